Background: an optimization exercise with open tools, aiming at a short achievable clock period and few clock cycles. Do not read the settings as production practice.
At most, simulation tests tie the RTL to the original design; equivalence was not proved.
Order is by start time. A run may have started before the one above it ended, and the first run may already hold edits.
Not every run is shown, and edits may drop behaviour that the tests do not exercise.
No functional check of the RTL was part of run 2.
No activity file was given, so power comes from the tool's default toggle rates.

===== flow/design.v =====
module alu(
    input signed      [31:0] SrcAE,SrcBE,              
    input             [3:0]  ALUControlE,              
    input             [2:0]  funct3E,
    input                    BranchE,
    output signed [31:0]     ALUResult,                
    output reg               branch_condition          
);
   parameter beq = 3'b000;
   parameter bne = 3'b001;
   parameter blt = 3'b100;
   parameter bge = 3'b101;
   parameter bltu = 3'b110;
   parameter bgeu = 3'b111;
   reg [31:0]		  ResultReg;
   wire [31:0]		temp,Sum;
   wire			      V,slt, sltu;
   assign temp = ALUControlE[0] ? ~SrcBE:SrcBE;
   assign Sum = SrcAE + temp + ALUControlE[0]; 
   assign slt = (SrcAE[31] == SrcBE[31]) ? (SrcAE < SrcBE) : SrcAE[31];  
   assign sltu = $unsigned(SrcAE) < $unsigned(SrcBE); 
   always@(*)
     case(ALUControlE)
       4'b0000: ResultReg <= Sum;  
       4'b0001: ResultReg <= Sum;  
       4'b0010: ResultReg <= SrcAE&SrcBE;  
       4'b0011: ResultReg <= SrcAE|SrcBE;  
       4'b0100: ResultReg <= SrcAE^SrcBE;  
       4'b0101: ResultReg <= {31'b0,slt};  
       4'b0110: ResultReg <= {31'b0,sltu};  
       4'b1000: ResultReg <= SrcAE + (SrcBE <<12);  
       4'b1001: ResultReg <= SrcBE <<12;  
       4'b1010: ResultReg <= SrcAE << SrcBE[4:0];  
       4'b1011: ResultReg <= SrcAE >>> SrcBE[4:0];  
       4'b1100: ResultReg <= SrcAE >> SrcBE[4:0];  
       default:  ResultReg <= 32'b0;
     endcase
   always @(*) begin
    if (BranchE == 1'b1) begin
      case (funct3E)
        beq: branch_condition = (SrcAE == SrcBE); 
        bne: branch_condition = (SrcAE != SrcBE);
        blt: branch_condition = (SrcAE < SrcBE);
        bge: branch_condition = (SrcAE >= SrcBE);         
        bltu: branch_condition = sltu;
        bgeu: branch_condition = !sltu;
        default: branch_condition = 0;
      endcase
    end
    else branch_condition = 0;
   end
  assign ALUResult = ResultReg;
endmodule
module Controller (
    input      [6:0] OP,
    input      [2:0] funct3,
    input            funct7b5,
    output           MemWriteD,
    output           ALUSrcD,
    output           RegWriteD,
    output           BranchD,
    output           JumpD,
    output     [1:0] ResultSrcD,
    output reg [3:0] ALUControlD,
    output     [2:0] ImmSrcD
);
    parameter op_LW_SW   = 2'b00 ;
    parameter op_Btype   = 2'b01 ;
    parameter op_R_Itype = 2'b10 ;
    parameter op_Utype   = 2'b11 ;
    reg [11:0] control_signals;
    wire [1:0]   ALUOP;
    always @(*) begin
        case (OP)
            7'b0000011: control_signals = 12'b1_000_1_0_01_0_00_0; 
            7'b0100011: control_signals = 12'b0_001_1_1_00_0_00_0; 
            7'b0110011: control_signals = 12'b1_000_0_0_00_0_10_0; 
            7'b1100011: control_signals = 12'b0_010_0_0_00_1_01_0; 
            7'b0010011: control_signals = 12'b1_000_1_0_00_0_10_0; 
            7'b1101111: control_signals = 12'b1_011_0_0_10_0_00_1; 
            7'b1100111: control_signals = 12'b1_000_1_0_10_0_00_1; 
            7'b0110111: control_signals = 12'b1_100_1_0_00_0_11_0; 
            7'b0010111: control_signals = 12'b1_100_1_0_00_0_11_0; 
            7'b0000000: control_signals = 12'b0_000_0_0_00_0_00_0; 
            default: control_signals = 12'b0_000_0_0_00_0_00_0;
        endcase
    end
    assign {RegWriteD,ImmSrcD,ALUSrcD,MemWriteD,
	   ResultSrcD,BranchD,ALUOP,JumpD} = control_signals;
    wire RtypeSub = funct7b5 & OP[5];  
    always @(*) begin
	    case(ALUOP)
          op_LW_SW:  ALUControlD = 4'b0000;  
          op_Btype:  ALUControlD = 4'b0001;  
          op_R_Itype:  
            case(funct3) 
                3'b000:    
                    if (RtypeSub) ALUControlD = 4'b0001;  
                    else ALUControlD = 4'b0000;  
                3'b001: ALUControlD = 4'b1010;  
                3'b010: ALUControlD = 4'b0101;  
                3'b011: ALUControlD = 4'b0110;  
                3'b100: ALUControlD = 4'b0100;  
                3'b101: 
                    if (funct7b5) ALUControlD = 4'b1011;  
                    else ALUControlD = 4'b1100;  
                3'b110: ALUControlD = 4'b0011;  
                3'b111: ALUControlD = 4'b0010;  
                default: ALUControlD = 4'b0000;
                endcase
            op_Utype:  
                case(OP[5])
                1'b0: ALUControlD = 4'b1000;  
                1'b1: ALUControlD = 4'b1001;  
                default: ALUControlD = 4'b0000;
                endcase
            default: ALUControlD = 4'b0000;
	    endcase
     end
endmodule
module Register_File (
    input             clk,
    input             rst_n,
    input      [4:0]  A1,
    input      [4:0]  A2,
    input      [4:0]  RdW,
    input      [31:0] ResultW,
    input             RegWriteW,
    output  [31:0] RD1,
    output  [31:0] RD2
);
    reg [31:0] Registers[31:0];
    assign RD1 = (A1 == 0) ? 32'd0: (RegWriteW && RdW == A1)? ResultW:Registers[A1];
    assign RD2 = (A2 == 0) ? 32'd0: (RegWriteW && RdW == A2)? ResultW:Registers[A2];
    always @(posedge clk) begin
        if (RegWriteW && (|RdW)) begin     
            Registers[RdW] <= ResultW;
        end
    end
endmodule
module hazard_unit (
    input      [4:0] Rs1E,
    input      [4:0] Rs2E,
    input      [4:0] RdM,
    input      [4:0] RdW,
    input      [4:0] Rs1D,
    input      [4:0] Rs2D,
    input      [4:0] RdE,
    input      [1:0] ResultSrcE,
    input            RegWriteM,
    input            RegWriteW,
    input            PCSrcE,
    output reg       StallF,
    output reg       StallD,
    output reg       FlushE,
    output reg       FlushD,
    output reg [1:0] ForwardAE,
    output reg [1:0] ForwardBE
);
    reg lwStall;
    always @(*) begin
        if (((Rs1E == RdM) && RegWriteM) && (Rs1E != 0) ) begin
            ForwardAE = 2'b10;
        end
        else if ( ((Rs1E == RdW) && RegWriteW) && (Rs1E != 0) ) begin
            ForwardAE = 2'b01;
        end
        else begin
            ForwardAE = 2'b00;
        end
    end
    always @(*) begin
        if (((Rs2E == RdM) && RegWriteM) && (Rs2E != 0) ) begin
            ForwardBE = 2'b10;
        end
        else if ( ((Rs2E == RdW) && RegWriteW) && (Rs2E != 0) ) begin
            ForwardBE = 2'b01;
        end
        else begin
            ForwardBE = 2'b00;
        end
    end
    always @ (*) begin
        lwStall = (ResultSrcE[0] & ((Rs1D == RdE) | (Rs2D == RdE)));
        StallD  = lwStall;
        FlushE  = lwStall | PCSrcE;
        StallF  = lwStall; 
        FlushD  = PCSrcE;
    end
endmodule
module first_register (
    input             clk,
    input             rst_n,
    input             StallD,
    input             FlushD,
    input      [31:0] instr,
    input      [31:0] PCF,
    input      [31:0] PCPlus4F,
    output reg [31:0] instrD, 
    output reg [31:0] PCD,
    output reg [31:0] PCPlus4D
);
    always @(posedge clk) begin
        if (!rst_n) begin
            instrD    <= 32'd0;
            PCD      <= 32'd0;
            PCPlus4D <= 32'd0;
        end
        else if (StallD) begin
            instrD   <= instrD;
            PCD      <= PCD;
            PCPlus4D <= PCPlus4D;
        end
        else if (FlushD) begin
            instrD   <= 32'd0;
            PCD      <= 32'd0;
            PCPlus4D <= 32'd0;
        end
        else begin
            instrD   <= instr;
            PCD      <= PCF;
            PCPlus4D <= PCPlus4F;
        end
    end
endmodule
module Second_register (
    input [31:0]      PCD, 
    input [31:0]      ImmExtD,
    input [31:0]      PCPlus4D,
    input [31:0]      RD1,
    input [31:0]      RD2,
    input [4:0]       RdD,
    input [4:0]       Rs1D,
    input [4:0]       Rs2D,
    input [2:0]       funct3,
    input             rst_n,
    input             clk,
    input             RegWriteD,
    input             MemWriteD,
    input             JumpD,
    input             BranchD,
    input             ALUSrcD,
    input             branch_condition,
    input             FlushE,
    input [1:0]       ResultSrcD,
    input [3:0]       ALUControlD,
    input [2:0]       ImmSrcD,
    output reg        RegWriteE,
    output reg        MemWriteE,
    output reg        JumpE,
    output reg        BranchE,
    output reg        ALUSrcE,
    output            PCSrcE,
    output reg [1:0]  ResultSrcE,
    output reg [3:0]  ALUControlE,
    output reg [31:0] PCE,
    output reg [31:0] ImmExtE,
    output reg [31:0] PCPlus4E,
    output reg [31:0] RD1E,
    output reg [31:0] RD2E,
    output reg [2:0]  funct3E,
    output reg [4:0]  RdE,
    output reg [4:0]  Rs1E,
    output reg [4:0]  Rs2E,
    output reg [2:0]  ImmSrcE
);
    always @(posedge clk) begin
        if (!rst_n) begin
            RegWriteE   <= 0;
            MemWriteE   <= 0;
            JumpE       <= 0;
            BranchE     <= 0;
            ALUSrcE     <= 0;
            ResultSrcE  <= 2'b00;
            ALUControlE <= 4'b0000;
            PCE         <= 32'd0;
            ImmExtE     <= 32'd0;
            PCPlus4E    <= 32'd0;
            RD1E        <= 32'd0;
            RD2E        <= 32'd0;
            funct3E     <= 3'd0;
            RdE         <= 5'd0;
            Rs1E        <= 5'd0;
            Rs2E        <= 5'd0;
            ImmSrcE     <= 3'b0;
        end
        else if (FlushE) begin
            RegWriteE   <= 0;
            MemWriteE   <= 0;
            JumpE       <= 0;
            BranchE     <= 0;
            ALUSrcE     <= 0;
            ResultSrcE  <= 2'b00;
            ALUControlE <= 4'b0000;
            PCE         <= 32'd0;
            ImmExtE     <= 32'd0;
            PCPlus4E    <= 32'd0;
            RD1E        <= 32'd0;
            RD2E        <= 32'd0;
            funct3E     <= 3'd0;
            RdE         <= 5'd0;
            Rs1E        <= 5'd0;
            Rs2E        <= 5'd0;
            ImmSrcE     <= 3'b0;
        end
        else begin
            RegWriteE   <= RegWriteD;
            MemWriteE   <= MemWriteD;
            JumpE       <= JumpD;
            BranchE     <= BranchD;
            ALUSrcE     <= ALUSrcD;
            ResultSrcE  <= ResultSrcD;
            ALUControlE <= ALUControlD;
            PCE         <= PCD;
            ImmExtE     <= ImmExtD;
            PCPlus4E    <= PCPlus4D;
            RD1E        <= RD1;
            RD2E        <= RD2;
            funct3E     <= funct3;
            RdE         <= RdD;
            Rs1E        <= Rs1D;
            Rs2E        <= Rs2D;
            ImmSrcE     <= ImmSrcD;
        end
    end
    assign PCSrcE = (branch_condition && BranchE) || JumpE;
endmodule
module third_register (
    input      [31:0] WriteDataE,
    input      [31:0] ALUResult,
    input      [31:0] PCPlus4E,
    input      [4:0]  RdE,
    input             clk,
    input             rst_n,
    input             RegWriteE,
    input             MemWriteE,
    input      [1:0]  ResultSrcE,
    input      [2:0]  funct3E,
    output reg [31:0] ALUResultM,
    output reg [31:0] WriteDataM,
    output reg [31:0] PCPlus4M,
    output reg [4:0]  RdM,
    output reg        RegWriteM,
    output reg        MemWriteM,
    output reg [1:0]  ResultSrcM,
    output reg [2:0]  funct3M
);
    always @(posedge clk) begin
        if (!rst_n) begin
           RegWriteM  <= 0;
           MemWriteM  <= 0;
           ResultSrcM <= 2'b00;
           ALUResultM <= 32'd0;
           WriteDataM <= 32'd0;
           RdM        <= 5'd0;
           PCPlus4M   <= 32'd0;
           funct3M    <= 3'b0;
        end
        else begin
           RegWriteM  <= RegWriteE;
           MemWriteM  <= MemWriteE;
           ResultSrcM <= ResultSrcE;
           ALUResultM <= ALUResult;
           WriteDataM <= WriteDataE;
           RdM        <= RdE;
           PCPlus4M   <= PCPlus4E;
           funct3M    <= funct3E;
        end
    end
endmodule
module fourth_register (
    input      [31:0] ALUResultM,
    input      [31:0] ReadData,
    input      [31:0] PCPlus4M,
    input      [4:0]  RdM,
    input             rst_n,
    input             clk,
    input             RegWriteM,
    input      [1:0]  ResultSrcM,
    output reg [31:0] ALUResultW,
    output reg [31:0] ReadDataW,
    output reg [31:0] PCPlus4W,
    output reg [4:0]  RdW,
    output reg [1:0]  ResultSrcW,
    output reg        RegWriteW
);
    always @(posedge clk) begin
        if(!rst_n) begin
            ALUResultW <= 32'd0;
            ReadDataW  <= 32'd0;
            PCPlus4W   <= 32'd0;
            RdW        <= 5'd0;
            ResultSrcW <= 2'd0;
            RegWriteW  <= 1'd0; 
        end
        else begin
            ALUResultW <= ALUResultM;
            ReadDataW  <= ReadData;
            PCPlus4W   <= PCPlus4M;
            RdW        <= RdM;
            ResultSrcW <= ResultSrcM;
            RegWriteW  <= RegWriteM; 
        end
    end
endmodule
module datapath (
    input             clk,rst_n,
    input      [31:0] instr,
    input             MemWriteD,
    input             ALUSrcD,
    input             RegWriteD,
    input             BranchD,
    input             JumpD,
    input      [1:0]  ResultSrcD,
    input      [3:0]  ALUControlD,
    input      [2:0]  ImmSrcD,
    input      [31:0] ReadData,
    input             StallF,
    input             StallD,
    input             FlushE,
    input             FlushD,
    input      [1:0]  ForwardAE,
    input      [1:0]  ForwardBE,
    output            MemWriteM,
    output reg [31:0] PCF,
    output     [4:0]  Rs1E,
    output     [4:0]  Rs2E,
    output     [4:0]  RdM,
    output     [4:0]  RdW,
    output     [4:0]  Rs1D,
    output     [4:0]  Rs2D,
    output     [4:0]  RdE,
    output     [1:0]  ResultSrcE,
    output            RegWriteM,
    output            RegWriteW,
    output            PCSrcE,
    output     [31:0] ALUResultM, WriteDataM,
    output     [31:0] instrD,
    output     [2:0]  funct3M
);
    wire [31:0] PCPlus4F,PCPlus4D, PCPlus4E, PCPlus4M, PCPlus4W;
    wire [31:0] PCD, ResultW, RD1, RD2;
    wire        branch_condition;
    wire        RegWriteE,MemWriteE,JumpE,BranchE,ALUSrcE;
    wire [31:0] PCE,ImmExtE, RD1E,RD2E;
    wire [2:0]  funct3E, ImmSrcE;
    wire [31:0] SrcAE,SrcBE,WriteDataE,ALUResult,ALUResultW;
    wire [3:0]  ALUControlE;
    wire [31:0] PCTargetE;
    wire [31:0] ImmExtD;
    wire [1:0]  ResultSrcM;
    wire [31:0] ReadDataW;
    wire [1:0]  ResultSrcW;
    reg  [31:0] ImmExtD_reg;
    assign      PCPlus4F = PCF + 32'd4;
    wire [31:0] FwdAE, FwdM;
    assign      FwdM = ResultSrcM[1] ? PCPlus4M : ALUResultM;
    assign      FwdAE = ForwardAE[1] ? FwdM : (ForwardAE[0] ? ResultW : RD1E);
    assign      PCTargetE = ALUSrcE ? ((FwdAE + ImmExtE) & 32'hFFFF_FFFE) : (PCE + ImmExtE);
    assign      ImmExtD = ImmExtD_reg;
    assign      Rs1D = instrD[19:15];
    assign      Rs2D = instrD[24:20];
    assign      SrcAE = (ImmSrcE == 3'b100) ? PCE : FwdAE;
    assign      WriteDataE = ForwardBE[1] ? FwdM : (ForwardBE[0] ? ResultW : RD2E);
    assign      SrcBE = ALUSrcE ?  ImmExtE:WriteDataE;
    always @(posedge clk) begin 
        if (!rst_n) begin
            PCF <= 32'd0;
        end
        else if(StallF) begin
             PCF <= PCF;   
        end
        else begin
            PCF <= PCSrcE ? PCTargetE : PCPlus4F;
        end
    end 
    first_register first_register_i (.clk(clk),
                                     .rst_n(rst_n),
                                     .StallD(StallD),
                                     .FlushD(FlushD),
                                     .instr(instr),
                                     .PCF(PCF),
                                     .PCPlus4F(PCPlus4F),
                                     .instrD(instrD),
                                     .PCD(PCD),
                                     .PCPlus4D(PCPlus4D)
                                     );
    always @(*) begin
      case(ImmSrcD)
        3'b000: ImmExtD_reg = {{20{instrD[31]}},instrD[31:20]}; 
        3'b001: ImmExtD_reg = {{20{instrD[31]}},instrD[31:25],instrD[11:7]}; 
        3'b010: ImmExtD_reg = {{20{instrD[31]}},instrD[7],instrD[30:25],instrD[11:8],1'b0}; 
        3'b011: ImmExtD_reg = {{12{instrD[31]}},instrD[19:12],instrD[20],instrD[30:21],1'b0}; 
        3'b100: ImmExtD_reg = {{12{instrD[31]}},instrD[31:12]}; 
        default: ImmExtD_reg = 32'b0;
      endcase
	end
    Register_File RF (.clk(clk),
                      .rst_n(rst_n),
                      .A1(instrD[19:15]),
                      .A2(instrD[24:20]),
                      .RdW(RdW),
                      .ResultW(ResultW),
                      .RegWriteW(RegWriteW),
                      .RD1(RD1),
                      .RD2(RD2)
                      );
    Second_register Second_register_i (.PCD(PCD),
                                       .ImmExtD(ImmExtD),
                                       .PCPlus4D(PCPlus4D),
                                       .RD1(RD1),
                                       .RD2(RD2),
                                       .RdD(instrD[11:7]),
                                       .Rs1D(Rs1D),
                                       .Rs2D(Rs2D),
                                       .funct3(instrD[14:12]),
                                       .rst_n(rst_n),
                                       .clk(clk),
                                       .RegWriteD(RegWriteD),
                                       .MemWriteD(MemWriteD),
                                       .JumpD(JumpD),
                                       .BranchD(BranchD),
                                       .ALUSrcD(ALUSrcD),
                                       .branch_condition(branch_condition),
                                       .FlushE(FlushE),
                                       .ResultSrcD(ResultSrcD),
                                       .ALUControlD(ALUControlD),
                                       .ImmSrcD(ImmSrcD),
                                       .RegWriteE(RegWriteE),
                                       .MemWriteE(MemWriteE),
                                       .JumpE(JumpE),
                                       .BranchE(BranchE),
                                       .ALUSrcE(ALUSrcE),
                                       .PCSrcE(PCSrcE),
                                       .ResultSrcE(ResultSrcE),
                                       .ALUControlE(ALUControlE),
                                       .PCE(PCE),
                                       .ImmExtE(ImmExtE),
                                       .PCPlus4E(PCPlus4E),
                                       .RD1E(RD1E),
                                       .RD2E(RD2E),
                                       .funct3E(funct3E),
                                       .RdE(RdE),
                                       .Rs1E(Rs1E),
                                       .Rs2E(Rs2E),
                                       .ImmSrcE(ImmSrcE)
                                       );
    alu alu_i (.SrcAE(SrcAE),
               .SrcBE(SrcBE),
               .ALUControlE(ALUControlE),
               .funct3E(funct3E),
               .BranchE(BranchE),
               .ALUResult(ALUResult),
               .branch_condition(branch_condition)
               );
    third_register third_register_i (.WriteDataE(WriteDataE),
                                     .ALUResult(ALUResult),
                                     .PCPlus4E(PCPlus4E),
                                     .RdE(RdE),
                                     .clk(clk),
                                     .rst_n(rst_n),
                                     .RegWriteE(RegWriteE),
                                     .MemWriteE(MemWriteE),
                                     .ResultSrcE(ResultSrcE),
                                     .funct3E(funct3E),
                                     .ALUResultM(ALUResultM),
                                     .WriteDataM(WriteDataM),
                                     .PCPlus4M(PCPlus4M),
                                     .RdM(RdM),
                                     .RegWriteM(RegWriteM),
                                     .MemWriteM(MemWriteM),
                                     .ResultSrcM(ResultSrcM),
                                     .funct3M(funct3M)
                                     );
    fourth_register fourth_register_i (.ALUResultM(ALUResultM),
                                       .ReadData(ReadData),
                                       .PCPlus4M(PCPlus4M),
                                       .RdM(RdM),
                                       .rst_n(rst_n),
                                       .clk(clk),
                                       .RegWriteM(RegWriteM),
                                       .ResultSrcM(ResultSrcM),
                                       .ALUResultW(ALUResultW),
                                       .ReadDataW(ReadDataW),
                                       .PCPlus4W(PCPlus4W),
                                       .RdW(RdW),
                                       .ResultSrcW(ResultSrcW),
                                       .RegWriteW(RegWriteW)
                                       );
     assign ResultW = ResultSrcW[1] ? PCPlus4W : (ResultSrcW[0] ? ReadDataW : ALUResultW);
endmodule
module riscv_core (
    input         clk,rst_n,
    input  [31:0] instr,  
    input  [31:0] ReadData,  
    output [31:0] PCF,  
    output        MemWriteM,     
    output [31:0] ALUResultM,  
    output [31:0] WriteDataM,  
    output [2:0]  funct3M
);
    wire       MemWriteD, ALUSrcD, RegWriteD,BranchD,JumpD;
    wire [1:0] ResultSrcD;
    wire [2:0] ImmSrcD;
    wire [3:0] ALUControlD;
    wire       StallF,StallD,FlushE,FlushD;
    wire [1:0] ForwardAE,ForwardBE;
    wire [4:0] Rs1E,Rs2E, RdM,RdW,Rs1D,Rs2D,RdE;
    wire [1:0] ResultSrcE;
    wire       RegWriteM, RegWriteW, PCSrcE;
    wire [31:0]instrD;
    Controller Controller_i (.OP(instrD[6:0]),
                             .funct3(instrD[14:12]),
                             .funct7b5(instrD[30]),
                             .MemWriteD(MemWriteD),
                             .ALUSrcD(ALUSrcD),
                             .RegWriteD(RegWriteD),
                             .BranchD(BranchD),
                             .JumpD(JumpD),
                             .ResultSrcD(ResultSrcD),
                             .ALUControlD(ALUControlD),
                             .ImmSrcD(ImmSrcD));
    datapath datapath_i (.clk(clk),
                         .rst_n(rst_n),
                         .instr(instr),
                         .MemWriteD(MemWriteD),
                         .ALUSrcD(ALUSrcD),
                         .RegWriteD(RegWriteD),
                         .BranchD(BranchD),
                         .JumpD(JumpD),
                         .ResultSrcD(ResultSrcD),
                         .ALUControlD(ALUControlD),
                         .ImmSrcD(ImmSrcD),
                         .ReadData(ReadData),
                         .StallF(StallF),
                         .StallD(StallD),
                         .FlushE(FlushE),
                         .FlushD(FlushD),
                         .ForwardAE(ForwardAE),
                         .ForwardBE(ForwardBE), 
                         .MemWriteM(MemWriteM),
                         .PCF(PCF),
                         .Rs1E(Rs1E),
                         .Rs2E(Rs2E),
                         .RdM(RdM),
                         .RdW(RdW),
                         .Rs1D(Rs1D),
                         .Rs2D(Rs2D),
                         .RdE(RdE),
                         .ResultSrcE(ResultSrcE),
                         .RegWriteM(RegWriteM),
                         .RegWriteW(RegWriteW),
                         .PCSrcE(PCSrcE),
                         .ALUResultM(ALUResultM),
                         .WriteDataM(WriteDataM),
                         .instrD(instrD),
                         .funct3M(funct3M));
    hazard_unit hazard_unit_i ( .Rs1E(Rs1E),
                                .Rs2E(Rs2E),
                                .RdM(RdM),
                                .RdW(RdW),
                                .Rs1D(Rs1D),
                                .Rs2D(Rs2D),
                                .RdE(RdE),
                                .ResultSrcE(ResultSrcE),
                                .RegWriteM(RegWriteM),
                                .RegWriteW(RegWriteW),
                                .PCSrcE(PCSrcE),
                                .StallF(StallF),
                                .StallD(StallD),
                                .FlushE(FlushE),
                                .FlushD(FlushD),
                                .ForwardAE(ForwardAE),
                                .ForwardBE(ForwardBE));
endmodule

===== flow/run.sh =====
#!/bin/bash
# synth_recipe.tcl (not shown) runs the flow's synth.tcl, then flattens the netlist and writes it again
# the make line also repeats each setting of config.mk as NAME=value (left out here)
make -C /OpenROAD-flow-scripts/flow DESIGN_CONFIG=/design/flow/config.mk WORK_HOME=/design/flow/orfs CLKGATE_MAP_FILE= SYNTH_SCRIPT=/design/flow/synth_recipe.tcl finish

===== flow/config.mk =====
export PLATFORM = sky130hd
export DESIGN_NAME = riscv_core
export DESIGN_NICKNAME = riscv_core
export VERILOG_FILES = /design/flow/design.v
export SDC_FILE = /design/flow/constraint.sdc
export NUM_CORES = 4
export LEC_CHECK = 0
export CAP_MARGIN = 20
export CORE_MARGIN = 2
export CORE_UTILIZATION = 40
export SLEW_MARGIN = 20

===== flow/constraint.sdc =====
create_clock -name core_clock -period 10.0 [get_ports {clk}]
set_input_delay 2.0000 -clock core_clock [delete_from_list [all_inputs] [get_ports {clk}]]
set_output_delay 2.0000 -clock core_clock [all_outputs]
set_load 0.01 [all_outputs]

==> run notes, run 1 <==
status complete, no violations; Synth Cell Area 79000 um^2; fin. max-slew vios 0; largest net degree at the start of global routing 120; crit-path max FO 56; Worst setup SP type flip-flop; Critical Path AT 8.56 ns; post-DR wirelength/cell 32.9 um; initial antenna violation count 14; critical path, cell by cell xnor2_1, nand4_1, nor2_4, mux2i_1, a211oi_1, ha_1, nor2b_1, o21ai_0, nand2b_1, a211oi_1, o21ai_0, nor3_1, nand2_1, fa_1, nor4_1, nor3_1, a41o_2, nor3_4, buf_4, a22o_1; DIE WIDTH 448 um; Initial Util 40.1%; hpwl dp 192000 um; critical path start-end classification flip-flop to flip-flop; Pwr per Cell Area 171 nW/um^2; die height 448 um; Max VDD drop 0.189 mV; Worst EP required 10.76 ns; share of cells above drive strength 1 20.1%; final-stage net count 6337; CTS tree done; fin crit share 78.0%; Clock Root Buffer clkbuf_16; FP Rows 163; Clock Tree Buf Depth 3; slew margin rel. 15.6%; Initial DRT Pass Iterations 9; H-tree Lvls 4; unique cell type count in the Yosys netlist 88; Total GRT Usage 28.7%; # hold bufs at CTS 0; CP max-delay cell nor2_4; fmax 128 MHz; Die Area 201000 um^2; Min-Delay Path Class flip-flop to flip-flop; vias after detailed routing 54800; cts bufs inserted 168; final setup violation count 0; Setup Buffers After CTS 0; clk latency of the worst-skew pair 0.85 ns; clk slew on worst S/H paths 0.06 ns; Final WS setup 2.20 ns; worst slew pin tran 1.23 ns; final wirelength 291000 um; Yosys top cell by area edfxtp_1; crit path capture type flip-flop; drt drc 0; Synth Warn # 9; first-pass GRT wire length 408000 um; vias per cell 6.20; syn avg cell area 13.3 um^2; Layout Utilization 45.6%; maxcap violations 0; number of port buffers 165; Final Hold Vio Count 0; CTS Sinks 1540; routability cong. 1.04; vias in the first global route 53900; Post-Syn Instances 5938; RSZ-0062 raised after global routing false; # fillers 17400; Seq cells post-synth 1540; Max stage delay on crit path 0.83 ns; Area Overhead vs Synth 13.7%; minimum clock period 7.80 ns; post-synth top area share 38.9%; DRT antenna net count 0; EDFF count, synth 1024; ys async rst share 0%; Fin Clk Skew 0.0721 ns; Remaining Overflow, GRT 0; setup tns final 0 ns; Synth Flop Type edfxtp_1; 1st-iter DRT viols 6850; DP Worst Slack 2.34 ns; Seq/Total Area, Yosys 52.0%; # IOs 166; static leakage power 31.0 nW; Core Area 197000 um^2; synth top area cells edfxtp_1 39%, mux4_2 18%, dfxtp_1 13%; post-CTS sizing 0
-- sequential cells by signal, summed over array words and instances (netlist names), 21 cells and up --
signal / cells
datapath_i.RF.Registers: 1024
datapath_i.first_register_i.instrD: 32
datapath_i.first_register_i.PCPlus4D: 32
datapath_i.third_register_i.PCPlus4M: 32
datapath_i.PCF: 32
datapath_i.Second_register_i.PCE: 30
datapath_i.fourth_register_i.ALUResultW: 32
datapath_i.Second_register_i.PCPlus4E: 32
datapath_i.fourth_register_i.PCPlus4W: 32
datapath_i.Second_register_i.RD2E: 32
datapath_i.Second_register_i.RD1E: 32
datapath_i.third_register_i.WriteDataM: 32
datapath_i.fourth_register_i.ReadDataW: 32
datapath_i.third_register_i.ALUResultM: 32
datapath_i.first_register_i.PCD: 30
datapath_i.Second_register_i.ImmExtE: 21
-- cell usage after synthesis (10+ instances only) --
library cell and n:
o21a_1 28, nor3_1 105, nand3b_1 12, a211oi_1 59, a211o_1 19, inv_1 97
buf_2 46, xnor2_1 136, a31oi_1 50, mux4_2 640, clkbuf_1 294, mux2_2 53
nand3_1 88, ha_1 203, a21o_1 55, nor2_1 460, buf_1 76, nand2b_1 26
o211ai_1 24, dfxtp_1 516, a221oi_1 22, xor2_1 53, and3_1 29, o22ai_1 39
o21ai_0 194, nand4_1 15, and2_1 248, a22oi_1 14, nor2b_1 18, or3_1 17
o21bai_1 10, nor3b_1 15, o21ai_1 36, edfxtp_1 1024, mux2i_1 302, o221ai_1 26
a22o_1 63, nand2_1 308, a21oi_1 378
-- cells by family after synthesis --
kind of cell,Yosys count,share of synthesized area [%]
fa+ha+maj,211,3.38
xor+xnor,189,2.10
buf+inv,523,2.57
mux,995,22.8
other cells,1,0.00475
flops,1540,52.0
compound gates,1098,8.77
simple gates,1381,8.33
-- through the flow --
| stage | power [mW] | std cells | hold slack [ns] | cell area, um^2 |
|---|---|---|---|---|
| after global placement | 9.32 | 8532 | 0.430 | 84300 |
| after floorplan | 8.46 | 5969 | 0.412 | 79100 |
| after CTS | 15.4 | 8834 | 0.436 | 89700 |
| final | 15.4 | 8842 | 0.428 | 89800 |
| after global routing | 15.8 | 8836 | 0.448 | 89800 |
| after detailed placement | 9.32 | 8532 | 0.425 | 84300 |
-- layer usage --
layer	global-route usage, %	up-vias	routed length [um]
li1	-	23200	-
met1	35.8	28000	108000
met2	45.4	2824	136000
met3	5.52	753	23900
met4	19.0	12	22100
met5	0	-	90
-- final cells by class --
cell class	count	area, um^2	share of cell area, %
repair buffers	342	3040	3.38
well taps	2640	3300	3.68
multi-input cells	3906	36500	40.6
clock inverters	79	832	0.927
clock buffers	223	4570	5.09
diodes	7	17.5	0.0195
inverters	105	394	0.439
flip-flops and latches	1540	41100	45.8
-- power by group --
part           total [mW]  switching (mW)  internal, mW
Combinational        2.14            1.31         0.825
Sequential           7.11           0.181          6.93
Clock                6.14            2.67          3.47
-- critical path: cells and delay by family (launching register included) --
kind                       cells  cell delay, ns
AOI/OAI and AO/OA              6            1.98
xor gates and xnor gates       1            0.22
adders and majority gates      2            0.95
buffers and inverters          1            0.58
DFF                            1            0.62
muxes                          1            0.25
and+or+nand+nor                9            3.07
-- placed cells by master (no fill, tap or decap), types with 164 or more instances in the layout --
| master | n |
|---|---|
| a21oi_1 | 378 |
| and2_1 | 247 |
| buf_4 | 172 |
| clkbuf_16 | 169 |
| clkdlybuf4s50_1 | 164 |
| dfxtp_1 | 501 |
| edfxtp_1 | 1024 |
| ha_1 | 203 |
| mux2i_1 | 300 |
| mux4_2 | 640 |
| nand2_1 | 307 |
| nor2_1 | 426 |
| o21ai_0 | 192 |
-- worst paths after layout --
path / startpoint / to / slack, ns / depth (start not counted)
hold / removal: datapath_i.first_register_i.PCPlus4D[21]$_SDFFE_PN0N_ / datapath_i.Second_register_i.PCPlus4E[21]$_SDFF_PP0_ / 0.43 / 1
setup / recovery: datapath_i.fourth_register_i.RdW[2]$_SDFF_PN0_ / datapath_i.first_register_i.PCD[21]$_SDFFE_PN0N_ / 2.20 / 20
hold reg to reg: datapath_i.first_register_i.PCPlus4D[21]$_SDFFE_PN0N_ / datapath_i.Second_register_i.PCPlus4E[21]$_SDFF_PP0_ / 0.43 / 1
setup reg to reg: datapath_i.fourth_register_i.RdW[2]$_SDFF_PN0_ / datapath_i.first_register_i.PCD[21]$_SDFFE_PN0N_ / 2.20 / 20
Testbench counts, summed over its fixed seeds: cycles 123,150.
==> run 2, diff against run 1 <==
==> flow/design.v (replaced) <==
module riscv_core (
    input         clk,rst_n,
    input  [31:0] instr,  
    input  [31:0] ReadData,  
    output [31:0] PCF,  
    output        MemWriteM,     
    output [31:0] ALUResultM,  
    output [31:0] WriteDataM,  
    output [2:0]  funct3M
);
    reg  [31:0] pc_q;
    reg  [31:0] rf [1:31];
    reg         vE;
    reg         brE, jalrE, ldE, stE, wrE, cstE, predE, retE;
    reg  [4:0]  rdE;
    reg  [2:0]  f3E;
    reg  [31:0] rf1E, rf2E, immE, cnstE, altE;
    reg         aM1, aW1, aX1, aR1;            
    reg         bM1, bW1, bX1, bR1, bI1;       
    reg         sM2, sW2, sX2, sR2;            
    reg         opAdd, opSub, opSll, opSlt, opSltu, opXor, opSrl, opSra, opOr, opAnd;
    reg         memWM, ldM, wrM;
    reg  [4:0]  rdM;
    reg  [2:0]  f3M;
    reg  [31:0] resM, wdM;
    reg         wrW, wrX;
    reg  [4:0]  rdW, rdX;
    reg  [31:0] resW, resX;
    reg  [31:0] ras0, ras1, ras2, ras3;
    assign PCF        = pc_q;
    assign MemWriteM  = memWM;
    assign ALUResultM = resM;
    assign WriteDataM = wdM;
    assign funct3M    = f3M;
    wire [4:0]  op   = instr[6:2];
    wire [4:0]  rs1  = instr[19:15];
    wire [4:0]  rs2  = instr[24:20];
    wire [4:0]  rd   = instr[11:7];
    wire [2:0]  f3   = instr[14:12];
    wire        isLUI  = (op == 5'b01101);
    wire        isAUI  = (op == 5'b00101);
    wire        isJAL  = (op == 5'b11011);
    wire        isJALR = (op == 5'b11001);
    wire        isBR   = (op == 5'b11000);
    wire        isLD   = (op == 5'b00000);
    wire        isST   = (op == 5'b01000);
    wire        isOPI  = (op == 5'b00100);
    wire        isOP   = (op == 5'b01100);
    wire        use1 = isJALR | isBR | isLD | isST | isOPI | isOP;
    wire        use2 = isBR | isST | isOP;
    wire        wrD  = (isLUI | isAUI | isJAL | isJALR | isLD | isOPI | isOP) & (rd != 5'd0);
    wire [31:0] immI = {{20{instr[31]}}, instr[31:20]};
    wire [31:0] immS = {{20{instr[31]}}, instr[31:25], instr[11:7]};
    wire [31:0] immB = {{20{instr[31]}}, instr[7], instr[30:25], instr[11:8], 1'b0};
    wire [31:0] immJ = {{12{instr[31]}}, instr[19:12], instr[20], instr[30:21], 1'b0};
    wire [31:0] immU = {instr[31:12], 12'b0};
    wire [31:0] pc4  = pc_q + 32'd4;
    wire [31:0] tJ   = pc_q + immJ;
    wire [31:0] tB   = pc_q + immB;
    wire [31:0] tU   = pc_q + immU;
    wire        rs1link = (rs1 == 5'd1) | (rs1 == 5'd5);
    wire        rdlink  = (rd  == 5'd1) | (rd  == 5'd5);
    wire        push    = (isJAL | isJALR) & rdlink;
    wire        pop     = isJALR & rs1link & ~rdlink;
    wire        ret     = pop & (instr[31:20] == 12'd0);
    wire        bback   = isBR & instr[31];
    wire [31:0] rd1 = (rs1 == 5'd0) ? 32'd0 : rf[rs1];
    wire [31:0] rd2 = (rs2 == 5'd0) ? 32'd0 : rf[rs2];
    wire        fE1 = vE & wrE & (rdE == rs1);
    wire        fM1 = wrM & (rdM == rs1);
    wire        fW1 = wrW & (rdW == rs1);
    wire        fE2 = vE & wrE & (rdE == rs2);
    wire        fM2 = wrM & (rdM == rs2);
    wire        fW2 = wrW & (rdW == rs2);
    wire        stall = vE & ldE & ((use1 & fE1) | (use2 & fE2));
    wire [31:0] A = ({32{aM1}} & resM) | ({32{aW1}} & resW) | ({32{aX1}} & resX) | ({32{aR1}} & rf1E);
    wire [31:0] B = ({32{bM1}} & resM) | ({32{bW1}} & resW) | ({32{bX1}} & resX) | ({32{bR1}} & rf2E)
                  | ({32{bI1}} & immE);
    wire [31:0] S = ({32{sM2}} & resM) | ({32{sW2}} & resW) | ({32{sX2}} & resX) | ({32{sR2}} & rf2E);
    wire [31:0] sum  = A + (opSub ? ~B : B) + {31'd0, opSub};
    wire        lt   = $signed(A) < $signed(B);
    wire        ltu  = A < B;
    wire        eq   = (A == B);
    wire [31:0] shl  = A << B[4:0];
    wire [31:0] shr  = $signed({opSra & A[31], A}) >>> B[4:0];
    wire [31:0] res = ({32{opAdd | opSub}} & sum)
                    | ({32{opSll}} & shl)
                    | ({32{opSrl | opSra}} & shr)
                    | ({32{opSlt}} & {31'd0, lt})
                    | ({32{opSltu}} & {31'd0, ltu})
                    | ({32{opXor}} & (A ^ B))
                    | ({32{opOr}} & (A | B))
                    | ({32{opAnd}} & (A & B))
                    | ({32{cstE}} & cnstE);
    wire        cmp    = f3E[2] ? (f3E[1] ? ltu : lt) : eq;
    wire        taken  = cmp ^ f3E[0];
    wire        mispBr = brE & (taken ^ predE);
    wire        mispJr = jalrE & ~(retE & (A[31:1] == altE[31:1]));
    wire        redir  = vE & (mispBr | mispJr);
    wire [31:0] redirPC = jalrE ? {sum[31:1], 1'b0} : altE;
    wire        acc   = ~redir & ~stall;       
    wire        predT = isJAL | bback | ret;
    wire [31:0] predPC = isJAL ? tJ : (isBR ? tB : ras0);
    always @(posedge clk) begin
        if (!rst_n)
            pc_q <= 32'd0;
        else if (redir)
            pc_q <= redirPC;
        else if (!stall)
            pc_q <= predT ? predPC : pc4;
    end
    always @(posedge clk) begin
        if (!rst_n) begin
            ras0 <= 32'd0; ras1 <= 32'd0; ras2 <= 32'd0; ras3 <= 32'd0;
        end else if (acc & push) begin
            ras0 <= pc4; ras1 <= ras0; ras2 <= ras1; ras3 <= ras2;
        end else if (acc & pop) begin
            ras0 <= ras1; ras1 <= ras2; ras2 <= ras3;
        end
    end
    always @(posedge clk) begin
        if (!rst_n)
            vE <= 1'b0;
        else
            vE <= acc;
        brE   <= isBR;
        jalrE <= isJALR;
        ldE   <= isLD;
        stE   <= isST;
        wrE   <= wrD;
        cstE  <= isLUI | isAUI | isJAL | isJALR;
        predE <= bback;
        retE  <= ret;
        rdE   <= rd;
        f3E   <= f3;
        rf1E  <= rd1;
        rf2E  <= rd2;
        immE  <= isST ? immS : immI;
        cnstE <= isLUI ? immU : (isAUI ? tU : pc4);
        altE  <= ret ? ras0 : (instr[31] ? pc4 : tB);
        aM1 <= fE1;
        aW1 <= ~fE1 & fM1;
        aX1 <= ~fE1 & ~fM1 & fW1;
        aR1 <= ~fE1 & ~fM1 & ~fW1;
        bI1 <= ~(isOP | isBR);
        bM1 <= (isOP | isBR) & fE2;
        bW1 <= (isOP | isBR) & ~fE2 & fM2;
        bX1 <= (isOP | isBR) & ~fE2 & ~fM2 & fW2;
        bR1 <= (isOP | isBR) & ~fE2 & ~fM2 & ~fW2;
        sM2 <= fE2;
        sW2 <= ~fE2 & fM2;
        sX2 <= ~fE2 & ~fM2 & fW2;
        sR2 <= ~fE2 & ~fM2 & ~fW2;
        opAdd  <= isLD | isST | ((isOP | isOPI) & (f3 == 3'b000) & ~(isOP & instr[30]));
        opSub  <= isOP & (f3 == 3'b000) & instr[30];
        opSll  <= (isOP | isOPI) & (f3 == 3'b001);
        opSlt  <= (isOP | isOPI) & (f3 == 3'b010);
        opSltu <= (isOP | isOPI) & (f3 == 3'b011);
        opXor  <= (isOP | isOPI) & (f3 == 3'b100);
        opSrl  <= (isOP | isOPI) & (f3 == 3'b101) & ~instr[30];
        opSra  <= (isOP | isOPI) & (f3 == 3'b101) & instr[30];
        opOr   <= (isOP | isOPI) & (f3 == 3'b110);
        opAnd  <= (isOP | isOPI) & (f3 == 3'b111);
    end
    always @(posedge clk) begin
        if (!rst_n) begin
            memWM <= 1'b0;
            wrM   <= 1'b0;
        end else begin
            memWM <= vE & stE;
            wrM   <= vE & wrE;
        end
        ldM  <= ldE;
        rdM  <= rdE;
        f3M  <= f3E;
        resM <= res;
        wdM  <= S;
    end
    always @(posedge clk) begin
        if (!rst_n) begin
            wrW <= 1'b0;
            wrX <= 1'b0;
        end else begin
            wrW <= wrM;
            wrX <= wrW;
        end
        rdW  <= rdM;
        resW <= ldM ? ReadData : resM;
        rdX  <= rdW;
        resX <= resW;
    end
    always @(posedge clk) begin
        if (wrW)
            rf[rdW] <= resW;
    end
endmodule
--- a/flow/config.mk
+++ b/flow/config.mk
@@ -7,2 +7,3 @@
 export LEC_CHECK = 0
+export ABC_CLOCK_PERIOD_IN_PS = 3000
 export CAP_MARGIN = 20
@@ -10,2 +11,4 @@
 export CORE_UTILIZATION = 40
+export SETUP_SLACK_MARGIN = 5
 export SLEW_MARGIN = 20
+export TNS_END_PERCENT = 100
==> run 2 against run 1 <==
Effect of this change: fmax up 52%; combinational power up 9.3%; synthesized area down 4.3%; via count down 0.42%; utilization up 0.80 points; hold slack worse by 0.071 ns; final area down 2.9%; first-iteration DRC count up 0.25%; cell count down 3.0%; worst setup slack better by 2.7 ns; sequential power down 3.5%; largest power group unchanged.
==> run notes, run 2 <==
FP Rows 159 (-2.5%); EDFF count, synth 992 (-3.1%); final wirelength 284000 um (-2.2%); Hold Path Depth 0 (-1); post-DR wirelength/cell 33.2 um (+0.83%); minimum clock period 5.14 ns (-2.65 ns); Post-Syn Instances 5831 (-1.8%); Area Overhead vs Synth 15.3%; Hold Crit Start ldE$_DFF_P_; fin. max-slew vios 0 (unchanged); Yosys top cell by area edfxtp_1; top cells by count, synth 992 x edfxtp_1, 576 x mux4_2, 485 x dfxtp_1; Synth Flop Type edfxtp_1; Core Area 188000 um^2 (-4.6%); R2R cell count 20 (unchanged); most common cell after layout, fill and taps aside edfxtp_1; reg2reg end ras2[13]$_SDFFE_PN0P_; fmax 194 MHz (+52%); DRT antenna net count 0 (unchanged); post-synth top area share 39.4% (+0.47 points); largest delay contributor family on the critical path compound AO/OA/AOI/OAI gates; vias after detailed routing 54600 (-0.42%); 1st-iter DRT viols 6867 (+0.25%); Pwr per Cell Area 174 nW/um^2 (+1.6%); Reg with most FFs rf; Reg2Reg Setup Slack 4.99 ns (+2.79 ns); clk latency of the worst-skew pair 0.85 ns (about the same); r2r startpoint aW1$_DFF_P_; hpwl dp 187000 um (-2.4%); DIE WIDTH 439 um (-2.1%); max reg flops 992 (-3.1%); RSZ-0062 raised after global routing true; die height 439 um (-2.1%); crit path capture type flip-flop; critical path start-end classification input port to flip-flop; routability cong. 1.03 (-1.6%); vias in the first global route 53100 (-1.6%); CTS Sinks 1477 (-4.1%); Synth Warn # 1 (-8); Worst setup SP type input port; worst slew pin tran 1.12 ns (-0.109 ns); Non-Filler Instances 8573 (-3.0%); Max stage delay on crit path 0.70 ns (-0.13 ns); status complete, no violations; final setup violation count 0 (unchanged); Synth Cell Area 75600 um^2 (-4.3%); ys async rst share 0% (unchanged); largest net degree at the start of global routing 133 (+11%); Die Area 192000 um^2 (-4.3%); WHS Endpoint ldM$_DFF_P_; clk slew on worst S/H paths 0.07 ns (about the same); maxcap violations 0 (unchanged); cts bufs inserted 159 (-5.4%); # IOs 166 (unchanged); critical path, cell by cell clkdlybuf4s50_1, ha_1, a21o_1, a21oi_1, nand2_1, a41oi_2, o41ai_4, buf_4, o41ai_4, buf_6, buf_4, mux2i_1, o221a_2, o21ai_0, a22oi_1, o22ai_1; Critical Path AT 5.80 ns (-2.76 ns); most frequent cells in the layout 992 x edfxtp_1, 576 x mux4_2, 466 x dfxtp_1, 451 x nand2_1, 365 x a21oi_1; share of cells above drive strength 1 21.5% (+1.4 points); Min-Delay Path Class flip-flop to flip-flop; unique cell type count in the Yosys netlist 82 (-6.8%); Clock Root Buffer clkbuf_16; fin crit share 51.4% (-27 points); first-pass GRT wire length 398000 um (-2.3%); slew margin rel. 25.2% (+9.6 points); syn avg cell area 13.0 um^2 (-2.5%); Initial DRT Pass Iterations 26 (+17); Initial Util 40.2% (+0.12 points); CP max-delay cell clkdlybuf4s50_1; initial antenna violation count 11 (-3); CP Buf/Inv Count 4 (+3); H-tree Lvls 4 (unchanged); crit-path max FO 6 (-89%); DP Worst Slack 2.47 ns (+0.136 ns); number of port buffers 163 (-1.2%); Remaining Overflow, GRT 0 (unchanged); Worst EP required 10.66 ns (-0.10 ns); Final Hold Vio Count 0 (unchanged); CTS tree done; drt drc 0 (unchanged); Clock Tree Buf Depth 3 (unchanged); Max VDD drop 0.182 mV (-3.7%); Seq/Total Area, Yosys 52.3% (+0.24 points); Fin Clk Skew 0.0575 ns (-0.0146 ns); vias per cell 6.37 (+2.7%); setup tns final 0 ns (unchanged); final-stage net count 6197 (-2.2%); placed insts 8221 (-3.6%); Total GRT Usage 28.9% (+0.26 points); Seq cells post-synth 1477 (-4.1%); synth top area cells edfxtp_1 39%, mux4_2 17%, dfxtp_1 13%; # hold bufs at CTS 0 (unchanged); static leakage power 30.5 nW (-1.4%); most frequent cell after synthesis edfxtp_1; Final WS setup 4.86 ns (+2.65 ns)
==> run 2: cell types whose count changed in the layout (fill, tap and decap cells not counted), sizes merged, moves of 48 or more <==
cell	change
and2	-232
a22oi	+248
nor3	-51
mux4	-64
inv	+51
a22o	-48
xnor2	-51
mux2i	-88
nand2	+161
nor2	-61
==> run 2: layer usage <==
layer / global-route usage, % / up-vias / part of all wire (%)
met4: 18.7 / 4 / 7.6
li1: - / 23100 / -
met5: 0 / - / 0.0091
met2: 46.1 / 2973 / 47
met1: 36.5 / 27900 / 38
met3: 4.90 / 684 / 8.0
==> run 2: worst max-delay path by stage <==
stage                                 from                     to  slack [ns]  depth (start not counted)
after floorplan                  instr[22]  pc_q[29]$_SDFFE_PN0P_        5.02                         16
after global placement    resW[31]$_DFF_P_  ras0[12]$_SDFFE_PN0P_        2.49                         15
after detailed placement  resW[31]$_DFF_P_   ras2[9]$_SDFFE_PN0P_        2.47                         17
after CTS                        instr[20]    rf2E[16]$_SDFF_PN0_        4.78                          8
after global routing              instr[7]  pc_q[28]$_SDFFE_PN0P_        4.81                         16
final                             instr[7]  pc_q[28]$_SDFFE_PN0P_        4.86                         16
==> run 2: layout make-up <==
cell class                 instances  area [um^2]
tap                             2495         3120
sequential                      1477        39500
inverter                         163          636
timing repair buffer             371         3620
antenna                            4         10.0
clock buffer                     203         4270
clock inverter                    87         1020
fill                           16700       101000
multi-input combinational       3773        35000
==> run 2: where the power goes <==
group          total, mW  internal (mW)  leakage [nW]  switching (mW)
clock               5.98           3.37          2.56            2.60
sequential          6.86           6.67          13.1           0.187
combinational       2.34          0.852          14.8            1.49
==> run 2: metrics by stage <==
step / area, um^2 / total power, mW / util, % / hold slack, ns
2_1_floorplan: 75700 / 8.20 / - / 0.331
3_3_place_gp: 80200 / 9.15 / 42.7 / 0.333
3_5_place_dp: 80200 / 9.16 / 42.7 / 0.346
4_1_cts: 86300 / 15.1 / 46.0 / 0.355
5_1_grt: 87200 / 15.6 / 46.4 / 0.361
6_report: 87200 / 15.2 / 46.4 / 0.357
==> run 2: kinds of logic (layout without fill, tap and decap cells) <==
| logic type | after synthesis | after routing | share of synthesized area (%) |
|---|---|---|---|
| adder cells (fa/ha/maj) | 186 | 186 | 3.12 |
| AO/OA/AOI/OAI | 1352 | 1352 | 11.8 |
| buffers and inverters | 583 | 824 | 2.95 |
| flip-flops | 1477 | 1477 | 52.3 |
| AND/OR/NAND/NOR | 1218 | 1220 | 7.10 |
| multiplexers | 841 | 841 | 20.8 |
| other | 0 | 4 | 0 |
| XOR/XNOR | 174 | 174 | 2.02 |
==> run 2: worst register-to-register path: stages (launching register included) <==
cell	delay, ns
dfxtp_4	0.41
buf_4	0.23
a22oi_2	0.41
nand2_2	0.26
ha_1	0.40
nor4_2	0.23
nand4_1	0.22
a21oi_2	0.22
nor4_4	0.06
buf_4	0.19
o32a_1	0.25
and2_2	0.28
a211oi_4	0.28
buf_12	0.18
buf_4	0.21
and2_2	0.33
buf_12	0.22
nor2_4	0.10
buf_8	0.18
nand2_1	0.09
a21oi_1	0.06
==> run 2: repair_timing <==
| item | in CTS | in global routing |
|---|---|---|
| gates resized for setup | 186 | 108 |
| gates cloned | 3 | 7 |
| endpoints found under the setup margin | 223 | 171 |
| endpoints found under the hold margin | 0 | 0 |
| pin swaps | 14 | 17 |
| buffers inserted | 15 | 33 |
==> run 3, diff against run 2 <==
==> flow/design.v (replaced) <==
module riscv_core (
    input         clk,rst_n,
    input  [31:0] instr,  
    input  [31:0] ReadData,  
    output [31:0] PCF,  
    output        MemWriteM,     
    output [31:0] ALUResultM,  
    output [31:0] WriteDataM,  
    output [2:0]  funct3M
);
    reg  [31:0] pc_q;
    reg  [31:0] rf [1:31];
    reg         vE;
    reg         brE, jalrE, ldE, stE, wrE, cstE, predE, retE, fuseE;
    reg  [4:0]  rdE;
    reg  [2:0]  f3E;
    reg  [3:0]  bixE;
    reg  [31:0] A, B, S, cnstE, altE;          
    reg         auiE;                          
    reg  [19:0] uimmE;
    reg         opAdd, opSub, opSll, opSlt, opSltu, opXor, opSrl, opSra, opOr, opAnd;
    reg         jrPend;
    reg  [31:0] jrTgt;
    reg         memWM, ldM, wrM;
    reg  [4:0]  rdM;
    reg  [2:0]  f3M;
    reg  [31:0] resM, wdM;
    reg  [31:0] ras0, ras1, ras2, ras3;
    reg         pushP, popP;
    reg  [31:0] pushV;
    reg  [15:0] bhtV, bhtT;
    reg         bhtWe, bhtD;
    reg  [3:0]  bhtI;
    assign PCF        = pc_q;
    assign MemWriteM  = memWM;
    assign ALUResultM = resM;
    assign WriteDataM = wdM;
    assign funct3M    = f3M;
    wire [4:0]  op   = instr[6:2];
    wire [4:0]  rs1  = instr[19:15];
    wire [4:0]  rs2  = instr[24:20];
    wire [4:0]  rd   = instr[11:7];
    wire [2:0]  f3   = instr[14:12];
    wire        isLUI  = (op == 5'b01101);
    wire        isAUI  = (op == 5'b00101);
    wire        isJAL  = (op == 5'b11011);
    wire        isJALR = (op == 5'b11001);
    wire        isBR   = (op == 5'b11000);
    wire        isLD   = (op == 5'b00000);
    wire        isST   = (op == 5'b01000);
    wire        isOPI  = (op == 5'b00100);
    wire        isOP   = (op == 5'b01100);
    wire        use1 = isJALR | isBR | isLD | isST | isOPI | isOP;
    wire        use2 = isBR | isST | isOP;
    wire        wrD  = (isLUI | isAUI | isJAL | isJALR | isLD | isOPI | isOP) & (rd != 5'd0);
    wire [31:0] immI = {{20{instr[31]}}, instr[31:20]};
    wire [31:0] immS = {{20{instr[31]}}, instr[31:25], instr[11:7]};
    wire [31:0] immB = {{20{instr[31]}}, instr[7], instr[30:25], instr[11:8], 1'b0};
    wire [31:0] immJ = {{12{instr[31]}}, instr[19:12], instr[20], instr[30:21], 1'b0};
    wire [31:0] immU = {instr[31:12], 12'b0};
    wire [31:0] pc4  = pc_q + 32'd4;
    wire [19:0] c0H  = cnstE[31:12];
    wire [19:0] auH  = c0H + uimmE;
    wire [19:0] auHp = c0H + uimmE + 20'd1;
    wire [19:0] auHm = c0H + uimmE + 20'hFFFFF;
    wire [31:0] cval = {auiE ? auH : c0H, cnstE[11:0]};
    wire        sgn  = instr[31];
    wire [19:0] pcH  = pc_q[31:12];
    wire [19:0] pcHp = pcH + 20'd1;
    wire [19:0] pcHm = pcH - 20'd1;
    wire [11:0] pcJ  = pc_q[31:20];
    wire [11:0] pcJp = pcJ + 12'd1;
    wire [11:0] pcJm = pcJ - 12'd1;
    wire [19:0] cH   = cval[31:12];
    wire [19:0] cHp  = auiE ? auHp : c0H + 20'd1;
    wire [19:0] cHm  = auiE ? auHm : c0H - 20'd1;
    wire [12:0] loB  = {1'b0, pc_q[11:0]} + {1'b0, immB[11:0]};
    wire [20:0] loJ  = {1'b0, pc_q[19:0]} + {1'b0, immJ[19:0]};
    wire [12:0] loR  = {1'b0, cnstE[11:0]} + {1'b0, immI[11:0]};
    wire [31:0] tB   = {sgn ? (loB[12] ? pcH : pcHm) : (loB[12] ? pcHp : pcH), loB[11:0]};
    wire [31:0] tJ   = {sgn ? (loJ[20] ? pcJ : pcJm) : (loJ[20] ? pcJp : pcJ), loJ[19:0]};
    wire [31:0] tR   = {sgn ? (loR[12] ? cH : cHm) : (loR[12] ? cHp : cH), loR[11:0]};
    wire        rs1link = (rs1 == 5'd1) | (rs1 == 5'd5);
    wire        rdlink  = (rd  == 5'd1) | (rd  == 5'd5);
    wire        push    = (isJAL | isJALR) & rdlink;
    wire        pop     = isJALR & rs1link & ~rdlink;
    wire        ret     = pop;
    wire [31:0] rtop    = pushP ? pushV : (popP ? ras1 : ras0);
    wire [3:0]  bix     = pc_q[5:2];
    wire        bhit    = bhtV[bix];
    wire        bpred   = bhit ? bhtT[bix] : instr[31];
    reg  [31:0] rd1, rd2;
    integer k;
    always @(*) begin
        rd1 = 32'd0;
        rd2 = 32'd0;
        for (k = 1; k < 32; k = k + 1) begin
            rd1 = rd1 | ({32{rs1 == k}} & rf[k]);
            rd2 = rd2 | ({32{rs2 == k}} & rf[k]);
        end
    end
    wire        exE = vE & ~jrPend;            
    wire        fE1 = exE & wrE & (rdE == rs1);
    wire        fM1 = wrM & (rdM == rs1);
    wire        fE2 = exE & wrE & (rdE == rs2);
    wire        fM2 = wrM & (rdM == rs2);
    wire        fuse = isJALR & exE & cstE & fE1;
    wire [31:0] resMW = ldM ? ReadData : resM;
    wire        stall = exE & ldE & ((use1 & fE1) | (use2 & fE2));
    wire [31:0] sum  = A + (opSub ? ~B : B) + {31'd0, opSub};
    wire        ltu  = A < B;
    wire        lt   = (A[31] ^ B[31]) ? A[31] : ltu;
    wire        eq   = (A == B);
    wire [31:0] shl  = A << B[4:0];
    wire signed [32:0] shx = {opSra & A[31], A};
    wire [32:0] shr  = shx >>> B[4:0];
    wire [31:0] res = ({32{opAdd | opSub}} & sum)
                    | ({32{opSll}} & shl)
                    | ({32{opSrl | opSra}} & shr[31:0])
                    | ({32{opSlt}} & {31'd0, lt})
                    | ({32{opSltu}} & {31'd0, ltu})
                    | ({32{opXor}} & (A ^ B))
                    | ({32{opOr}} & (A | B))
                    | ({32{opAnd}} & (A & B))
                    | ({32{cstE}} & cval);
    wire        cmp    = f3E[2] ? (f3E[1] ? ltu : lt) : eq;
    wire        taken  = cmp ^ f3E[0];
    wire        mispBr = exE & brE & (taken ^ predE);
    wire        jrBad  = exE & jalrE & ~(fuseE | (retE & (sum[31:1] == altE[31:1])));
    wire        kill   = mispBr | jrPend;      
    wire        selJ = ~stall & isJAL;
    wire        selB = ~stall & isBR & bpred;
    wire        selR = ~stall & fuse;
    wire        selT = ~stall & ret & ~fuse;
    wire        sel4 = ~stall & ~(isJAL | (isBR & bpred) | fuse | ret);
    wire [31:0] npcFD = ({32{selJ}} & tJ)
                      | ({32{selB}} & tB)
                      | ({32{selR}} & {tR[31:1], 1'b0})
                      | ({32{selT}} & rtop)
                      | ({32{sel4}} & pc4)
                      | ({32{stall}} & pc_q);
    always @(posedge clk) begin
        if (!rst_n)
            pc_q <= 32'd0;
        else if (jrPend)
            pc_q <= jrTgt;
        else if (mispBr)
            pc_q <= altE;
        else
            pc_q <= npcFD;
    end
    always @(posedge clk) begin
        if (!rst_n)
            jrPend <= 1'b0;
        else
            jrPend <= jrBad;
        jrTgt <= {sum[31:1], 1'b0};
    end
    always @(posedge clk) begin
        if (!rst_n) begin
            pushP <= 1'b0;
            popP  <= 1'b0;
        end else begin
            pushP <= push & ~stall & ~kill;
            popP  <= pop & ~stall & ~kill;
        end
        pushV <= pc4;
        if (!rst_n) begin
            ras0 <= 32'd0; ras1 <= 32'd0; ras2 <= 32'd0; ras3 <= 32'd0;
        end else if (pushP) begin
            ras0 <= pushV; ras1 <= ras0; ras2 <= ras1; ras3 <= ras2;
        end else if (popP) begin
            ras0 <= ras1; ras1 <= ras2; ras2 <= ras3;
        end
    end
    always @(posedge clk) begin
        if (!rst_n)
            bhtWe <= 1'b0;
        else
            bhtWe <= exE & brE;
        bhtI <= bixE;
        bhtD <= taken;
        if (!rst_n) begin
            bhtV <= 16'd0;
            bhtT <= 16'd0;
        end else if (bhtWe) begin
            bhtV[bhtI] <= 1'b1;
            bhtT[bhtI] <= bhtD;
        end
    end
    always @(posedge clk) begin
        if (!rst_n)
            vE <= 1'b0;
        else
            vE <= ~kill & ~stall;
        brE   <= isBR;
        jalrE <= isJALR;
        ldE   <= isLD;
        stE   <= isST;
        wrE   <= wrD;
        cstE  <= isLUI | isAUI | isJAL | isJALR;
        predE <= bpred;
        retE  <= ret;
        fuseE <= fuse;
        rdE   <= rd;
        f3E   <= f3;
        bixE  <= bix;
        A     <= fE1 ? res : (fM1 ? resMW : rd1);
        S     <= fE2 ? res : (fM2 ? resMW : rd2);
        B     <= (isOP | isBR) ? (fE2 ? res : (fM2 ? resMW : rd2)) : (isST ? immS : immI);
        cnstE <= isLUI ? immU : (isAUI ? pc_q : pc4);
        auiE  <= isAUI;
        uimmE <= instr[31:12];
        altE  <= isBR ? (bpred ? pc4 : tB) : rtop;
        opAdd  <= isLD | isST | ((isOP | isOPI) & (f3 == 3'b000) & ~(isOP & instr[30]));
        opSub  <= isOP & (f3 == 3'b000) & instr[30];
        opSll  <= (isOP | isOPI) & (f3 == 3'b001);
        opSlt  <= (isOP | isOPI) & (f3 == 3'b010);
        opSltu <= (isOP | isOPI) & (f3 == 3'b011);
        opXor  <= (isOP | isOPI) & (f3 == 3'b100);
        opSrl  <= (isOP | isOPI) & (f3 == 3'b101) & ~instr[30];
        opSra  <= (isOP | isOPI) & (f3 == 3'b101) & instr[30];
        opOr   <= (isOP | isOPI) & (f3 == 3'b110);
        opAnd  <= (isOP | isOPI) & (f3 == 3'b111);
    end
    always @(posedge clk) begin
        if (!rst_n) begin
            memWM <= 1'b0;
            wrM   <= 1'b0;
        end else begin
            memWM <= exE & stE;
            wrM   <= exE & wrE;
        end
        ldM  <= ldE;
        rdM  <= rdE;
        f3M  <= f3E;
        resM <= res;
        wdM  <= S;
    end
    always @(posedge clk) begin
        if (wrM)
            rf[rdM] <= resMW;
    end
endmodule
==> flow/flow/run.sh (new file) <==
#!/bin/bash
# Layout flow: the standard flow (standard.sh: ORFS synthesis and layout
# steps, the standard flow's SDC unchanged) with two changes to how the layout is made:
#  - the resizer repairs setup towards a tighter target than the 10 ns clock
#    (SETUP_SLACK_MARGIN 7), so the achieved period is as short as it can get;
#  - the slow OR3/OR4 cells are kept out of technology mapping (added to the
#    platform's own don't-use list), so abc builds carry chains from faster gates.
# The full output of the flow goes to standard_flow.log in this folder.
set -euo pipefail
here=$(pwd)
DU=" sky130_fd_sc_hd__probe_p_8 sky130_fd_sc_hd__probec_p_8 sky130_fd_sc_hd__lpflow_bleeder_1 sky130_fd_sc_hd__lpflow_clkbufkapwr_1 sky130_fd_sc_hd__lpflow_clkbufkapwr_16 sky130_fd_sc_hd__lpflow_clkbufkapwr_2 sky130_fd_sc_hd__lpflow_clkbufkapwr_4 sky130_fd_sc_hd__lpflow_clkbufkapwr_8 sky130_fd_sc_hd__lpflow_clkinvkapwr_1 sky130_fd_sc_hd__lpflow_clkinvkapwr_16 sky130_fd_sc_hd__lpflow_clkinvkapwr_2 sky130_fd_sc_hd__lpflow_clkinvkapwr_4 sky130_fd_sc_hd__lpflow_clkinvkapwr_8 sky130_fd_sc_hd__lpflow_decapkapwr_12 sky130_fd_sc_hd__lpflow_decapkapwr_3 sky130_fd_sc_hd__lpflow_decapkapwr_4 sky130_fd_sc_hd__lpflow_decapkapwr_6 sky130_fd_sc_hd__lpflow_decapkapwr_8 sky130_fd_sc_hd__lpflow_inputiso0n_1 sky130_fd_sc_hd__lpflow_inputiso0p_1 sky130_fd_sc_hd__lpflow_inputiso1n_1 sky130_fd_sc_hd__lpflow_inputiso1p_1 sky130_fd_sc_hd__lpflow_inputisolatch_1 sky130_fd_sc_hd__lpflow_isobufsrc_1 sky130_fd_sc_hd__lpflow_isobufsrc_16 sky130_fd_sc_hd__lpflow_isobufsrc_2 sky130_fd_sc_hd__lpflow_isobufsrc_4 sky130_fd_sc_hd__lpflow_isobufsrc_8 sky130_fd_sc_hd__lpflow_isobufsrckapwr_16 sky130_fd_sc_hd__lpflow_lsbuf_lh_hl_isowell_tap_1 sky130_fd_sc_hd__lpflow_lsbuf_lh_hl_isowell_tap_2 sky130_fd_sc_hd__lpflow_lsbuf_lh_hl_isowell_tap_4 sky130_fd_sc_hd__lpflow_lsbuf_lh_isowell_4 sky130_fd_sc_hd__lpflow_lsbuf_lh_isowell_tap_1 sky130_fd_sc_hd__lpflow_lsbuf_lh_isowell_tap_2 sky130_fd_sc_hd__lpflow_lsbuf_lh_isowell_tap_4  sky130_fd_sc_hd__or3_1 sky130_fd_sc_hd__or3_2 sky130_fd_sc_hd__or3_4 sky130_fd_sc_hd__or3b_1 sky130_fd_sc_hd__or3b_2 sky130_fd_sc_hd__or3b_4 sky130_fd_sc_hd__or4_1 sky130_fd_sc_hd__or4_2 sky130_fd_sc_hd__or4_4 sky130_fd_sc_hd__or4b_1 sky130_fd_sc_hd__or4b_2 sky130_fd_sc_hd__or4b_4 sky130_fd_sc_hd__or4bb_1 sky130_fd_sc_hd__or4bb_2 sky130_fd_sc_hd__or4bb_4"
bash standard.sh SETUP_SLACK_MARGIN=7 "DONT_USE_CELLS=$DU" finish > "$here/standard_flow.log" 2>&1
==> flow/standard.sh (new file) <==
#!/bin/bash
# synth_recipe.tcl (not shown) runs the flow's synth.tcl, then flattens the netlist and writes it again
# the make line also repeats each setting of config.mk as NAME=value (left out here)
make -C /OpenROAD-flow-scripts/flow DESIGN_CONFIG=/design/flow/config.mk WORK_HOME=/design/flow/orfs CLKGATE_MAP_FILE= SYNTH_SCRIPT=/design/flow/synth_recipe.tcl "${@:-finish}"
--- a/flow/config.mk
+++ b/flow/config.mk
@@ -7,3 +7,3 @@
 export LEC_CHECK = 0
-export ABC_CLOCK_PERIOD_IN_PS = 3000
+export ABC_CLOCK_PERIOD_IN_PS = 2500
 export CAP_MARGIN = 20
@@ -11,2 +11,3 @@
 export CORE_UTILIZATION = 40
+export PLACE_DENSITY = 0.5
 export SETUP_SLACK_MARGIN = 5
removed: flow/run.sh
==> run 3 against run 2 <==
Effect of this change: still clean on timing, DRC and antenna; sequential share of layout area down 7.2 points; flip-flop and latch count increased by 64; cell count up 24%; clock power increased by 13%; via count grew 39%; combinational power grew 64%; utilization is 10 points higher; fmax grew 17%; largest cell class unchanged.
==> run notes, run 3 <==
routability cong. 0.964 (-6.0%); maxcap violations 0 (unchanged); Reg with most FFs rf; Critical Path AT 5.13 ns (-0.67 ns); RSZ-0062 raised after global routing true; P_sw 5.40 mW (+26%); Fin Clk Skew 0.0576 ns (+0.0000821 ns); worst slew pin tran 1.25 ns (+0.128 ns); critical path, cell by cell buf_16, buf_12, and2_4, fa_2, a211oi_2, o21bai_1, o41a_1, o211ai_1, nand2_2, buf_12, buf_16, buf_6, nand2_4, xnor2_2, o211ai_1, nand3_1, o22ai_2, o21ai_1; GRT busiest layer met2; clk latency of the worst-skew pair 0.89 ns (+0.04 ns); static leakage power 39.2 nW (+28%); status complete, no violations; number of port buffers 163 (unchanged); Int Power 12.4 mW (+14%); Max VDD drop 0.142 mV (-22%); FF/Latch Area 41100 um^2 (+3.9%); vias after detailed routing 75800 (+39%); Worst EP required 10.73 ns (+0.07 ns); Area Overhead vs Synth 40.1%; Total GRT Usage 43.8% (+15 points); FP Rows 160 (+0.63%); Core Area 191000 um^2 (+1.5%); final-stage net count 8244 (+33%); final wirelength 454000 um (+60%); crit path capture type flip-flop; fin. max-slew vios 0 (unchanged); H-tree Lvls 4 (unchanged); met3 usage 16.5% (+12 points); CTS Sinks 1541 (+4.3%); # IOs 166 (unchanged); post-synth top area share 38.7% (-0.67 points); Min-Delay Path Class flip-flop to flip-flop; area of the multi-input gates 40500 um^2 (+16%); Final Hold Vio Count 0 (unchanged); cts bufs inserted 170 (+6.9%); Worst setup SP type input port; crit-path max FO 4 (-2); CP max-delay cell o41a_1; CTS tree done; unique cell type count in the Yosys netlist 105 (+28%); vias in the first global route 69700 (+31%); post-DR wirelength/cell 42.6 um (+28%); sequential power share 40.6% (-4.6 points); syn avg cell area 11.0 um^2 (-15%); 1st-iter DRT viols 13900 (+100%); Die Area 196000 um^2 (+1.7%); top cells by count, synth 992 x edfxtp_1, 549 x dfxtp_1, 480 x nor2_1; Remaining Overflow, GRT 0 (unchanged); Initial Util 40.3% (+0.10 points); first-pass GRT wire length 594000 um (+49%); final setup violation count 0 (unchanged); Clock Tree Buf Depth 3 (unchanged); # fillers 15700 (-5.9%); Sw Ratio 30.3% (+2.1 points); critical path start-end classification input port to flip-flop; GR Util met2 65.2% (+19 points); die height 442 um (+0.85%); max reg flops 992 (unchanged); minimum clock period 4.40 ns (-0.744 ns); Post-Syn Instances 6960 (+19%); combinational share of power 21.5% (+6.1 points); Synth Cell Area 76900 um^2 (+1.7%); initial antenna violation count 24 (+13); setup tns final 0 ns (unchanged); most frequent cells in the layout 992 x edfxtp_1, 636 x buf_4, 419 x a22oi_1, 413 x dfxtp_1, 401 x nand2_1; Seq cells post-synth 1541 (+4.3%); most frequent cell after synthesis edfxtp_1; Clock Root Buffer clkbuf_16; Initial DRT Pass Iterations 10 (-62%); ys async rst share 0% (unchanged); most common cell after layout, fill and taps aside edfxtp_1; Pwr per Cell Area 165 nW/um^2 (-5.0%); fin crit share 44.0% (-7.4 points); slew margin rel. 16.7% (-8.6 points); grt met1 use 48.6% (+12 points); synth top area cells edfxtp_1 39%, dfxtp_1 14%, a22oi_1 4.5%; Synth Flop Type edfxtp_1; Seq/Total Area, Yosys 53.0% (+0.78 points); Max stage delay on crit path 0.37 ns (-0.33 ns); clk slew on worst S/H paths 0.06 ns (about the same); hpwl dp 242000 um (+30%); Power Total 17.8 mW (+17%); vias per cell 7.12 (+12%); fmax 227 MHz (+17%); EDFF count, synth 992 (unchanged); clock group share of total power 37.9% (-1.5 points); share of cells above drive strength 1 34.9% (+13 points); Synth Warn # 1 (unchanged); DRT antenna net count 0 (unchanged); DIE WIDTH 442 um (+0.85%); Yosys top cell by area edfxtp_1; drt drc 0 (unchanged); largest net degree at the start of global routing 140 (+5.3%)
==> run 3: final timing paths <==
kind,startpoint,to,slack [ns],cells past startpoint
worst max-delay path,instr[20],pc_q[14]$_SDFF_PN0_,5.60,18
worst min-delay path,bixE[2]$_DFF_P_,bhtI[2]$_DFF_P_,0.32,0
worst min register to register,bixE[2]$_DFF_P_,bhtI[2]$_DFF_P_,0.32,0
worst max register to register,opSub$_DFF_P_,jrPend$_SDFF_PN0_,5.67,15
==> run 3: kinds of logic after synthesis <==
group | count (synthesis) | synth area share (%)
AO/OA/AOI/OAI | 2114 | 20.1
XOR/XNOR | 265 | 3.07
adder cells (fa/ha/maj) | 198 | 3.27
buffers and inverters | 678 | 3.49
flip-flops | 1541 | 53.0
multiplexers | 338 | 5.52
AND/OR/NAND/NOR | 1826 | 11.5
==> run 3: what timing repair did <==
action / 4_1_cts / 5_1_grt
pin swaps: 381 / 337
buffers inserted: 668 / 235
cloned: 59 / 12
hold buffers: 0 / 0
endpoints found under the setup margin: 402 / 419
gates resized for setup: 2043 / 444
==> run 3: layer usage <==
metal | vias up | part of all wire, % | routed length (um)
met1 | 36600 | 32 | 146000
met2 | 7431 | 42 | 192000
met4 | 14 | 12 | 53900
li1 | 29200 | - | -
met3 | 2541 | 14 | 62800
met5 | - | 0.020 | 92
==> run 3: cell type report <==
class	instances	area share [%]
Antenna cell	15	0.0348
Clock buffer	213	4.25
Clock inverter	103	1.24
Inverter	164	0.619
Multi-Input combinational cell	4745	37.6
Sequential cell	1541	38.1
Tap cell	2511	2.92
Timing Repair Buffer	1358	15.2
==> run 3: worst max-delay path: cells and delay by family <==
kind | cells | cell delay [ns]
XOR/XNOR | 1 | 0.05
adder cells (fa/ha/maj) | 1 | 0.36
buffers and inverters | 5 | 0.64
AND/OR/NAND/NOR | 4 | 0.54
AO/OA/AOI/OAI | 7 | 1.51
==> run 3: power by group through the flow <==
stage	combinational [mW]	sequential (mW)	clock [mW]
2_1_floorplan	1.56	7.26	0
3_3_place_gp	2.52	7.37	0
3_5_place_dp	2.52	7.37	0
4_1_cts	3.38	7.23	6.75
5_1_grt	3.93	7.25	7.00
6_report	3.83	7.24	6.75
==> run 3: stage by stage <==
step           hold slack (ns)  cells  setup slack, ns  util (%)  cell area, um^2
6_report                 0.315  10700             5.60      56.5           108000
5_1_grt                  0.322  10600             5.55      56.5           108000
4_1_cts                  0.314  10400             5.55      54.1           103000
3_5_place_dp             0.312   9345             3.24      43.7            83200
3_3_place_gp             0.311   9342             3.21      43.6            83200
2_1_floorplan            0.310   6960             5.05         -            79300
Testbench counts for the RTL of run 3, summed over its fixed seeds: cycles 90,405.
==> run 4, diff against run 3 <==
==> flow/run.sh (new file) <==
#!/bin/bash
# synth_recipe.tcl (not shown) runs the flow's synth.tcl, then flattens the netlist and writes it again
# the make line also repeats each setting of config.mk as NAME=value (left out here)
make -C /OpenROAD-flow-scripts/flow DESIGN_CONFIG=/design/flow/config.mk WORK_HOME=/design/flow/orfs CLKGATE_MAP_FILE= SYNTH_SCRIPT=/design/flow/synth_recipe.tcl finish
removed: flow/flow/run.sh
removed: flow/standard.sh
==> run 4 against run 3 <==
Effect of this change: critical path type unchanged; non-clock buffer count decreased by 872; routed wire length decreased by 13%; sequential share of layout area increased by 7.5 points; critical endpoint is now A[27]$_DFF_P_; still clean on timing, DRC and antenna; first-iteration DRC count decreased by 14%; final area decreased by 17%; largest power group unchanged.
==> run notes, run 4 <==
clk latency of the worst-skew pair 0.86 ns (-0.03 ns); Pwr per Cell Area 184 nW/um^2 (+11%); syn avg cell area 11.0 um^2 (-0.59%); Max VDD drop 0.144 mV (+1.6%); start point of the critical path instr[17]; Synth Warn # 1 (unchanged); Seq/Total Area, Yosys 53.0% (about the same); DP Worst Slack 3.07 ns (-0.161 ns); Final Hold Vio Count 0 (unchanged); Min-Delay Path Class flip-flop to flip-flop; H-tree Lvls 4 (unchanged); setup tns final 0 ns (unchanged); post-DR wirelength/cell 40.1 um (-5.8%); status complete, no violations; max reg flops 992 (unchanged); Non-Filler Instances 9829 (-7.7%); r2r startpoint opSub$_DFF_P_; static leakage power 31.5 nW (-20%); cts bufs inserted 171 (+0.59%); CTS tree done; Worst setup SP type input port; die height 443 um (about the same); Die Area 196000 um^2 (about the same); CTS Sinks 1541 (unchanged); FP Rows 161 (+0.63%); final-stage net count 7419 (-10%); Core Area 192000 um^2 (+0.62%); RSZ-0062 raised after global routing true; Final WS setup 4.92 ns (-0.683 ns); R2R cell count 14 (-1); DIE WIDTH 443 um (about the same); Synth Flop Type edfxtp_1; final setup violation count 0 (unchanged); ys async rst share 0% (unchanged); WHS Endpoint wdM[0]$_DFF_P_; Total GRT Usage 38.9% (-4.9 points); minimum clock period 5.08 ns (+0.683 ns); 1st-iter DRT viols 12000 (-14%); largest net degree at the start of global routing 148 (+5.7%); synth top area cells edfxtp_1 39%, dfxtp_1 14%, a22oi_1 6.3%; vias per cell 6.92 (-2.8%); fin. max-slew vios 0 (unchanged); unique cell type count in the Yosys netlist 109 (+3.8%); slew margin rel. 14.9% (-1.7 points); clk slew on worst S/H paths 0.06 ns (about the same); most frequent cell after synthesis edfxtp_1; fmax 197 MHz (-13%); share of cells above drive strength 1 13.2% (-22 points); worst slew pin tran 1.26 ns (+0.0144 ns); DRT antenna net count 0 (unchanged); Initial Util 40.1% (-0.21 points); first-pass GRT wire length 532000 um (-10%); Reg with most FFs rf; Area Overhead vs Synth 16.3%; Yosys top cell by area edfxtp_1; crit-path max FO 16 (+12); crit path capture type flip-flop; Synth Cell Area 77000 um^2 (about the same); placed insts 9430 (+0.91%); Hold Crit Start S[0]$_DFF_P_; Clock Root Buffer clkbuf_16; critical path start-end classification input port to flip-flop; Fin Hold WS 0.321 ns (+0.00590 ns); fin crit share 50.8% (+6.8 points); post-synth top area share 38.7% (about the same); most common cell after layout, fill and taps aside edfxtp_1; vias after detailed routing 68000 (-10%); top cells by count, synth 992 x edfxtp_1, 644 x a22oi_1, 549 x dfxtp_1; EDFF count, synth 992 (unchanged); routability cong. 0.974 (+1.0%); vias in the first global route 64400 (-7.7%); most frequent cells in the layout 992 x edfxtp_1, 644 x a22oi_1, 538 x dfxtp_1, 479 x nand2_1, 374 x nor2_1; Worst EP required 10.77 ns (+0.04 ns); Initial DRT Pass Iterations 8 (-2); Post-Syn Instances 7008 (+0.69%); # hold bufs at CTS 0 (unchanged); final wirelength 395000 um (-13%); Critical Path AT 5.85 ns (+0.72 ns); Hold Path Depth 0 (unchanged); Seq cells post-synth 1541 (unchanged); Clock Tree Buf Depth 3 (unchanged); Fin Clk Skew 0.0447 ns (-0.0129 ns); Reg2Reg Setup Slack 5.04 ns (-0.63 ns); maxcap violations 0 (unchanged); number of port buffers 163 (unchanged); Remaining Overflow, GRT 0 (unchanged); initial antenna violation count 13 (-46%); # IOs 166 (unchanged); hpwl dp 244000 um (+0.95%); drt drc 0 (unchanged); reg2reg end B[29]$_DFF_P_
run 4: cell count changes after synthesis, moves of 11 or more:
cell,delta
a21oi_1,+27
a221oi_1,-93
a22o_1,-91
a22oi_1,+180
and4_1,+18
buf_1,+14
nand2_1,+21
nand2b_1,-11
nand4_1,-39
nor2b_1,+16
nor3_1,-24
nor4_1,+13
o21ai_1,-13
or3_1,+34
run 4: kinds of logic after synthesis:
family	after synthesis	synth area share, %
AO/OA/AOI/OAI	2124	19.7
XOR/XNOR	267	3.11
adder cells (fa/ha/maj)	199	3.28
buffers and inverters	683	3.41
flip-flops	1541	53.0
multiplexers	341	5.66
AND/OR/NAND/NOR	1853	11.8
run 4: worst max path at each step:
stage	cells past startpoint	to	slack, ns
after CTS	15	pc_q[26]$_SDFF_PN0_	4.81
after global routing	15	pc_q[26]$_SDFF_PN0_	4.86
after floorplan	16	pc_q[29]$_SDFF_PN0_	5.01
after detailed placement	13	pc_q[26]$_SDFF_PN0_	3.07
after global placement	13	pc_q[26]$_SDFF_PN0_	3.06
final	12	A[27]$_DFF_P_	4.92
run 4: power by group:
group | internal [mW] | switching (mW)
Sequential | 7.01 | 0.232
Combinational | 0.897 | 1.72
Clock | 3.84 | 2.80
Total | 11.7 | 4.75
run 4: timing repair:
item,CTS,global route
buffers inserted,45,31
pin swaps,18,15
endpoints found under the setup margin,148,84
resized for setup,78,77
cloned,1,0
run 4: critical path: stages:
cell	delay, ns
clkdlybuf4s50_1	0.41
buf_4	0.26
or3b_2	0.63
nor2_4	0.64
buf_4	0.62
buf_4	0.36
a22oi_1	0.13
nand4_1	0.15
nor3_1	0.08
nand2_1	0.28
o211ai_1	0.15
o21ai_0	0.10
run 4: through the flow:
| step | utilization (%) | power, mW | area, um^2 |
|---|---|---|---|
| after global placement | 43.0 | 9.82 | 82500 |
| after global routing | 46.7 | 16.9 | 89500 |
| final | 46.7 | 16.5 | 89500 |
| after CTS | 46.4 | 16.4 | 88900 |
| after floorplan | - | 8.72 | 77000 |
| after detailed placement | 43.0 | 9.82 | 82500 |
run 4: cell type report:
| class | count | area, um^2 |
|---|---|---|
| Clock buffer | 212 | 4590 |
| Tap cell | 2526 | 3160 |
| Sequential cell | 1541 | 40800 |
| Fill cell | 17700 | 102000 |
| Antenna cell | 7 | 17.5 |
| Timing Repair Buffer | 486 | 4290 |
| Clock inverter | 102 | 1210 |
| Inverter | 170 | 641 |
| Multi-Input combinational cell | 4785 | 34800 |
run 4: metal layers:
metal | vias to the layer above | global-route usage [%] | routed length [um]
li1 | 27400 | - | -
met1 | 33200 | 45.6 | 136000
met2 | 5663 | 60.4 | 174000
met3 | 1628 | 11.8 | 48500
met4 | 8 | 28.1 | 35700
met5 | - | 0 | 46
==> run 5, diff against run 4 <==
--- a/flow/design.v
+++ b/flow/design.v
@@ -130,7 +130,9 @@
     wire        kill   = mispBr | jrPend;      
-    wire        selJ = ~stall & isJAL;
-    wire        selB = ~stall & isBR & bpred;
-    wire        selR = ~stall & fuse;
-    wire        selT = ~stall & ret & ~fuse;
-    wire        sel4 = ~stall & ~(isJAL | (isBR & bpred) | fuse | ret);
+    wire        hold = ~jrPend & stall;
+    wire        go   = ~jrPend & ~stall;
+    wire        selJ = go & isJAL;
+    wire        selB = go & isBR & bpred;
+    wire        selR = go & fuse;
+    wire        selT = go & ret & ~fuse;
+    wire        sel4 = go & ~(isJAL | (isBR & bpred) | fuse | ret);
     wire [31:0] npcFD = ({32{selJ}} & tJ)
@@ -140,3 +142,4 @@
                       | ({32{sel4}} & pc4)
-                      | ({32{stall}} & pc_q);
+                      | ({32{hold}} & pc_q)
+                      | ({32{jrPend}} & jrTgt);
     always @(posedge clk) begin
@@ -144,5 +147,3 @@
             pc_q <= 32'd0;
-        else if (jrPend)
-            pc_q <= jrTgt;
-        else if (mispBr)
+        else if (mispBr)                       
             pc_q <= altE;
==> flow/flow/run.sh (new file) <==
#!/bin/bash
# Layout flow: the standard flow (standard.sh: ORFS synthesis and layout
# steps, the standard flow's SDC unchanged) with two changes to how the layout is made:
#  - the resizer repairs setup towards a tighter target than the 10 ns clock
#    (SETUP_SLACK_MARGIN 7), so the achieved period is as short as it can get;
#  - the slow OR3/OR4 cells are kept out of technology mapping (added to the
#    platform's own don't-use list), so abc builds carry chains from faster gates.
# The full output of the flow goes to standard_flow.log in this folder.
set -euo pipefail
here=$(pwd)
DU=" sky130_fd_sc_hd__probe_p_8 sky130_fd_sc_hd__probec_p_8 sky130_fd_sc_hd__lpflow_bleeder_1 sky130_fd_sc_hd__lpflow_clkbufkapwr_1 sky130_fd_sc_hd__lpflow_clkbufkapwr_16 sky130_fd_sc_hd__lpflow_clkbufkapwr_2 sky130_fd_sc_hd__lpflow_clkbufkapwr_4 sky130_fd_sc_hd__lpflow_clkbufkapwr_8 sky130_fd_sc_hd__lpflow_clkinvkapwr_1 sky130_fd_sc_hd__lpflow_clkinvkapwr_16 sky130_fd_sc_hd__lpflow_clkinvkapwr_2 sky130_fd_sc_hd__lpflow_clkinvkapwr_4 sky130_fd_sc_hd__lpflow_clkinvkapwr_8 sky130_fd_sc_hd__lpflow_decapkapwr_12 sky130_fd_sc_hd__lpflow_decapkapwr_3 sky130_fd_sc_hd__lpflow_decapkapwr_4 sky130_fd_sc_hd__lpflow_decapkapwr_6 sky130_fd_sc_hd__lpflow_decapkapwr_8 sky130_fd_sc_hd__lpflow_inputiso0n_1 sky130_fd_sc_hd__lpflow_inputiso0p_1 sky130_fd_sc_hd__lpflow_inputiso1n_1 sky130_fd_sc_hd__lpflow_inputiso1p_1 sky130_fd_sc_hd__lpflow_inputisolatch_1 sky130_fd_sc_hd__lpflow_isobufsrc_1 sky130_fd_sc_hd__lpflow_isobufsrc_16 sky130_fd_sc_hd__lpflow_isobufsrc_2 sky130_fd_sc_hd__lpflow_isobufsrc_4 sky130_fd_sc_hd__lpflow_isobufsrc_8 sky130_fd_sc_hd__lpflow_isobufsrckapwr_16 sky130_fd_sc_hd__lpflow_lsbuf_lh_hl_isowell_tap_1 sky130_fd_sc_hd__lpflow_lsbuf_lh_hl_isowell_tap_2 sky130_fd_sc_hd__lpflow_lsbuf_lh_hl_isowell_tap_4 sky130_fd_sc_hd__lpflow_lsbuf_lh_isowell_4 sky130_fd_sc_hd__lpflow_lsbuf_lh_isowell_tap_1 sky130_fd_sc_hd__lpflow_lsbuf_lh_isowell_tap_2 sky130_fd_sc_hd__lpflow_lsbuf_lh_isowell_tap_4  sky130_fd_sc_hd__or3_1 sky130_fd_sc_hd__or3_2 sky130_fd_sc_hd__or3_4 sky130_fd_sc_hd__or3b_1 sky130_fd_sc_hd__or3b_2 sky130_fd_sc_hd__or3b_4 sky130_fd_sc_hd__or4_1 sky130_fd_sc_hd__or4_2 sky130_fd_sc_hd__or4_4 sky130_fd_sc_hd__or4b_1 sky130_fd_sc_hd__or4b_2 sky130_fd_sc_hd__or4b_4 sky130_fd_sc_hd__or4bb_1 sky130_fd_sc_hd__or4bb_2 sky130_fd_sc_hd__or4bb_4"
bash standard.sh SETUP_SLACK_MARGIN=7 "DONT_USE_CELLS=$DU" finish > "$here/standard_flow.log" 2>&1
==> flow/standard.sh (new file) <==
#!/bin/bash
# synth_recipe.tcl (not shown) runs the flow's synth.tcl, then flattens the netlist and writes it again
# the make line also repeats each setting of config.mk as NAME=value (left out here)
make -C /OpenROAD-flow-scripts/flow DESIGN_CONFIG=/design/flow/config.mk WORK_HOME=/design/flow/orfs CLKGATE_MAP_FILE= SYNTH_SCRIPT=/design/flow/synth_recipe.tcl "${@:-finish}"
removed: flow/run.sh
==> run 5 against run 4 <==
Effect of this change: non-clock buffer count up 846; hold slack gained 0.0030 ns; utilization up 9.7 points; first-iteration DRC count grew 13%; synthesized cell count down 1.4%; sequential share of layout area is 7.3 points lower; critical endpoint is now pc_q[19]$_SDFF_PN0_; final area rose by 20%; fmax rose by 18%.
==> run notes, run 5 <==
# hold bufs at CTS 0 (unchanged); slew margin rel. 17.8% (+2.9 points); Initial Util 40.3% (+0.20 points); Min-Delay Path Class flip-flop to flip-flop; fin crit share 43.0% (-7.8 points); WHS Endpoint wdM[28]$_DFF_P_; Clock Tree Buf Depth 3 (unchanged); vias after detailed routing 74700 (+10%); CTS Sinks 1541 (unchanged); Synth Warn # 1 (unchanged); top cells by count, synth 992 x edfxtp_1, 549 x dfxtp_1, 502 x a22oi_1; critical path start-end classification input port to flip-flop; main combinational cell family by area after synthesis compound AO/OA/AOI/OAI gates; FP Rows 160 (-0.62%); status complete, no violations; most common cell after layout, fill and taps aside edfxtp_1; synth top area cells edfxtp_1 39%, dfxtp_1 14%, a22oi_1 4.9%; critical path, cell by cell buf_6, buf_12, and2_4, fa_2, a211oi_4, o21a_1, o31a_1, buf_4, o21ai_4, buf_8, and3_4, buf_4, buf_6, nand2_4, xnor2_2, o211ai_1, a31oi_1; initial antenna violation count 32 (+19); RSZ-0062 raised after global routing true; Max stage delay on crit path 0.47 ns (-0.17 ns); clk latency of the worst-skew pair 0.90 ns (+0.04 ns); most frequent cell after synthesis edfxtp_1; most frequent cells in the layout 992 x edfxtp_1, 667 x buf_4, 462 x a22oi_1, 396 x dfxtp_1, 349 x nand2_1; Worst setup SP type input port; DRT antenna net count 0 (unchanged); 1st-iter DRT viols 13500 (+13%); post-DR wirelength/cell 42.1 um (+4.8%); R2R cell count 12 (-2); cts bufs inserted 171 (unchanged); CTS tree done; Die Area 196000 um^2 (-0.12%); Seq/Total Area, Yosys 53.0% (+0.066 points); final-stage net count 8176 (+10%); Hold Path Depth 0 (unchanged); Critical Path AT 5.02 ns (-0.83 ns); EDFF count, synth 992 (unchanged); Synth Cell Area 76900 um^2 (-0.13%); Fin Clk Skew 0.0782 ns (+0.0335 ns); routability cong. 0.993 (+2.0%); vias per cell 7.06 (+2.1%); Clock Root Buffer clkbuf_16; first-pass GRT wire length 581000 um (+9.2%); CP Buf/Inv Count 6 (+2); Reg with most FFs rf; Synth Area in Compound Gates 20.5% (+0.82 points); grt met1 use 49.0% (+3.3 points); unique cell type count in the Yosys netlist 119 (+9.2%); Core Area 191000 um^2 (-0.62%); number of port buffers 163 (unchanged); Hold Crit Start S[28]$_DFF_P_; die height 442 um (about the same); largest net degree at the start of global routing 82 (-45%); vias in the first global route 69400 (+7.9%); crit-path max FO 5 (-11); H-tree Lvls 4 (unchanged); Final Hold Vio Count 0 (unchanged); maxcap violations 0 (unchanged); adder-cell area share of the yosys netlist 3.30% (+0.017 points); Seq cells post-synth 1541 (unchanged); Yosys top cell by area edfxtp_1; r2r startpoint uimmE[0]$_DFF_P_; Post-Synth XOR/XNOR Area 3.19% (+0.074 points); static leakage power 38.8 nW (+23%); final wirelength 446000 um (+13%); start point of the critical path instr[20]; setup tns final 0 ns (unchanged); Total GRT Usage 42.9% (+4.0 points); final setup violation count 0 (unchanged); syn avg cell area 11.1 um^2 (+1.3%); share of cells above drive strength 1 35.3% (+22 points); Initial DRT Pass Iterations 7 (-1); Post-Syn Instances 6907 (-1.4%); GR Util met2 62.6% (+2.2 points); Synth Flop Type edfxtp_1; met3 usage 15.5% (+3.7 points); Area Overhead vs Synth 39.6%; max reg flops 992 (unchanged); CP max-delay cell o211ai_1; # IOs 166 (unchanged); ys async rst share 0% (unchanged); worst slew pin tran 1.23 ns (-0.0314 ns); clk slew on worst S/H paths 0.06 ns (about the same); post-synth top area share 38.7% (+0.049 points); final instance area 107000 um^2 (+20%); hpwl dp 246000 um (+0.82%); DIE WIDTH 442 um (about the same); drt drc 0 (unchanged); crit path capture type flip-flop; fin. max-slew vios 0 (unchanged); reg2reg end pc_q[27]$_SDFF_PN0_; Pwr per Cell Area 167 nW/um^2 (-9.4%); GRT busiest layer met2; Remaining Overflow, GRT 0 (unchanged); minimum clock period 4.30 ns (-0.778 ns); Synth Area in Simple Gates 11.0% (-0.81 points); DP Area 83500 um^2 (+1.2%); largest delay contributor family on the critical path compound AO/OA/AOI/OAI gates; fmax 232 MHz (+18%); Worst EP required 10.72 ns (-0.05 ns); Max VDD drop 0.163 mV (+14%); Reg2Reg Setup Slack 5.84 ns (+0.80 ns); post-synthesis mux area share 5.39% (-0.27 points)
## run 5: cell types whose count changed after synthesis, sizes merged, moves of 37 or more
| cell | change |
|---|---|
| nor2 | -37 |
| a22o | +86 |
| nand4 | +39 |
| a22oi | -141 |
| a221oi | +83 |
| nand2 | -84 |
## run 5: worst max path at each step
stage / endpoint / slack (ns) / depth (start not counted)
floorplan: pc_q[26]$_SDFF_PN0_ / 5.46 / 14
finish: pc_q[19]$_SDFF_PN0_ / 5.70 / 17
global route: pc_q[26]$_SDFF_PN0_ / 5.69 / 15
global placement: pc_q[30]$_SDFF_PN0_ / 2.76 / 13
detailed placement: pc_q[30]$_SDFF_PN0_ / 2.78 / 13
CTS: pc_q[26]$_SDFF_PN0_ / 5.82 / 15
## run 5: power by group
group	switching, mW	internal, mW	total, mW
Clock	2.85	3.95	6.80
Sequential	0.240	7.01	7.25
Combinational	2.30	1.58	3.88
## run 5: layout make-up
cell class / instances / area [um^2]
clock inverters: 102 / 1340
clock buffers: 216 / 4660
flip-flops and latches: 1541 / 41100
repair buffers: 1332 / 15500
well taps: 2511 / 3140
diodes: 19 / 47.5
multi-input cells: 4696 / 40800
inverters: 169 / 674
fillers: 15700 / 83200
repair inverters: 1 / 7.51
## run 5: through the flow
stage               hold WS (ns)  setup WS (ns)  cells  util (%)  power (mW)
global route               0.324           5.69  10600      56.3        18.3
CTS                        0.323           5.82  10300      53.5        17.4
detailed placement         0.312           2.78   9308      43.8        9.93
floorplan                  0.310           5.46   6907         -        8.79
finish                     0.324           5.70  10600      56.3        17.9
global placement           0.312           2.76   9308      43.8        9.93
## run 5: layer usage
metal  vias up  wire (um)
met5         -        192
met4        32      52100
met3      2344      61500
met2      7044     184000
met1     36300     148000
li1      29000          -
## run 5: repair_timing
| action | in CTS | in global routing |
|---|---|---|
| buffers inserted | 588 | 287 |
| setup endpoints to repair | 565 | 956 |
| pin swaps | 396 | 353 |
| cloned | 46 | 21 |
| resized for setup | 1918 | 568 |
## run 5: kinds of logic after synthesis
| logic type | count (synthesis) |
|---|---|
| AOI/OAI and AO/OA | 2163 |
| and+or+nand+nor | 1708 |
| DFF | 1541 |
| buffers and inverters | 679 |
| muxes | 347 |
| xor gates and xnor gates | 269 |
| adders and majority gates | 200 |
Testbench counts for the RTL of run 5, summed over its fixed seeds: cycles 90,405.
==> run 6, diff against run 5 <==
--- a/flow/config.mk
+++ b/flow/config.mk
@@ -10,4 +10,4 @@
 export CORE_MARGIN = 2
-export CORE_UTILIZATION = 40
-export PLACE_DENSITY = 0.5
+export CORE_UTILIZATION = 45
+export PLACE_DENSITY = 0.55
 export SETUP_SLACK_MARGIN = 5
==> run 6 against run 5 <==
Effect of this change: register-to-register slack improved by 0.02 ns; sequential power barely moved; global-route usage up 5.3 points; cell count shrank 3.5%; via count rose by 0.68%.
==> run notes, run 6 <==
crit-path max FO 5 (unchanged); Remaining Overflow, GRT 0 (unchanged); met2 wire length 179000 um (-2.9%); vias per cell 7.37 (+4.3%); # IOs 166 (unchanged); hpwl dp 238000 um (-3.5%); final-stage net count 8099 (-0.94%); fin crit share 42.3% (-0.78 points); minimum clock period 4.23 ns (-0.0783 ns); CTS tree done; DP Worst Slack 2.94 ns (+0.161 ns); setup tns final 0 ns (unchanged); Max VDD drop 0.203 mV (+24%); Critical Path AT 5.01 ns (about the same); Post-Syn Instances 6907 (unchanged); Total GRT Usage 48.1% (+5.3 points); met3 wire len 65300 um (+6.2%); combinational share of power 21.3% (-0.3 points); worst slew pin tran 1.35 ns (+0.118 ns); Int Power 12.3 mW (-2.2%); number of port buffers 163 (unchanged); syn avg cell area 11.1 um^2 (unchanged); synth top area cells edfxtp_1 39%, dfxtp_1 14%, a22oi_1 4.9%; # hold bufs at CTS 0 (unchanged); reg2reg end B[24]$_DFF_P_; ys async rst share 0% (unchanged); clk latency of the worst-skew pair 0.87 ns (-0.03 ns); critical path start-end classification input port to flip-flop; static leakage power 38.3 nW (-1.3%); Initial Util 45.4% (+5.0 points); final wirelength 438000 um (-1.7%); status complete, no violations; Pwr per Cell Area 166 nW/um^2 (-0.51%); 1st-iter DRT viols 15500 (+15%); Synth Warn # 1 (unchanged); initial antenna violation count 32 (unchanged); EDFF count, synth 992 (unchanged); Die Area 174000 um^2 (-11%); uppermost layer routed met5; maxcap violations 0 (unchanged); # fillers 13200 (-16%); largest delay contributor family on the critical path compound AO/OA/AOI/OAI gates; sequential power share 41.1% (+0.7 points); Hold Crit Start bixE[2]$_DFF_P_; Clock Root Buffer clkbuf_16; Fin Clk Skew 0.0728 ns (-0.00540 ns); clk slew on worst S/H paths 0.06 ns (about the same); H-tree Lvls 4 (unchanged); vias after detailed routing 75300 (+0.68%); CTS Sinks 1541 (unchanged); post-synth top area share 38.7% (unchanged); Area Overhead vs Synth 37.5%; CP max-delay cell fa_2; vias in the first global route 69400 (-0.0014%); crit path capture type flip-flop; Seq cells post-synth 1541 (unchanged); Power Total 17.6 mW (-2.0%); unique cell type count in the Yosys netlist 119 (unchanged); WHS Endpoint bhtI[2]$_DFF_P_; Final Hold Vio Count 0 (unchanged); Initial DRT Pass Iterations 12 (+5); Min-Delay Path Class flip-flop to flip-flop; Hold Path Depth 0 (unchanged); Reg with most FFs rf; post-DR wirelength/cell 42.8 um (+1.8%); r2r startpoint A[2]$_DFF_P_; cts bufs inserted 168 (-1.8%); Worst setup SP type input port; Final WS setup 5.77 ns (+0.0783 ns); Core Area 169000 um^2 (-11%); die height 417 um (-5.7%); Sw Ratio 30.2% (+0.10 points); clock group share of total power 37.6% (-0.3 points); Seq/Total Area, Yosys 53.0% (unchanged); max reg flops 992 (unchanged); drt drc 0 (unchanged); P_sw 5.30 mW (-1.7%); slew margin rel. 9.93% (-7.9 points); Max stage delay on crit path 0.36 ns (-0.11 ns); Synth Flop Type edfxtp_1; Worst EP required 10.78 ns (+0.06 ns); fmax 237 MHz (+1.9%); final setup violation count 0 (unchanged); fin. max-slew vios 0 (unchanged); Reg2Reg Setup Slack 5.86 ns (+0.02 ns); most frequent cells in the layout 992 x edfxtp_1, 618 x buf_4, 466 x a22oi_1, 422 x dfxtp_1, 355 x nand2_1; largest net degree at the start of global routing 158 (+93%); Synth Cell Area 76900 um^2 (unchanged); CP Buf/Inv Count 2 (-4); Clock Tree Buf Depth 3 (unchanged); RSZ-0062 raised after global routing true; R2R cell count 14 (+2); Fin Hold WS 0.327 ns (+0.00259 ns); Layout Utilization 62.4% (+6.0 points); share of cells above drive strength 1 34.2% (-1.1 points); Post-Route M1 WL 141000 um (-4.8%); most common cell after layout, fill and taps aside edfxtp_1; routability cong. 0.996 (+0.24%); Yosys top cell by area edfxtp_1; DIE WIDTH 417 um (-5.7%); DRT antenna net count 0 (unchanged); FP Rows 151 (-5.6%); critical path, cell by cell buf_6, buf_12, and2_4, fa_2, a211oi_4, o21a_1, o31a_1, o21a_4, nand2_4, nor4b_4, nor2b_4, xor2_2, a21oi_2, o22ai_4, o221a_1; top cells by count, synth 992 x edfxtp_1, 549 x dfxtp_1, 502 x a22oi_1; most frequent cell after synthesis edfxtp_1; first-pass GRT wire length 577000 um (-0.68%)
[run 6: cell count changes in the layout (fill, tap and decap cells not counted), moves of 10 or more]
cell       previous run  this run
buf_12              201       176
buf_4               667       618
bufbuf_16            12        27
dfxtp_1             396       422
dfxtp_2              93        80
dfxtp_4              60        47
ha_1                130       144
ha_4                 53        37
xor2_2               28        18
[run 6: area by class of cell]
type                       instances  area (um^2)  share of cell area (%)
clock inverter                    98         1170                    1.11
antenna                           28         70.1                  0.0663
timing repair buffer            1261        14900                    14.1
timing repair inverter             1         7.51                 0.00710
tap                             2218         2780                    2.63
multi-input combinational       4693        40500                    38.3
inverter                         169          661                   0.625
sequential                      1541        41100                    38.8
clock buffer                     209         4580                    4.33
[run 6: layer usage]
layer / GRT usage (%) / vias up
met4: 43.5 / 34
met3: 20.0 / 2666
met1: 54.4 / 36200
met2: 69.1 / 7489
met5: 1.53 / -
li1: - / 28800
[run 6: repair_timing]
action                                   CTS  global route
endpoints found under the setup margin   446           423
resized for setup                       2015           360
pin swaps                                448           311
setup buffers                            618           172
cloned                                    63            12
[run 6: cell families (layout without fill, tap and decap cells)]
kind of cell / Yosys count / in the layout / share of synthesized area [%]
AOI/OAI and AO/OA: 2163 / 2164 / 20.5
xor gates and xnor gates: 269 / 269 / 3.19
adders and majority gates: 200 / 200 / 3.30
buffers and inverters: 679 / 1738 / 3.52
DFF: 1541 / 1541 / 53.0
muxes: 347 / 349 / 5.39
other: 0 / 28 / 0
and+or+nand+nor: 1708 / 1711 / 11.0
[run 6: worst max-delay path by stage]
stage,startpoint,end,slack [ns],depth (start not counted)
after floorplan,instr[20],pc_q[26]$_SDFF_PN0_,5.46,14
after global placement,instr[17],pc_q[27]$_SDFF_PN0_,3.06,14
after detailed placement,instr[17],pc_q[27]$_SDFF_PN0_,2.94,14
after CTS,instr[20],pc_q[26]$_SDFF_PN0_,5.87,15
after global routing,instr[20],pc_q[27]$_SDFF_PN0_,5.80,15
final,instr[20],pc_q[26]$_SDFF_PN0_,5.77,15
[run 6: power by group through the flow]
stage / sequential, mW / clock (mW) / combinational, mW
floorplan: 7.25 / 0 / 1.54
global placement: 7.35 / 0 / 2.54
detailed placement: 7.35 / 0 / 2.55
CTS: 7.21 / 6.56 / 3.37
global route: 7.22 / 6.82 / 3.82
finish: 7.23 / 6.60 / 3.74
[run 6: metrics by stage]
step,cell area (um^2),std cells
floorplan,79800,6907
CTS,102000,10000
finish,106000,10200
global route,106000,10200
global placement,83200,9018
detailed placement,83200,9018

static timing again, ports no longer ideal:
The results above use ideal ports. As a check the final layouts listed here were re-extracted and re-timed, cells and wires unchanged.
Step 1 sets driving cells, clkbuf_16 on the clock port and buf_2 on the other inputs (assumed; they add their load-dependent delay and slew).
Step 2, shift: input delay + t, output delay - t, t = (earliest + latest rising clock arrival at the registers) / 2. This alone moves slack from input paths to output paths.
a / b / c = no drivers / after step 1 / after step 2; a / b = the first two.
run	t (ns)	slack for setup (ns)	worst hold slack (ns)
run 1	0.897	2.203 / 2.203 / 2.203	0.428 / 0.428 / 0.428
run 2	0.901	4.857 / 4.916 / 4.015	0.357 / 0.357 / 0.357
run 3	0.961	5.601 / 5.631 / 4.670	0.315 / 0.315 / 0.315
run 4	0.925	4.918 / 4.983 / 4.057	0.321 / 0.321 / 0.321
run 5	0.953	5.696 / 5.755 / 4.802	0.324 / 0.324 / 0.324
run 6	0.942	5.774 / 5.839 / 4.898	0.327 / 0.327 / 0.327
After both steps setup and hold are still met in every run listed. The setup slack of run 3, which loses most, moves by +0.030 ns with the drivers and by -0.931 ns with both steps.
